Source: an optimization exercise on an open RTL-to-GDS flow (aim: small area and a short achievable clock period). Production flows keep margins and buffers that such runs may drop.
The RTL was checked by simulation tests, not by an equivalence proof against the original design.
Order is by start time. A run may have started before the one above it ended, and the first run may already hold edits.
Not every run is shown, and edits may drop behaviour that the tests do not exercise.
Power figures rest on the tool's default switching activity, not on a simulated workload.

===== design/flow/run.sh =====
#!/bin/bash
# synth_recipe.tcl (not shown) runs the flow's synth.tcl, then flattens the netlist and writes it again
# the make line also repeats each setting of config.mk as NAME=value (left out here)
make -C /OpenROAD-flow-scripts/flow DESIGN_CONFIG=/design/flow/config.mk WORK_HOME=/design/flow/orfs CLKGATE_MAP_FILE= SYNTH_SCRIPT=/design/flow/synth_recipe.tcl finish

===== design/flow/config.mk =====
export PLATFORM = sky130hd
export DESIGN_NAME = tlb
export DESIGN_NICKNAME = tlb
export VERILOG_FILES = /design/flow/design.v
export SDC_FILE = /design/flow/constraint.sdc
export NUM_CORES = 4
export LEC_CHECK = 0
export CAP_MARGIN = 20
export CORE_MARGIN = 2
export CORE_UTILIZATION = 40
export SLEW_MARGIN = 20

===== design/flow/constraint.sdc =====
create_clock -name core_clock -period 10.0 [get_ports {clk}]
set_input_delay 2.0000 -clock core_clock [delete_from_list [all_inputs] [get_ports {clk}]]
set_output_delay 2.0000 -clock core_clock [all_outputs]
set_load 0.01 [all_outputs]

===== design/flow/design.v =====
`timescale 1ns / 1ps
module tlb(
    input wire clk,
    input wire [18:0] s0_vppn,
    input wire        s0_va_bit12,
    input wire [ 9:0] s0_asid,
    output wire        s0_found,
    output wire [ 3:0] s0_index,
    output wire [19:0] s0_ppn, 
    output wire [ 5:0] s0_ps,
    output wire [ 1:0] s0_plv, 
    output wire [ 1:0] s0_mat,
    output wire        s0_d   ,
    output wire        s0_v   ,
    input wire [18:0] s1_vppn,
    input wire        s1_va_bit12,
    input wire [ 9:0] s1_asid,
    output wire        s1_found,
    output wire [ 3:0] s1_index,
    output wire [19:0] s1_ppn, 
    output wire [ 5:0] s1_ps,
    output wire [ 1:0] s1_plv, 
    output wire [ 1:0] s1_mat,
    output wire        s1_d   ,
    output wire        s1_v   ,
    input wire         invtlb_valid,
    input wire  [ 4:0] invtlb_op,
    input wire        we,
    input wire        w_e,
    input wire [18:0] w_vppn,
    input wire [ 9:0] w_asid,
    input wire        w_g,
    input wire [ 5:0] w_ps,    
    input wire [ 3:0] w_index,
    input wire [19:0] w_ppn0, 
    input wire [ 1:0] w_plv0, 
    input wire [ 1:0] w_mat0,
    input wire        w_d0   ,
    input wire        w_v0   ,
    input wire [19:0] w_ppn1, 
    input wire [ 1:0] w_plv1, 
    input wire [ 1:0] w_mat1,
    input wire        w_d1   ,
    input wire        w_v1   ,    
    input wire [ 3:0] r_index,
    output wire        r_e,
    output wire [18:0] r_vppn,
    output wire [ 9:0] r_asid,
    output wire        r_g,
    output wire [ 5:0] r_ps,    
    output wire [19:0] r_ppn0, 
    output wire [ 1:0] r_plv0, 
    output wire [ 1:0] r_mat0,
    output wire        r_d0   ,
    output wire        r_v0   ,
    output wire [19:0] r_ppn1, 
    output wire [ 1:0] r_plv1, 
    output wire [ 1:0] r_mat1,
    output wire        r_d1   ,
    output wire        r_v1   
    );
reg [15:0] tlb_e;
reg [15:0] tlb_ps4MB;   
reg [18:0] tlb_vppn [15:0];
reg [ 9:0] tlb_asid [15:0];
reg        tlb_g    [15:0];
reg [19:0] tlb_ppn0 [15:0];
reg [ 1:0] tlb_plv0 [15:0]; 
reg [ 1:0] tlb_mat0 [15:0];
reg        tlb_d0   [15:0];
reg        tlb_v0   [15:0];
reg [19:0] tlb_ppn1 [15:0];
reg [ 1:0] tlb_plv1 [15:0]; 
reg [ 1:0] tlb_mat1 [15:0];
reg        tlb_d1   [15:0];
reg        tlb_v1   [15:0];  
wire [15:0] match0;
wire [15:0] match1;
always @(posedge clk) begin
    if (we) begin
        tlb_e[w_index] <= w_e;
        tlb_vppn[w_index] <= w_vppn;
        tlb_asid[w_index] <= w_asid;
        tlb_g[w_index] <= w_g;
        tlb_ps4MB[w_index] <= (w_ps == 6'd21);
        tlb_ppn0[w_index] <= w_ppn0;
        tlb_plv0[w_index] <= w_plv0;
        tlb_mat0[w_index] <= w_mat0;
        tlb_d0[w_index] <= w_d0;
        tlb_v0[w_index] <= w_v0;
        tlb_ppn1[w_index] <= w_ppn1;
        tlb_plv1[w_index] <= w_plv1;
        tlb_mat1[w_index] <= w_mat1;
        tlb_d1[w_index] <= w_d1;
        tlb_v1[w_index] <= w_v1;
    end
    else if(invtlb_valid)begin
        tlb_e <= ~invtlb_mask[invtlb_op] & tlb_e;
    end
end
assign r_e = tlb_e[r_index];
assign r_vppn = tlb_vppn[r_index];
assign r_asid = tlb_asid[r_index];
assign r_g = tlb_g[r_index];
assign r_ps = tlb_ps4MB[r_index] ? 6'd21 : 6'b001100;
assign r_ppn0 = tlb_ppn0[r_index];
assign r_plv0 = tlb_plv0[r_index];
assign r_mat0 = tlb_mat0[r_index];
assign r_d0 = tlb_d0[r_index];
assign r_v0 = tlb_v0[r_index];
assign r_ppn1 = tlb_ppn1[r_index];
assign r_plv1 = tlb_plv1[r_index];
assign r_mat1 = tlb_mat1[r_index];
assign r_d1 = tlb_d1[r_index];
assign r_v1 = tlb_v1[r_index];
assign match0[0] = (s0_vppn[18:9] == tlb_vppn[0][18:9])
                &&  (tlb_ps4MB[0] || s0_vppn[8:0] == tlb_vppn[0][8:0])
                &&  ( (s0_asid == tlb_asid[0]) || tlb_g[0] ) && tlb_e[0];
assign match0[1] = (s0_vppn[18:9] == tlb_vppn[1][18:9])
                &&  (tlb_ps4MB[1] || s0_vppn[8:0] == tlb_vppn[1][8:0])
                &&  ( (s0_asid == tlb_asid[1]) || tlb_g[1] ) && tlb_e[1];
assign match0[2] = (s0_vppn[18:9] == tlb_vppn[2][18:9])
                &&  (tlb_ps4MB[2] || s0_vppn[8:0] == tlb_vppn[2][8:0])
                &&  ( (s0_asid == tlb_asid[2]) || tlb_g[2] ) && tlb_e[2];
assign match0[3] = (s0_vppn[18:9] == tlb_vppn[3][18:9])
                &&  (tlb_ps4MB[3] || s0_vppn[8:0] == tlb_vppn[3][8:0])
                &&  ( (s0_asid == tlb_asid[3]) || tlb_g[3] ) && tlb_e[3];
assign match0[4] = (s0_vppn[18:9] == tlb_vppn[4][18:9])
                &&  (tlb_ps4MB[4] || s0_vppn[8:0] == tlb_vppn[4][8:0])
                &&  ( (s0_asid == tlb_asid[4]) || tlb_g[4] ) && tlb_e[4];
assign match0[5] = (s0_vppn[18:9] == tlb_vppn[5][18:9])
                &&  (tlb_ps4MB[5] || s0_vppn[8:0] == tlb_vppn[5][8:0])
                &&  ( (s0_asid == tlb_asid[5]) || tlb_g[5] ) && tlb_e[5];
assign match0[6] = (s0_vppn[18:9] == tlb_vppn[6][18:9])
                &&  (tlb_ps4MB[6] || s0_vppn[8:0] == tlb_vppn[6][8:0])
                &&  ( (s0_asid == tlb_asid[6]) || tlb_g[6] ) && tlb_e[6];
assign match0[7] = (s0_vppn[18:9] == tlb_vppn[7][18:9])
                &&  (tlb_ps4MB[7] || s0_vppn[8:0] == tlb_vppn[7][8:0])
                &&  ( (s0_asid == tlb_asid[7]) || tlb_g[7] ) && tlb_e[7];
assign match0[8] = (s0_vppn[18:9] == tlb_vppn[8][18:9])
                &&  (tlb_ps4MB[8] || s0_vppn[8:0] == tlb_vppn[8][8:0])
                &&  ( (s0_asid == tlb_asid[8]) || tlb_g[8] ) && tlb_e[8];
assign match0[9] = (s0_vppn[18:9] == tlb_vppn[9][18:9])
                &&  (tlb_ps4MB[9] || s0_vppn[8:0] == tlb_vppn[9][8:0])
                &&  ( (s0_asid == tlb_asid[9]) || tlb_g[9] ) && tlb_e[9];
assign match0[10] = (s0_vppn[18:9] == tlb_vppn[10][18:9])
                &&  (tlb_ps4MB[10] || s0_vppn[8:0] == tlb_vppn[10][8:0])
                &&  ( (s0_asid == tlb_asid[10]) || tlb_g[10] ) && tlb_e[10];
assign match0[11] = (s0_vppn[18:9] == tlb_vppn[11][18:9])
                &&  (tlb_ps4MB[11] || s0_vppn[8:0] == tlb_vppn[11][8:0])
                &&  ( (s0_asid == tlb_asid[11]) || tlb_g[11] ) && tlb_e[11];
assign match0[12] = (s0_vppn[18:9] == tlb_vppn[12][18:9])
                &&  (tlb_ps4MB[12] || s0_vppn[8:0] == tlb_vppn[12][8:0])
                &&  ( (s0_asid == tlb_asid[12]) || tlb_g[12] ) && tlb_e[12];
assign match0[13] = (s0_vppn[18:9] == tlb_vppn[13][18:9])
                &&  (tlb_ps4MB[13] || s0_vppn[8:0] == tlb_vppn[13][8:0])
                &&  ( (s0_asid == tlb_asid[13]) || tlb_g[13] ) && tlb_e[13];
assign match0[14] = (s0_vppn[18:9] == tlb_vppn[14][18:9])
                &&  (tlb_ps4MB[14] || s0_vppn[8:0] == tlb_vppn[14][8:0])
                &&  ( (s0_asid == tlb_asid[14]) || tlb_g[14] ) && tlb_e[14];
assign match0[15] = (s0_vppn[18:9] == tlb_vppn[15][18:9])
                &&  (tlb_ps4MB[15] || s0_vppn[8:0] == tlb_vppn[15][8:0])
                &&  ( (s0_asid == tlb_asid[15]) || tlb_g[15] ) && tlb_e[15];                
assign match1[0] = (s1_vppn[18:9] == tlb_vppn[0][18:9])
                &&  (tlb_ps4MB[0] || s1_vppn[8:0] == tlb_vppn[0][8:0])
                &&  ( (s1_asid == tlb_asid[0]) || tlb_g[0] ) && tlb_e[0];
assign match1[1] = (s1_vppn[18:9] == tlb_vppn[1][18:9])
                &&  (tlb_ps4MB[1] || s1_vppn[8:0] == tlb_vppn[1][8:0])
                &&  ( (s1_asid == tlb_asid[1]) || tlb_g[1] ) && tlb_e[1];
assign match1[2] = (s1_vppn[18:9] == tlb_vppn[2][18:9])
                &&  (tlb_ps4MB[2] || s1_vppn[8:0] == tlb_vppn[2][8:0])
                &&  ( (s1_asid == tlb_asid[2]) || tlb_g[2] ) && tlb_e[2];
assign match1[3] = (s1_vppn[18:9] == tlb_vppn[3][18:9])
                &&  (tlb_ps4MB[3] || s1_vppn[8:0] == tlb_vppn[3][8:0])
                &&  ( (s1_asid == tlb_asid[3]) || tlb_g[3] ) && tlb_e[3];
assign match1[4] = (s1_vppn[18:9] == tlb_vppn[4][18:9])
                &&  (tlb_ps4MB[4] || s1_vppn[8:0] == tlb_vppn[4][8:0])
                &&  ( (s1_asid == tlb_asid[4]) || tlb_g[4] ) && tlb_e[4];
assign match1[5] = (s1_vppn[18:9] == tlb_vppn[5][18:9])
                &&  (tlb_ps4MB[5] || s1_vppn[8:0] == tlb_vppn[5][8:0])
                &&  ( (s1_asid == tlb_asid[5]) || tlb_g[5] ) && tlb_e[5];
assign match1[6] = (s1_vppn[18:9] == tlb_vppn[6][18:9])
                &&  (tlb_ps4MB[6] || s1_vppn[8:0] == tlb_vppn[6][8:0])
                &&  ( (s1_asid == tlb_asid[6]) || tlb_g[6] ) && tlb_e[6];
assign match1[7] = (s1_vppn[18:9] == tlb_vppn[7][18:9])
                &&  (tlb_ps4MB[7] || s1_vppn[8:0] == tlb_vppn[7][8:0])
                &&  ( (s1_asid == tlb_asid[7]) || tlb_g[7] ) && tlb_e[7];
assign match1[8] = (s1_vppn[18:9] == tlb_vppn[8][18:9])
                &&  (tlb_ps4MB[8] || s1_vppn[8:0] == tlb_vppn[8][8:0])
                &&  ( (s1_asid == tlb_asid[8]) || tlb_g[8] ) && tlb_e[8];
assign match1[9] = (s1_vppn[18:9] == tlb_vppn[9][18:9])
                &&  (tlb_ps4MB[9] || s1_vppn[8:0] == tlb_vppn[9][8:0])
                &&  ( (s1_asid == tlb_asid[9]) || tlb_g[9] ) && tlb_e[9];
assign match1[10] = (s1_vppn[18:9] == tlb_vppn[10][18:9])
                &&  (tlb_ps4MB[10] || s1_vppn[8:0] == tlb_vppn[10][8:0])
                &&  ( (s1_asid == tlb_asid[10]) || tlb_g[10] ) && tlb_e[10];
assign match1[11] = (s1_vppn[18:9] == tlb_vppn[11][18:9])
                &&  (tlb_ps4MB[11] || s1_vppn[8:0] == tlb_vppn[11][8:0])
                &&  ( (s1_asid == tlb_asid[11]) || tlb_g[11] ) && tlb_e[11];
assign match1[12] = (s1_vppn[18:9] == tlb_vppn[12][18:9])
                &&  (tlb_ps4MB[12] || s1_vppn[8:0] == tlb_vppn[12][8:0])
                &&  ( (s1_asid == tlb_asid[12]) || tlb_g[12] ) && tlb_e[12];
assign match1[13] = (s1_vppn[18:9] == tlb_vppn[13][18:9])
                &&  (tlb_ps4MB[13] || s1_vppn[8:0] == tlb_vppn[13][8:0])
                &&  ( (s1_asid == tlb_asid[13]) || tlb_g[13] ) && tlb_e[13];
assign match1[14] = (s1_vppn[18:9] == tlb_vppn[14][18:9])
                &&  (tlb_ps4MB[14] || s1_vppn[8:0] == tlb_vppn[14][8:0])
                &&  ( (s1_asid == tlb_asid[14]) || tlb_g[14] ) && tlb_e[14];
assign match1[15] = (s1_vppn[18:9] == tlb_vppn[15][18:9])
                &&  (tlb_ps4MB[15] || s1_vppn[8:0] == tlb_vppn[15][8:0])
                &&  ( (s1_asid == tlb_asid[15]) || tlb_g[15] ) && tlb_e[15];
assign s0_found = (match0[15:0] != 16'b0);
assign s0_index = ({4{match0[15]}} & 4'd15) | ({4{match0[14]}} & 4'd14) | ({4{match0[13]}} & 4'd13) |
                   ({4{match0[12]}} & 4'd12) | ({4{match0[11]}} & 4'd11) | ({4{match0[10]}} & 4'd10) |
                   ({4{match0[9]}} & 4'd9) | ({4{match0[8]}} & 4'd8) | ({4{match0[7]}} & 4'd7) |
                   ({4{match0[6]}} & 4'd6) | ({4{match0[5]}} & 4'd5) | ({4{match0[4]}} & 4'd4) |
                   ({4{match0[3]}} & 4'd3) | ({4{match0[2]}} & 4'd2) | ({4{match0[1]}} & 4'd1) |({4{match0[0]}} & 4'd0);            
wire s0_odd = tlb_ps4MB[s0_index] ? s0_vppn[8] : s0_va_bit12;
assign s0_ps  =   tlb_ps4MB[s0_index]==1'b1 ? 6'd21 :6'd12;
assign s0_ppn =   s0_odd ? tlb_ppn1 [s0_index] : tlb_ppn0 [s0_index];
assign s0_mat =   s0_odd ? tlb_mat1 [s0_index] : tlb_mat0 [s0_index];
assign s0_d   =   s0_odd ? tlb_d1   [s0_index] : tlb_d0   [s0_index];
assign s0_v   =   s0_odd ? tlb_v1   [s0_index] : tlb_v0   [s0_index];
assign s0_plv =   s0_odd ? tlb_plv1 [s0_index] : tlb_plv0 [s0_index];
wire s1_odd  =   tlb_ps4MB[s1_index] ? s1_vppn[8] : s1_va_bit12;
assign s1_ps  =   tlb_ps4MB[s1_index]==1'b1 ? 6'd21 :6'd12;
assign s1_ppn =   s1_odd ? tlb_ppn1 [s1_index] : tlb_ppn0 [s1_index];
assign s1_mat =   s1_odd ? tlb_mat1 [s1_index] : tlb_mat0 [s1_index];
assign s1_d   =   s1_odd ? tlb_d1   [s1_index] : tlb_d0   [s1_index];
assign s1_v   =   s1_odd ? tlb_v1   [s1_index] : tlb_v0   [s1_index];
assign s1_plv =   s1_odd ? tlb_plv1 [s1_index] : tlb_plv0 [s1_index];
assign s1_found = (match1[15:0] != 16'b0);
assign s1_index = ({4{match1[15]}} & 4'd15) | ({4{match1[14]}} & 4'd14) | ({4{match1[13]}} & 4'd13) |
                   ({4{match1[12]}} & 4'd12) | ({4{match1[11]}} & 4'd11) | ({4{match1[10]}} & 4'd10) |
                   ({4{match1[9]}} & 4'd9) | ({4{match1[8]}} & 4'd8) | ({4{match1[7]}} & 4'd7) |
                   ({4{match1[6]}} & 4'd6) | ({4{match1[5]}} & 4'd5) | ({4{match1[4]}} & 4'd4) |
                   ({4{match1[3]}} & 4'd3) | ({4{match1[2]}} & 4'd2) | ({4{match1[1]}} & 4'd1) | ({4{match1[0]}} & 4'd0);           
wire [15:0] cond [3:0];
wire [15:0] invtlb_mask [31:0];
genvar i;
generate for (i = 0;i < 16; i = i + 1)begin
    assign cond[0][i] = ~tlb_g[i];
    assign cond[1][i] = tlb_g[i];
    assign cond[2][i] = s1_asid == tlb_asid[i];
    assign cond[3][i] = (s1_vppn[18:9] == tlb_vppn[i][18:9]) &&  (tlb_ps4MB[i] || s1_vppn[8:0] == tlb_vppn[i][8:0]);
end
endgenerate 
assign invtlb_mask[0] = 16'hffff;
assign invtlb_mask[1] = 16'hffff;
assign invtlb_mask[2] = cond[1];
assign invtlb_mask[3] = cond[0];
assign invtlb_mask[4] = cond[0] & cond[2];
assign invtlb_mask[5] = cond[0] & cond[2] & cond[3];
assign invtlb_mask[6] = (cond[1] | cond[2]) & cond[3];
generate for (i = 7; i < 32; i = i + 1) begin
    assign invtlb_mask[i] = 16'b0; 
end
endgenerate
endmodule

==> results.cfg, run 1 <==
[power]
seqPwrFrac_pct = 46.6
internal_power_mw = 10.4
leakage_nw = 28.1
switching_share_pct = 24.9
total_power_mw = 13.9
ir_worst_vdd_v = 0.000149
power.share.combinational_pct = 10.7
power.density_nw_per_um2 = 151
switchingPower_mw = 3.46
clkPwrFrac_pct = 42.7

[placed_design]
placed_cell_area_um2 = 86800
gp_congestion = 0.983
dpl_worst_slack_ns = 0.350
port_buffers = 318
dp_hpwl_um = 197000

[cts]
clockBufferDepth = 3
cts_max_level = 4
clock_latency_ns = 0.83
post_cts_buffers = 0
cts_inserted_buffers = 157
cts_num_sinks = 1344
clk_pin_slew_ns = 0.07
cts_hold_buf = 0
cts_resized = 0
cts-root-buf = clkbuf_16
cts_tree = yes

[detailed_routing]
highest_layer = met5
wire_per_inst_um = 33.8
wl_met2_um = 144000
viasPerCell = 6.36
antenna_left = 0
drc = 0
drt_wl_total_um = 302000
dr_wl_met3_um = 25800
met1_length_um = 115000
first_iter_violations = 6995
vias = 56800
dr.pass1.iters = 6

[synth]
synth-simple-area-share_pct = 7.65
yosysSeqAreaShare_pct = 50.7
yosys.area.top_type = edfxtp_1
synth_mux_area_share_pct = 24.1
synth_flop_cell = edfxtp_1
syn-cell-area_um2 = 79700
synth-adder-area-share_pct = 0.0785
synthTopCellsByArea = edfxtp_1, mux4_2, mux2i_1, xor2_1, xnor2_1
synth_top_family_by_area = multiplexers
postSynthCellCount = 5830
synth_top_area_share_pct = 50.7
synth_edf_count = 1344
synth_xor_area_share_pct = 10.2
ys_types = 71
synth-async-reset-ratio_pct = 0
synth_area_per_cell_um2 = 13.7
synth_compound_area_share_pct = 3.82
ys_ff_latch = 1344
yosysWarnings = 1

[sta]
rsz0062_at_grt = false
slew_violations = 0
slew_headroom_pct = 20.2
fmax_ghz = 0.101
worstMarginPinSlew_ns = 1.19
fin_ws_ns = 0.116
period_needed_ns = 9.88
clock_skew_ns = 0.0314
final-hold-violation-count = 0
setup_tns_ns = 0
finalSetupViolations = 0
fin_crit_sh_pct = 98.8

[layout]
fin_nets = 6320
mostFrequentLayoutCells = edfxtp_1, mux2i_1, nand2_1
layout_commonest_cell = edfxtp_1
area_growth_syn_to_layout_pct = 15.6
fin_area_um2 = 92100
drive_gt1_share_pct = 16.9

[min_path]
hold_class = reg2reg

[critical_path]
worstPathArrival_ns = 7.88
start_kind = primary input
crit_fanout = 19
cp.required_ns = 8.00
end_kind = output pin
critical_path_class = in2out

[floorplan]
die-width_um = 450
fp.coreArea_um2 = 198000
boundaryPins = 328
die_h_um = 450
die_area_um2 = 203000
initial_core_util_pct = 40.3
rows = 163

[grt]
grt_max_degree = 115
grt_pass1_vias = 56200
grt-ovfl-total = 0
antenna_found_initial = 35
grt_first_pass_wirelength_um = 425000
globalRouteTotalUtil_pct = 29.1

[job]
maxCapViolCount = 0

[status]
status = finished clean
worst paths after layout:
check                 start         end  slack, ns  cells after the start
min reg2reg       tlb_e[13]   tlb_e[13]       0.69                      2
max              s0_asid[5]  s0_ppn[18]       0.12                     17
min               tlb_e[13]   tlb_e[13]       0.69                      2
max reg2reg  tlb_vppn[0][3]    tlb_e[0]       7.06                      9
metal layers:
| layer | GRT usage, % | vias up |
|---|---|---|
| li1 | - | 23300 |
| met1 | 36.8 | 29500 |
| met2 | 47.4 | 3335 |
| met3 | 5.48 | 733 |
| met4 | 15.3 | 26 |
| met5 | 0 | - |
power by group through the flow:
stage	combinational (mW)	sequential, mW	clock, mW
finish	1.49	6.48	5.94
global route	1.55	6.48	6.21
CTS	1.48	6.47	6.00
detailed placement	1.47	6.59	0
global placement	1.48	6.58	0
floorplan	0.808	6.54	0
kinds of logic (layout without fill, tap and decap cells):
group,count (synthesis),count (layout)
compound gates,399,399
xor+xnor,928,928
buf+inv,506,947
fa+ha+maj,5,5
simple gates,1265,1265
mux,1381,1381
other cells,2,21
flops,1344,1344
sequential cells by signal (all words and copies together) (netlist names), 32 cells and up:
signal / cells
tlb_mat1: 32
tlb_vppn: 304
tlb_plv0: 32
tlb_asid: 160
tlb_ppn0: 320
tlb_ppn1: 320
tlb_mat0: 32
tlb_plv1: 32
area by class of cell:
type | count | area, um^2
repair buffers | 620 | 6290
flip-flops and latches | 1344 | 40400
diodes | 12 | 30.0
clock inverters | 104 | 1180
fillers | 17300 | 106000
inverters | 40 | 153
multi-input cells | 3987 | 36700
clock buffers | 183 | 4050
well taps | 2640 | 3300
synth_stat cells (all sizes together) (51+ instances only):
cell type	count
xor2	571
o21ai	80
nor4	135
nand4	191
mux2	60
xnor2	357
buf	286
a21oi	51
edfxtp	1344
nand3	136
clkbuf	163
mux4	420
nand2	630
a32oi	156
mux2i	901
worst max-delay path, stage by stage:
cell and delay [ns]:
clkdlybuf4s50_1 0.79, xor2_1 0.30, nor4_1 0.69, a41oi_1 0.46
a21oi_1 0.34, a21oi_1 0.17, nand4_1 0.24, buf_12 0.21
buf_12 0.23, buf_4 0.24, mux2i_1 0.09, mux2i_1 0.17
mux2i_1 0.10, buf_4 0.13, o21ai_0 0.49, mux2_1 0.53
clkdlybuf4s50_1 0.63
through the flow:
stage	std cells	util [%]	hold slack, ns
final	8930	46.6	0.689
after global routing	8929	46.6	0.739
after CTS	8918	46.6	0.681
after detailed placement	8631	43.9	0.666
after global placement	8630	43.9	0.672
after floorplan	5837	-	0.593
==> inputs of run 2 (changes only) <==
==> design/flow/design.v (replaced) <==
`timescale 1ns / 1ps
module tlb(
    input wire clk,
    input wire [18:0] s0_vppn,
    input wire        s0_va_bit12,
    input wire [ 9:0] s0_asid,
    output wire        s0_found,
    output wire [ 3:0] s0_index,
    output wire [19:0] s0_ppn,
    output wire [ 5:0] s0_ps,
    output wire [ 1:0] s0_plv,
    output wire [ 1:0] s0_mat,
    output wire        s0_d   ,
    output wire        s0_v   ,
    input wire [18:0] s1_vppn,
    input wire        s1_va_bit12,
    input wire [ 9:0] s1_asid,
    output wire        s1_found,
    output wire [ 3:0] s1_index,
    output wire [19:0] s1_ppn,
    output wire [ 5:0] s1_ps,
    output wire [ 1:0] s1_plv,
    output wire [ 1:0] s1_mat,
    output wire        s1_d   ,
    output wire        s1_v   ,
    input wire         invtlb_valid,
    input wire  [ 4:0] invtlb_op,
    input wire        we,
    input wire        w_e,
    input wire [18:0] w_vppn,
    input wire [ 9:0] w_asid,
    input wire        w_g,
    input wire [ 5:0] w_ps,
    input wire [ 3:0] w_index,
    input wire [19:0] w_ppn0,
    input wire [ 1:0] w_plv0,
    input wire [ 1:0] w_mat0,
    input wire        w_d0   ,
    input wire        w_v0   ,
    input wire [19:0] w_ppn1,
    input wire [ 1:0] w_plv1,
    input wire [ 1:0] w_mat1,
    input wire        w_d1   ,
    input wire        w_v1   ,
    input wire [ 3:0] r_index,
    output wire        r_e,
    output wire [18:0] r_vppn,
    output wire [ 9:0] r_asid,
    output wire        r_g,
    output wire [ 5:0] r_ps,
    output wire [19:0] r_ppn0,
    output wire [ 1:0] r_plv0,
    output wire [ 1:0] r_mat0,
    output wire        r_d0   ,
    output wire        r_v0   ,
    output wire [19:0] r_ppn1,
    output wire [ 1:0] r_plv1,
    output wire [ 1:0] r_mat1,
    output wire        r_d1   ,
    output wire        r_v1
    );
wire [25:0] w_p0 = {w_ppn0, w_plv0, w_mat0, w_d0, w_v0};
wire [25:0] w_p1 = {w_ppn1, w_plv1, w_mat1, w_d1, w_v1};
wire        w_big = (w_ps == 6'd21);
wire        inv = invtlb_valid & ~we;
wire [15:0] e_q, big_q, g_q;
wire [18:0] vppn_q [15:0];
wire [ 9:0] asid_q [15:0];
wire [25:0] p0_q   [15:0];
wire [25:0] p1_q   [15:0];
wire [15:0] m0, m1;
wire [15:0] h0e, h0o, h1e, h1o;
genvar i;
generate for (i = 0; i < 16; i = i + 1) begin : ent
    reg        e, big, g;
    reg [18:0] vppn;
    reg [ 9:0] asid;
    reg [25:0] p0, p1;
    wire wsel = we & (w_index == i);
    always @(posedge clk) begin
        if (wsel) begin
            vppn <= w_vppn;
            asid <= w_asid;
            g    <= w_g;
            big  <= w_big;
            p0   <= w_p0;
            p1   <= w_p1;
        end
    end
    wire vm0 = (s0_vppn[18:9] == vppn[18:9]) & (big | (s0_vppn[8:0] == vppn[8:0]));
    wire vm1 = (s1_vppn[18:9] == vppn[18:9]) & (big | (s1_vppn[8:0] == vppn[8:0]));
    wire am0 = (s0_asid == asid);
    wire am1 = (s1_asid == asid);
    assign m0[i] = e & vm0 & (g | am0);
    assign m1[i] = e & vm1 & (g | am1);
    wire kill = (invtlb_op == 5'd0) | (invtlb_op == 5'd1)
              | ((invtlb_op == 5'd2) &  g)
              | ((invtlb_op == 5'd3) & ~g)
              | ((invtlb_op == 5'd4) & ~g & am1)
              | ((invtlb_op == 5'd5) & ~g & am1 & vm1)
              | ((invtlb_op == 5'd6) & (g | am1) & vm1);
    always @(posedge clk) begin
        if (wsel)
            e <= w_e;
        else if (inv & kill)
            e <= 1'b0;
    end
    wire odd0 = big ? s0_vppn[8] : s0_va_bit12;
    wire odd1 = big ? s1_vppn[8] : s1_va_bit12;
    assign h0e[i] = m0[i] & ~odd0;
    assign h0o[i] = m0[i] &  odd0;
    assign h1e[i] = m1[i] & ~odd1;
    assign h1o[i] = m1[i] &  odd1;
    assign e_q[i] = e;
    assign big_q[i] = big;
    assign g_q[i] = g;
    assign vppn_q[i] = vppn;
    assign asid_q[i] = asid;
    assign p0_q[i] = p0;
    assign p1_q[i] = p1;
end endgenerate
wire [25:0] s0_pg, s1_pg;
genvar b;
generate for (b = 0; b < 26; b = b + 1) begin : sel
    wire [15:0] d0, d1;
    for (i = 0; i < 16; i = i + 1) begin : col
        assign d0[i] = p0_q[i][b];
        assign d1[i] = p1_q[i][b];
    end
    tlb_ao32 u0 (.s({h0o, h0e}), .d({d1, d0}), .q(s0_pg[b]));
    tlb_ao32 u1 (.s({h1o, h1e}), .d({d1, d0}), .q(s1_pg[b]));
end endgenerate
wire s0_big = |(m0 & big_q);
wire s1_big = |(m1 & big_q);
assign s0_found = |m0;
assign s0_index = {|(m0 & 16'hff00), |(m0 & 16'hf0f0), |(m0 & 16'hcccc), |(m0 & 16'haaaa)};
assign s0_ps    = s0_big ? 6'd21 : 6'd12;
assign {s0_ppn, s0_plv, s0_mat, s0_d, s0_v} = s0_pg;
assign s1_found = |m1;
assign s1_index = {|(m1 & 16'hff00), |(m1 & 16'hf0f0), |(m1 & 16'hcccc), |(m1 & 16'haaaa)};
assign s1_ps    = s1_big ? 6'd21 : 6'd12;
assign {s1_ppn, s1_plv, s1_mat, s1_d, s1_v} = s1_pg;
wire [15:0] rsel;
wire [83:0] rq;
wire [83:0] rd [15:0];
generate for (i = 0; i < 16; i = i + 1) begin : rdec
    assign rsel[i] = (r_index == i);
    assign rd[i] = {e_q[i], vppn_q[i], asid_q[i], g_q[i], big_q[i], p0_q[i], p1_q[i]};
end endgenerate
generate for (b = 0; b < 84; b = b + 1) begin : rdb
    wire [15:0] c;
    for (i = 0; i < 16; i = i + 1) begin : col
        assign c[i] = rd[i][b];
    end
    tlb_ao16 u (.s(rsel), .d(c), .q(rq[b]));
end endgenerate
wire r_big;
assign {r_e, r_vppn, r_asid, r_g, r_big,
        r_ppn0, r_plv0, r_mat0, r_d0, r_v0,
        r_ppn1, r_plv1, r_mat1, r_d1, r_v1} = rq;
assign r_ps = r_big ? 6'd21 : 6'd12;
endmodule
module tlb_ao32(input wire [31:0] s, input wire [31:0] d, output wire q);
assign q = |(s & d);
endmodule
module tlb_ao16(input wire [15:0] s, input wire [15:0] d, output wire q);
assign q = |(s & d);
endmodule
--- a/design/flow/config.mk
+++ b/design/flow/config.mk
@@ -8,4 +8,6 @@
 export CAP_MARGIN = 20
 export CORE_MARGIN = 2
-export CORE_UTILIZATION = 40
+export CORE_UTILIZATION = 35
+export SETUP_SLACK_MARGIN = 3
 export SLEW_MARGIN = 20
+export SYNTH_HIERARCHICAL = 1
==> results.cfg, run 2 <==
[placed_design]
dp_hpwl_um = 240000
port_buffers = 318
placed_cell_area_um2 = 80000
dpl_worst_slack_ns = 0.810
gp_congestion = 1.01

[synth]
postSynthCellCount = 5023
yosysWarnings = 7
synth_common_cells = edfxtp_1, a22oi_1, xor2_1
ys_ff_latch = 1344
synthTopCellsByArea = edfxtp_1, a22oi_1, a221oi_2, xor2_1, xnor2_1
synth-async-reset-ratio_pct = 0
synth_flop_cell = edfxtp_1
synth_top_area_share_pct = 56.9
synth.most_common_cell = edfxtp_1
yosys.area.top_type = edfxtp_1
synth_edf_count = 1344
ys_types = 73
syn-cell-area_um2 = 70900
yosysSeqAreaShare_pct = 56.9
synth_area_per_cell_um2 = 14.1

[sta]
period_needed_ns = 7.07
fmax_ghz = 0.141
final-hold-violation-count = 0
worstMarginPinSlew_ns = 1.23
rsz0062_at_grt = true
slew_violations = 0
finalSetupViolations = 0
clock_skew_ns = 0.0588
fin_ws_ns = 2.93
fin_crit_sh_pct = 70.7
setup_tns_ns = 0
slew_headroom_pct = 18.0
holdWs_ns = 1.10

[detailed_routing]
dr.pass1.iters = 10
wire_per_inst_um = 43.5
first_iter_violations = 10700
drc = 0
drt_wl_total_um = 379000
viasPerCell = 7.03
antenna_left = 0
vias = 61200

[layout]
drive_gt1_share_pct = 28.1
fin_util_pct = 45.0
area_growth_syn_to_layout_pct = 28.1
largestRegisters = ent.p0 x416, ent.p1 x416, ent.vppn x304
fin_nets = 6065
nFillCells = 17900
fin_area_um2 = 90900
mostFrequentLayoutCells = edfxtp_1, a22oi_1, xor2_1
seq_area_um2 = 40400
multi_input_area_um2 = 32200
layout_commonest_cell = edfxtp_1

[cts]
cts_num_sinks = 1344
cts_inserted_buffers = 153
clk_pin_slew_ns = 0.06
cts_hold_buf = 0
cts_max_level = 4
cts_tree = yes
clock_latency_ns = 0.85
clockBufferDepth = 3
cts-root-buf = clkbuf_16

[min_path]
hold_class = reg2reg

[floorplan]
boundaryPins = 328
rows = 165
die_area_um2 = 206000
fp.coreArea_um2 = 202000
die_h_um = 454
initial_core_util_pct = 35.1
die-width_um = 454

[grt]
antenna_found_initial = 28
globalRouteTotalUtil_pct = 35.4
grt_max_degree = 72
grt_pass1_vias = 58900
grt_first_pass_wirelength_um = 503000
grt-ovfl-total = 0

[critical_path]
crit_end = s1_ppn[11]
reg2regPathDepth = 7
crit_start = s1_asid[2]
reg2reg_slack_ns = 7.32
cp.required_ns = 8.00
end_kind = output pin
rr_startpoint = ent[12].asid[3]
critical_path_class = in2out
start_kind = primary input
worstPathArrival_ns = 5.07
crit_fanout = 11
reg2reg_to = ent[12].e

[status]
status = finished clean

[power]
power.density_nw_per_um2 = 151
ir_worst_vdd_v = 0.000138
leakage_nw = 29.3

[job]
maxCapViolCount = 0
[run 2: worst min-delay path by stage]
| stage | to | depth (start not counted) | slack [ns] | start |
|---|---|---|---|---|
| after floorplan | ent[5].e | 2 | 0.74 | ent[5].g |
| after global placement | ent[5].e | 2 | 0.93 | ent[5].g |
| after detailed placement | ent[5].e | 2 | 0.95 | ent[5].g |
| after CTS | ent[5].e | 2 | 1.01 | ent[5].g |
| after global routing | ent[8].e | 3 | 1.09 | ent[8].g |
| final | ent[5].e | 2 | 1.10 | ent[5].g |
[run 2: timing repair]
action	in CTS	in global routing
pin swaps	157	109
endpoints found under the setup margin	154	69
setup buffers	218	41
gates cloned	14	7
gates resized for setup	827	247
[run 2: cell type report]
type	instances	share of cell area, %
antenna	13	0.0358
clock buffer	176	4.35
clock inverter	106	1.47
inverter	11	0.0454
multi-input combinational	3515	35.4
sequential	1344	44.4
tap	2672	3.68
timing repair buffer	875	10.7
[run 2: power breakdown]
group	internal (mW)	switching, mW	total (mW)
registers	6.33	0.136	6.46
logic	0.479	0.796	1.27
clock network	3.45	2.56	6.01
total	10.3	3.49	13.8
[run 2: per-module statistics from Yosys, one instance, submodules excluded]
module | area (um^2) | times used | flip-flops and latches | cells
tlb | 54200 | 1 | 1344 | 3175
tlb_ao32 | 158 | 52 | 0 | 21
tlb_ao16 | 101 | 84 | 0 | 9
[run 2: cell families (layout without fill, tap and decap cells)]
group                  after synthesis  count (layout)  share of synthesized area [%]
buffers and inverters              177            1168                           1.55
XOR/XNOR                           928             928                           11.5
AO/OA/AOI/OAI                     1657            1657                           22.1
other                                2              22                         0.0106
AND/OR/NAND/NOR                    882             888                           7.53
flip-flops                        1344            1344                           56.9
multiplexers                        33              33                          0.467
[run 2: stage by stage]
| step | instances | total power, mW |
|---|---|---|
| floorplan | 5030 | 7.11 |
| global placement | 8135 | 7.72 |
| detailed placement | 8137 | 7.72 |
| CTS | 8651 | 13.7 |
| global route | 8704 | 14.0 |
| finish | 8712 | 13.8 |
[run 2: metal layers]
layer | vias to the layer above | part of all wire [%] | GRT usage, %
met4 | 30 | 9.7 | 26.5
li1 | 23300 | - | -
met3 | 1672 | 12 | 10.7
met2 | 5688 | 43 | 53.2
met5 | - | 0.073 | 0.280
met1 | 30500 | 35 | 42.6
[run 2: critical path: stages]
cell and delay, ns:
buf_6 0.16, xor2_1 0.36, nor4_1 0.15, a41oi_2 0.38, nor3_2 0.12, and2_4 0.21
buf_12 0.15, buf_4 0.17, a22oi_2 0.19, nand4_1 0.36, or4_4 0.63, buf_2 0.16
==> inputs of run 3 (changes only) <==
--- a/design/flow/design.v
+++ b/design/flow/design.v
@@ -69,5 +69,5 @@
 wire [25:0] p0_q   [15:0];
 wire [25:0] p1_q   [15:0];
-wire [15:0] m0, m1;
+wire [15:0] m0_n, m1_n;
 wire [15:0] h0e, h0o, h1e, h1o;
 genvar i;
@@ -88,16 +88,20 @@
         end
     end
-    wire vm0 = (s0_vppn[18:9] == vppn[18:9]) & (big | (s0_vppn[8:0] == vppn[8:0]));
-    wire vm1 = (s1_vppn[18:9] == vppn[18:9]) & (big | (s1_vppn[8:0] == vppn[8:0]));
-    wire am0 = (s0_asid == asid);
-    wire am1 = (s1_asid == asid);
-    assign m0[i] = e & vm0 & (g | am0);
-    assign m1[i] = e & vm1 & (g | am1);
+    wire odd0 = big ? s0_vppn[8] : s0_va_bit12;
+    wire odd1 = big ? s1_vppn[8] : s1_va_bit12;
+    wire hi0, lo0, as0, hi1, lo1, as1;
+    tlb_cmp c0 (.v(s0_vppn), .a(s0_asid), .sv(vppn), .sa(asid), .e(e), .big(big), .g(g),
+                .odd(odd0), .odd_n(~odd0), .m_n(m0_n[i]), .he(h0e[i]), .ho(h0o[i]),
+                .hi_e(hi0), .lo_eq(lo0), .as_eq(as0));
+    tlb_cmp c1 (.v(s1_vppn), .a(s1_asid), .sv(vppn), .sa(asid), .e(e), .big(big), .g(g),
+                .odd(odd1), .odd_n(~odd1), .m_n(m1_n[i]), .he(h1e[i]), .ho(h1o[i]),
+                .hi_e(hi1), .lo_eq(lo1), .as_eq(as1));
+    wire vm1 = hi1 & (big | lo1);
     wire kill = (invtlb_op == 5'd0) | (invtlb_op == 5'd1)
               | ((invtlb_op == 5'd2) &  g)
               | ((invtlb_op == 5'd3) & ~g)
-              | ((invtlb_op == 5'd4) & ~g & am1)
-              | ((invtlb_op == 5'd5) & ~g & am1 & vm1)
-              | ((invtlb_op == 5'd6) & (g | am1) & vm1);
+              | ((invtlb_op == 5'd4) & ~g & as1)
+              | ((invtlb_op == 5'd5) & ~g & as1 & vm1)
+              | ((invtlb_op == 5'd6) & (g | as1) & vm1);
     always @(posedge clk) begin
         if (wsel)
@@ -106,10 +110,4 @@
             e <= 1'b0;
     end
-    wire odd0 = big ? s0_vppn[8] : s0_va_bit12;
-    wire odd1 = big ? s1_vppn[8] : s1_va_bit12;
-    assign h0e[i] = m0[i] & ~odd0;
-    assign h0o[i] = m0[i] &  odd0;
-    assign h1e[i] = m1[i] & ~odd1;
-    assign h1o[i] = m1[i] &  odd1;
     assign e_q[i] = e;
     assign big_q[i] = big;
@@ -128,7 +126,9 @@
         assign d1[i] = p1_q[i][b];
     end
-    tlb_ao32 u0 (.s({h0o, h0e}), .d({d1, d0}), .q(s0_pg[b]));
-    tlb_ao32 u1 (.s({h1o, h1e}), .d({d1, d0}), .q(s1_pg[b]));
-end endgenerate
+    tlb_sel32 u0 (.he(h0e), .ho(h0o), .d0(d0), .d1(d1), .q(s0_pg[b]));
+    tlb_sel32 u1 (.he(h1e), .ho(h1o), .d0(d0), .d1(d1), .q(s1_pg[b]));
+end endgenerate
+wire [15:0] m0 = ~m0_n;
+wire [15:0] m1 = ~m1_n;
 wire s0_big = |(m0 & big_q);
 wire s1_big = |(m1 & big_q);
@@ -161,8 +161,92 @@
 assign r_ps = r_big ? 6'd21 : 6'd12;
 endmodule
-module tlb_ao32(input wire [31:0] s, input wire [31:0] d, output wire q);
+module tlb_cmp(
+    input  wire [18:0] v,
+    input  wire [ 9:0] a,
+    input  wire [18:0] sv,
+    input  wire [ 9:0] sa,
+    input  wire        e, big, g, odd, odd_n,
+    output wire        m_n, he, ho,
+    output wire        hi_e, lo_eq, as_eq
+);
+wire [18:0] ve;
+wire [ 9:0] ae;
+genvar k;
+generate for (k = 0; k < 19; k = k + 1) begin : vx
+    tlb_xnor2 x (.a(v[k]), .b(sv[k]), .y(ve[k]));
+end
+for (k = 0; k < 10; k = k + 1) begin : ax
+    tlb_xnor2 x (.a(a[k]), .b(sa[k]), .y(ae[k]));
+end endgenerate
+wire h0, h1, h2, l0, l1, l2, a0, a1, a2;
+tlb_nand4 nh0 (.a(ve[18]), .b(ve[17]), .c(ve[16]), .d(ve[15]), .y(h0));
+tlb_nand4 nh1 (.a(ve[14]), .b(ve[13]), .c(ve[12]), .d(e),      .y(h1));
+tlb_nand3 nh2 (.a(ve[11]), .b(ve[10]), .c(ve[9]),               .y(h2));
+tlb_nand3 nl0 (.a(ve[8]),  .b(ve[7]),  .c(ve[6]),               .y(l0));
+tlb_nand3 nl1 (.a(ve[5]),  .b(ve[4]),  .c(ve[3]),               .y(l1));
+tlb_nand3 nl2 (.a(ve[2]),  .b(ve[1]),  .c(ve[0]),               .y(l2));
+tlb_nand4 na0 (.a(ae[9]),  .b(ae[8]),  .c(ae[7]),  .d(ae[6]),   .y(a0));
+tlb_nand3 na1 (.a(ae[5]),  .b(ae[4]),  .c(ae[3]),               .y(a1));
+tlb_nand3 na2 (.a(ae[2]),  .b(ae[1]),  .c(ae[0]),               .y(a2));
+tlb_nor3 rh (.a(h0), .b(h1), .c(h2), .y(hi_e));
+tlb_nor3 rl (.a(l0), .b(l1), .c(l2), .y(lo_eq));
+tlb_nor3 ra (.a(a0), .b(a1), .c(a2), .y(as_eq));
+tlb_o221ai m (.a1(big), .a2(lo_eq), .b1(g), .b2(as_eq), .c1(hi_e), .y(m_n));
+tlb_nor2 se (.a(m_n), .b(odd),   .y(he));
+tlb_nor2 so (.a(m_n), .b(odd_n), .y(ho));
+endmodule
+module tlb_sel32(
+    input  wire [15:0] he, ho, d0, d1,
+    output wire        q
+);
+wire [3:0] n;
+wire [1:0] r;
+genvar k;
+generate for (k = 0; k < 4; k = k + 1) begin : n_
+    tlb_ao8 x (.s({ho[4*k+3:4*k], he[4*k+3:4*k]}), .d({d1[4*k+3:4*k], d0[4*k+3:4*k]}), .q(n[k]));
+end endgenerate
+tlb_nor2 r0 (.a(n[0]), .b(n[1]), .y(r[0]));
+tlb_nor2 r1 (.a(n[2]), .b(n[3]), .y(r[1]));
+tlb_nand2 o (.a(r[0]), .b(r[1]), .y(q));
+endmodule
+module tlb_ao16(
+    input  wire [15:0] s, d,
+    output wire        q
+);
+wire [1:0] n;
+wire r;
+tlb_ao8 n0 (.s(s[7:0]),  .d(d[7:0]),  .q(n[0]));
+tlb_ao8 n1 (.s(s[15:8]), .d(d[15:8]), .q(n[1]));
+tlb_nor2 r0 (.a(n[0]), .b(n[1]), .y(r));
+tlb_inv o (.a(r), .y(q));
+endmodule
+module tlb_ao8(
+    input  wire [7:0] s, d,
+    output wire       q
+);
 assign q = |(s & d);
 endmodule
-module tlb_ao16(input wire [15:0] s, input wire [15:0] d, output wire q);
-assign q = |(s & d);
-endmodule
+module tlb_xnor2(input wire a, b, output wire y);
+assign y = ~(a ^ b);
+endmodule
+module tlb_nand2(input wire a, b, output wire y);
+assign y = ~(a & b);
+endmodule
+module tlb_nand3(input wire a, b, c, output wire y);
+assign y = ~(a & b & c);
+endmodule
+module tlb_nand4(input wire a, b, c, d, output wire y);
+assign y = ~(a & b & c & d);
+endmodule
+module tlb_nor2(input wire a, b, output wire y);
+assign y = ~(a | b);
+endmodule
+module tlb_nor3(input wire a, b, c, output wire y);
+assign y = ~(a | b | c);
+endmodule
+module tlb_inv(input wire a, output wire y);
+assign y = ~a;
+endmodule
+module tlb_o221ai(input wire a1, a2, b1, b2, c1, output wire y);
+assign y = ~((a1 | a2) & (b1 | b2) & c1);
+endmodule
==> design/flow/flow/run.sh (new file) <==
#!/bin/bash
# Standard ORFS layout, except that the port buffers are buf_2 cells instead of
# the default pick (a clock delay cell), which adds about 0.5 ns to every port path.
set -euo pipefail
export BUFFER_PORTS_ARGS="-buffer_cell sky130_fd_sc_hd__buf_2"
bash standard.sh > standard.log 2>&1
==> design/flow/standard.sh (new file) <==
#!/bin/bash
# synth_recipe.tcl (not shown) runs the flow's synth.tcl, then flattens the netlist and writes it again
# the make line also repeats each setting of config.mk as NAME=value (left out here)
make -C /OpenROAD-flow-scripts/flow DESIGN_CONFIG=/design/flow/config.mk WORK_HOME=/design/flow/orfs CLKGATE_MAP_FILE= SYNTH_SCRIPT=/design/flow/synth_recipe.tcl "${@:-finish}"
--- a/design/flow/config.mk
+++ b/design/flow/config.mk
@@ -9,5 +9,8 @@
 export CORE_MARGIN = 2
 export CORE_UTILIZATION = 35
-export SETUP_SLACK_MARGIN = 3
+export CTS_BUF_LIST = sky130_fd_sc_hd__clkbuf_8
+export CTS_CLUSTER_DIAMETER = 50
+export CTS_CLUSTER_SIZE = 12
+export SETUP_SLACK_MARGIN = 3.5
 export SLEW_MARGIN = 20
 export SYNTH_HIERARCHICAL = 1
removed: design/flow/run.sh
==> results.cfg, run 3 <==
[power]
total_power_mw = 11.6
clkPwrFrac_pct = 35.3
leakage_nw = 26.1
internal_power_mw = 8.50
switching_share_pct = 26.5
power.share.combinational_pct = 9.2
switchingPower_mw = 3.06
seqPwrFrac_pct = 55.5
ir_worst_vdd_v = 0.000129
power.density_nw_per_um2 = 139

[critical_path]
critical_path_class = in2out
crit_chain = buf_12, xnor2_1, nand4_1, nor3_4, o221ai_4, nor2_4, buf_12, a22oi_1, nand4_1, nor2_1, nand2_1, buf_2
end_kind = output pin
critPathSlowestCell = nor3_4
worstPathArrival_ns = 4.62
path_buf_inv = 3
crit_family = simple AND/OR/NAND/NOR gates
cp.required_ns = 8.00
slowest_delay_ns = 0.52
start_kind = primary input
crit_fanout = 26

[synth]
synth_edf_count = 1344
synth_flop_cell = edfxtp_1
synth_top_area_share_pct = 58.4
ys_ff_latch = 1344
postSynthCellCount = 5348
synth.most_common_cell = a22oi_1
synth_common_cells = a22oi_1, edfxtp_1, xnor2_1
synth_area_per_cell_um2 = 12.9
yosysSeqAreaShare_pct = 58.4
yosysWarnings = 7
yosys.area.top_type = edfxtp_1
syn-cell-area_um2 = 69100
ys_types = 40
synth-async-reset-ratio_pct = 0
synthTopCellsByArea = edfxtp_1, a22oi_1, xnor2_1, nand4_1, nor2_1

[sta]
fin_crit_sh_pct = 66.2
fin_ws_ns = 3.38
finalSetupViolations = 0
fmax_ghz = 0.151
slew_violations = 0
holdWs_ns = 1.14
period_needed_ns = 6.62
worstMarginPinSlew_ns = 1.17
slew_headroom_pct = 22.0
rsz0062_at_grt = true
setup_tns_ns = 0
final-hold-violation-count = 0
clock_skew_ns = 0.0467

[layout]
mostFrequentLayoutCells = a22oi_1, edfxtp_1, xnor2_1
area_growth_syn_to_layout_pct = 20.2
largestRegisters = ent.p0 x416, ent.p1 x416, ent.vppn x304
layout_commonest_cell = a22oi_1
nFillCells = 18000
fin_nets = 6280
drive_gt1_share_pct = 19.3
final_cell_count_no_fill = 8879

[floorplan]
initial_core_util_pct = 35.1
die_area_um2 = 201000
die-width_um = 448
die_h_um = 448
boundaryPins = 328
rows = 163
fp.coreArea_um2 = 197000

[cts]
clock_latency_ns = 0.98
cts_hold_buf = 0
cts_tree = yes
cts_max_level = 4
cts-root-buf = clkbuf_8
clk_pin_slew_ns = 0.08
clockBufferDepth = 3
cts_num_sinks = 1344
cts_inserted_buffers = 157

[grt]
grt_first_pass_wirelength_um = 438000
grt_max_degree = 85
antenna_found_initial = 30
grt_pass1_vias = 57300
globalRouteTotalUtil_pct = 30.8
grt-ovfl-total = 0

[placed_design]
gp_congestion = 0.994
dpl_worst_slack_ns = 2.24
place_inst = 8404
dp_hpwl_um = 197000
port_buffers = 318

[detailed_routing]
wire_per_inst_um = 36.3
drc = 0
dr.pass1.iters = 11
drt_wl_total_um = 322000
viasPerCell = 6.76
vias = 60000
first_iter_violations = 11000
antenna_left = 0

[job]
maxCapViolCount = 0

[status]
status = finished clean

[min_path]
hold_class = reg2reg
## run 3: cell types whose count changed after synthesis, moves of 61 or more
cell      change
a221oi_2    -336
a22o_1      -336
a22oi_1     +716
buf_2        -61
inv_1       +107
nand3_1     +160
nand4_1     +120
nor2_1      +216
nor3_2       +96
nor4_1      -133
xnor2_1     +555
xor2_1      -538
## run 3: layout make-up
type | count | area (um^2) | area share (%)
repair buffers | 633 | 5890 | 7.09
diodes | 22 | 55.1 | 0.0663
clock inverters | 103 | 981 | 1.18
inverters | 138 | 518 | 0.624
multi-input cells | 3841 | 29800 | 35.8
clock buffers | 158 | 2170 | 2.62
well taps | 2640 | 3300 | 3.98
flip-flops and latches | 1344 | 40400 | 48.6
## run 3: through the flow
stage | utilization (%) | area, um^2
floorplan | - | 69200
global placement | 38.4 | 75600
detailed placement | 38.4 | 75600
CTS | 41.7 | 82000
global route | 42.2 | 83000
finish | 42.2 | 83000
## run 3: worst register-to-register path, cell delays in order (launching register included)
cell and delay, ns:
edfxtp_1 0.44, xnor2_1 0.22, nand4_1 0.28, nor3_4 0.47, o21ai_0 0.28, a211oi_2 0.26, a211o_1 0.15
## run 3: worst paths after layout
check | depth (start not counted) | endpoint | slack, ns | from
worst min-delay path | 3 | ent[6].e | 1.14 | ent[6].g
worst min register to register | 3 | ent[6].e | 1.14 | ent[6].g
worst max register to register | 6 | ent[10].e | 7.63 | ent[10].vppn[16]
worst max-delay path | 12 | s0_ppn[3] | 3.38 | s0_asid[7]
## run 3: layer usage
layer	vias up	part of all wire [%]	GRT usage, %
met5	-	0.11	0.433
met4	32	8.4	20.5
met3	1512	14	11.1
met2	5598	42	45.1
met1	29300	35	38.0
li1	23600	-	-
## run 3: repair_timing
item / in CTS / in global routing
resized for setup: 274 / 121
cloned: 8 / 8
buffers inserted: 158 / 18
endpoints found under the setup margin: 132 / 60
pin swaps: 99 / 54
## run 3: kinds of logic (layout without fill, tap and decap cells)
kind of cell / Yosys count / count (layout) / synth area share (%)
and+or+nand+nor: 1202 / 1208 / 9.81
other: 2 / 31 / 0.0109
xor gates and xnor gates: 944 / 944 / 12.0
buffers and inverters: 176 / 1032 / 1.06
muxes: 32 / 32 / 0.522
DFF: 1344 / 1344 / 58.4
AOI/OAI and AO/OA: 1648 / 1648 / 18.2
## run 3: Yosys stat by module (local to each module, per instance), a selection
module	cell area (um^2)	flops+latches	cells	copies in the design
tlb_nand3	5.00	0	1	192
tlb_nand2	3.75	0	1	52
tlb_nor3	10.0	0	1	96
tlb	42800	1344	1736	1
tlb_inv	3.75	0	1	84
tlb_o221ai	15.0	0	1	32
tlb_xnor2	8.76	0	1	928
tlb_nor2	3.75	0	1	252
tlb_ao8	36.3	0	5	376
tlb_nand4	6.26	0	1	96
## run 3: power by group through the flow
stage / registers, mW / clock network [mW] / logic [mW]
2_1_floorplan: 6.52 / 0 / 0.506
3_3_place_gp: 6.54 / 0 / 0.976
3_5_place_dp: 6.54 / 0 / 0.988
4_1_cts: 6.42 / 4.11 / 1.03
5_1_grt: 6.43 / 4.33 / 1.12
6_report: 6.42 / 4.08 / 1.06
==> inputs of run 4 (changes only) <==
--- a/design/flow/design.v
+++ b/design/flow/design.v
@@ -70,5 +70,8 @@
 wire [25:0] p1_q   [15:0];
 wire [15:0] m0_n, m1_n;
-wire [15:0] h0e, h0o, h1e, h1o;
+wire [15:0] h0e [1:0];
+wire [15:0] h0o [1:0];
+wire [15:0] h1e [1:0];
+wire [15:0] h1o [1:0];
 genvar i;
 generate for (i = 0; i < 16; i = i + 1) begin : ent
@@ -92,8 +95,10 @@
     wire hi0, lo0, as0, hi1, lo1, as1;
     tlb_cmp c0 (.v(s0_vppn), .a(s0_asid), .sv(vppn), .sa(asid), .e(e), .big(big), .g(g),
-                .odd(odd0), .odd_n(~odd0), .m_n(m0_n[i]), .he(h0e[i]), .ho(h0o[i]),
+                .odd(odd0), .odd_n(~odd0), .m_n(m0_n[i]),
+                .he({h0e[1][i], h0e[0][i]}), .ho({h0o[1][i], h0o[0][i]}),
                 .hi_e(hi0), .lo_eq(lo0), .as_eq(as0));
     tlb_cmp c1 (.v(s1_vppn), .a(s1_asid), .sv(vppn), .sa(asid), .e(e), .big(big), .g(g),
-                .odd(odd1), .odd_n(~odd1), .m_n(m1_n[i]), .he(h1e[i]), .ho(h1o[i]),
+                .odd(odd1), .odd_n(~odd1), .m_n(m1_n[i]),
+                .he({h1e[1][i], h1e[0][i]}), .ho({h1o[1][i], h1o[0][i]}),
                 .hi_e(hi1), .lo_eq(lo1), .as_eq(as1));
     wire vm1 = hi1 & (big | lo1);
@@ -126,6 +131,6 @@
         assign d1[i] = p1_q[i][b];
     end
-    tlb_sel32 u0 (.he(h0e), .ho(h0o), .d0(d0), .d1(d1), .q(s0_pg[b]));
-    tlb_sel32 u1 (.he(h1e), .ho(h1o), .d0(d0), .d1(d1), .q(s1_pg[b]));
+    tlb_sel32 u0 (.he(h0e[b / 13]), .ho(h0o[b / 13]), .d0(d0), .d1(d1), .q(s0_pg[b]));
+    tlb_sel32 u1 (.he(h1e[b / 13]), .ho(h1o[b / 13]), .d0(d0), .d1(d1), .q(s1_pg[b]));
 end endgenerate
 wire [15:0] m0 = ~m0_n;
@@ -141,9 +146,11 @@
 assign s1_ps    = s1_big ? 6'd21 : 6'd12;
 assign {s1_ppn, s1_plv, s1_mat, s1_d, s1_v} = s1_pg;
-wire [15:0] rsel;
+wire [15:0] rsel [3:0];
 wire [83:0] rq;
 wire [83:0] rd [15:0];
+generate for (i = 0; i < 4; i = i + 1) begin : rdup
+    tlb_dec4 d (.a(r_index), .y(rsel[i]));
+end endgenerate
 generate for (i = 0; i < 16; i = i + 1) begin : rdec
-    assign rsel[i] = (r_index == i);
     assign rd[i] = {e_q[i], vppn_q[i], asid_q[i], g_q[i], big_q[i], p0_q[i], p1_q[i]};
 end endgenerate
@@ -153,5 +160,5 @@
         assign c[i] = rd[i][b];
     end
-    tlb_ao16 u (.s(rsel), .d(c), .q(rq[b]));
+    tlb_ao16 u (.s(rsel[b / 21]), .d(c), .q(rq[b]));
 end endgenerate
 wire r_big;
@@ -167,5 +174,6 @@
     input  wire [ 9:0] sa,
     input  wire        e, big, g, odd, odd_n,
-    output wire        m_n, he, ho,
+    output wire        m_n,
+    output wire [1:0]  he, ho,
     output wire        hi_e, lo_eq, as_eq
 );
@@ -193,6 +201,8 @@
 tlb_nor3 ra (.a(a0), .b(a1), .c(a2), .y(as_eq));
 tlb_o221ai m (.a1(big), .a2(lo_eq), .b1(g), .b2(as_eq), .c1(hi_e), .y(m_n));
-tlb_nor2 se (.a(m_n), .b(odd),   .y(he));
-tlb_nor2 so (.a(m_n), .b(odd_n), .y(ho));
+tlb_nor2 se0 (.a(m_n), .b(odd),   .y(he[0]));
+tlb_nor2 se1 (.a(m_n), .b(odd),   .y(he[1]));
+tlb_nor2 so0 (.a(m_n), .b(odd_n), .y(ho[0]));
+tlb_nor2 so1 (.a(m_n), .b(odd_n), .y(ho[1]));
 endmodule
 module tlb_sel32(
@@ -227,4 +237,10 @@
 assign q = |(s & d);
 endmodule
+module tlb_dec4(input wire [3:0] a, output wire [15:0] y);
+genvar k;
+generate for (k = 0; k < 16; k = k + 1) begin : d
+    assign y[k] = (a == k);
+end endgenerate
+endmodule
 module tlb_xnor2(input wire a, b, output wire y);
 assign y = ~(a ^ b);
--- a/design/flow/config.mk
+++ b/design/flow/config.mk
@@ -8,5 +8,5 @@
 export CAP_MARGIN = 20
 export CORE_MARGIN = 2
-export CORE_UTILIZATION = 35
+export CORE_UTILIZATION = 65
 export CTS_BUF_LIST = sky130_fd_sc_hd__clkbuf_8
 export CTS_CLUSTER_DIAMETER = 50
==> results.cfg, run 4 <==
[status]
status = finished clean

[synth]
yosysWarnings = 7
synthTopCellsByArea = edfxtp_1, a22oi_1, xnor2_1, nand4_1, nor2_1
synth.most_common_cell = a22oi_1
synth_edf_count = 1344
synth_common_cells = a22oi_1, edfxtp_1, xnor2_1
synth_top_area_share_pct = 57.4
ys_ff_latch = 1344
ys_types = 45
synth-async-reset-ratio_pct = 0
yosys.area.top_type = edfxtp_1
postSynthCellCount = 5471
yosysSeqAreaShare_pct = 57.4
synth_flop_cell = edfxtp_1
synth_area_per_cell_um2 = 12.9
syn-cell-area_um2 = 70300

[detailed_routing]
drc = 0
antenna_left = 0
vias = 63600
wire_per_inst_um = 40.6
first_iter_violations = 14300
drt_wl_total_um = 311000
dr.pass1.iters = 21
viasPerCell = 8.30

[sta]
fmax_ghz = 0.147
slew_headroom_pct = 16.5
setup_tns_ns = 0
rsz0062_at_grt = true
worstMarginPinSlew_ns = 1.25
final-hold-violation-count = 0
clock_skew_ns = 0.0379
slew_violations = 0
period_needed_ns = 6.79
fin_crit_sh_pct = 67.9
finalSetupViolations = 0

[critical_path]
start_kind = primary input
worstPathArrival_ns = 4.79
critical_path_class = in2out
reg2regPathDepth = 6
end_kind = output pin
reg2reg_slack_ns = 7.31
crit_fanout = 16
cp.required_ns = 8.00

[cts]
cts_max_level = 4
cts_num_sinks = 1344
clk_pin_slew_ns = 0.08
clock_latency_ns = 0.91
cts_tree = yes
cts-root-buf = clkbuf_8
clockBufferDepth = 3
cts_inserted_buffers = 148

[grt]
grtUsageMet1_pct = 67.1
use_met2_pct = 72.4
grt_max_degree = 54
antenna_found_initial = 24
grt-ovfl-total = 0
use_met3_pct = 31.7
grt.busiest_layer = met2
grt_pass1_vias = 59200
globalRouteTotalUtil_pct = 54.2
grt_first_pass_wirelength_um = 426000

[layout]
seq_area_um2 = 40400
drive_gt1_share_pct = 17.1
fin_nets = 6332
layout_commonest_cell = a22oi_1
mostFrequentLayoutCells = a22oi_1, edfxtp_1, xnor2_1
multi_input_area_um2 = 30200
fin_area_um2 = 80200
area_growth_syn_to_layout_pct = 14.1
nFillCells = 6812
largestRegisters = ent.p0 x416, ent.p1 x416, ent.vppn x304

[min_path]
hold_class = reg2reg
min_path_cells = 3

[placed_design]
placed_cell_area_um2 = 75100
dp_hpwl_um = 193000
gp_congestion = 1.05
port_buffers = 318

[floorplan]
fp.coreArea_um2 = 107000
boundaryPins = 328
die-width_um = 333
die_area_um2 = 111000
rows = 120
initial_core_util_pct = 65.6
die_h_um = 333

[power]
power.density_nw_per_um2 = 139
ir_worst_vdd_v = 0.000191
leakage_nw = 25.7

[job]
maxCapViolCount = 0
-- run 4: cell count changes after synthesis, sizes merged, moves of 6 or more --
cell and delta:
nor3 -6, and4bb +24, nor2 +51, nor4b +16, buf +17, and4b +16
-- run 4: final timing paths --
check                        from   endpoint
hold / removal          ent[10].g  ent[10].e
setup / recovery       s1_vppn[4]  s1_ppn[2]
setup reg to reg  ent[2].vppn[18]   ent[2].e
hold reg to reg         ent[10].g  ent[10].e
-- run 4: routing by layer --
layer	share of wire, %	vias to the layer above
met5	0.16	-
met1	31	29700
met2	39	7770
met3	22	2175
met4	8.5	25
li1	-	23900
-- run 4: per-stage QoR --
| stage | std cells | setup slack (ns) | power (mW) | utilization [%] | hold slack [ns] |
|---|---|---|---|---|---|
| 6_report | 7660 | 3.21 | 11.2 | 74.8 | 1.11 |
| 5_1_grt | 7653 | 3.42 | 11.4 | 74.8 | 1.12 |
| 4_1_cts | 7608 | 3.47 | 11.0 | 73.8 | 1.04 |
| 3_5_place_dp | 7358 | 2.77 | 7.53 | 70.1 | 1.02 |
| 3_3_place_gp | 7358 | 2.81 | 7.51 | 70.1 | 1.02 |
| 2_1_floorplan | 5478 | 1.35 | 7.05 | - | 0.909 |
-- run 4: cells by family (layout without fill, tap and decap cells) --
family          Yosys count  in the layout  share of synthesized area (%)
buf+inv                 197            961                           1.32
mux                      32             32                          0.512
other cells               2             24                         0.0107
compound gates         1648           1648                           17.9
simple gates           1304           1304                           11.1
flops                  1344           1344                           57.4
xor+xnor                944            944                           11.8
-- run 4: layout make-up --
| cell class | instances | share of cell area, % |
|---|---|---|
| Antenna cell | 15 | 0.0468 |
| Clock buffer | 153 | 2.62 |
| Clock inverter | 72 | 0.731 |
| Inverter | 143 | 0.669 |
| Multi-Input combinational cell | 3937 | 37.6 |
| Sequential cell | 1344 | 50.3 |
| Tap cell | 1403 | 2.19 |
| Timing Repair Buffer | 593 | 5.84 |
-- run 4: report_power, final --
part	internal, mW	switching, mW
clock network	1.59	2.07
registers	6.31	0.111
logic	0.368	0.729
total	8.27	2.91
-- run 4: critical path, cell delays in order --
cell,delay (ns)
buf_4,0.28
xnor2_1,0.18
nand3_1,0.15
nor3_2,0.53
o221ai_2,0.30
nor2_1,0.17
buf_4,0.40
a22oi_1,0.16
nand4_1,0.12
nor2_1,0.08
nand2_1,0.20
buf_2,0.18
-- run 4: Yosys stat by module (local to each module, per instance), excerpt --
module	times used	cells inside	flops+latches
tlb_o221ai	32	1	0
tlb_nand2	52	1	0
tlb_ao8	376	5	0
tlb	1	1715	1344
tlb_nand4	96	1	0
tlb_dec4	4	20	0
tlb_xnor2	928	1	0
tlb_nand3	192	1	0
tlb_inv	84	1	0
tlb_nor3	96	1	0
tlb_nor2	316	1	0
-- run 4: what timing repair did --
item | in CTS | in global routing
buffers inserted | 25 | 34
pin swaps | 37 | 35
resized for setup | 177 | 155
hold buffers | 0 | 0
endpoints found under the setup margin | 150 | 94
gates cloned | 0 | 3
==> inputs of run 5 (changes only) <==
--- a/design/flow/design.v
+++ b/design/flow/design.v
@@ -97,10 +97,10 @@
                 .odd(odd0), .odd_n(~odd0), .m_n(m0_n[i]),
                 .he({h0e[1][i], h0e[0][i]}), .ho({h0o[1][i], h0o[0][i]}),
-                .hi_e(hi0), .lo_eq(lo0), .as_eq(as0));
+                .hi_e(hi0), .lo_ok(lo0), .as_ok(as0));
     tlb_cmp c1 (.v(s1_vppn), .a(s1_asid), .sv(vppn), .sa(asid), .e(e), .big(big), .g(g),
                 .odd(odd1), .odd_n(~odd1), .m_n(m1_n[i]),
                 .he({h1e[1][i], h1e[0][i]}), .ho({h1o[1][i], h1o[0][i]}),
-                .hi_e(hi1), .lo_eq(lo1), .as_eq(as1));
-    wire vm1 = hi1 & (big | lo1);
+                .hi_e(hi1), .lo_ok(lo1), .as_ok(as1));
+    wire vm1 = hi1 & lo1;
     wire kill = (invtlb_op == 5'd0) | (invtlb_op == 5'd1)
               | ((invtlb_op == 5'd2) &  g)
@@ -108,5 +108,5 @@
               | ((invtlb_op == 5'd4) & ~g & as1)
               | ((invtlb_op == 5'd5) & ~g & as1 & vm1)
-              | ((invtlb_op == 5'd6) & (g | as1) & vm1);
+              | ((invtlb_op == 5'd6) & as1 & vm1);
     always @(posedge clk) begin
         if (wsel)
@@ -176,5 +176,5 @@
     output wire        m_n,
     output wire [1:0]  he, ho,
-    output wire        hi_e, lo_eq, as_eq
+    output wire        hi_e, lo_ok, as_ok
 );
 wire [18:0] ve;
@@ -191,14 +191,14 @@
 tlb_nand4 nh1 (.a(ve[14]), .b(ve[13]), .c(ve[12]), .d(e),      .y(h1));
 tlb_nand3 nh2 (.a(ve[11]), .b(ve[10]), .c(ve[9]),               .y(h2));
-tlb_nand3 nl0 (.a(ve[8]),  .b(ve[7]),  .c(ve[6]),               .y(l0));
-tlb_nand3 nl1 (.a(ve[5]),  .b(ve[4]),  .c(ve[3]),               .y(l1));
-tlb_nand3 nl2 (.a(ve[2]),  .b(ve[1]),  .c(ve[0]),               .y(l2));
-tlb_nand4 na0 (.a(ae[9]),  .b(ae[8]),  .c(ae[7]),  .d(ae[6]),   .y(a0));
-tlb_nand3 na1 (.a(ae[5]),  .b(ae[4]),  .c(ae[3]),               .y(a1));
-tlb_nand3 na2 (.a(ae[2]),  .b(ae[1]),  .c(ae[0]),               .y(a2));
+tlb_a31oi nl0 (.a1(ve[8]), .a2(ve[7]), .a3(ve[6]), .b1(big),    .y(l0));
+tlb_a31oi nl1 (.a1(ve[5]), .a2(ve[4]), .a3(ve[3]), .b1(big),    .y(l1));
+tlb_a31oi nl2 (.a1(ve[2]), .a2(ve[1]), .a3(ve[0]), .b1(big),    .y(l2));
+tlb_a41oi na0 (.a1(ae[9]), .a2(ae[8]), .a3(ae[7]), .a4(ae[6]), .b1(g), .y(a0));
+tlb_a31oi na1 (.a1(ae[5]), .a2(ae[4]), .a3(ae[3]), .b1(g),      .y(a1));
+tlb_a31oi na2 (.a1(ae[2]), .a2(ae[1]), .a3(ae[0]), .b1(g),      .y(a2));
 tlb_nor3 rh (.a(h0), .b(h1), .c(h2), .y(hi_e));
-tlb_nor3 rl (.a(l0), .b(l1), .c(l2), .y(lo_eq));
-tlb_nor3 ra (.a(a0), .b(a1), .c(a2), .y(as_eq));
-tlb_o221ai m (.a1(big), .a2(lo_eq), .b1(g), .b2(as_eq), .c1(hi_e), .y(m_n));
+tlb_nor3 rl (.a(l0), .b(l1), .c(l2), .y(lo_ok));
+tlb_nor3 ra (.a(a0), .b(a1), .c(a2), .y(as_ok));
+tlb_nand3 m (.a(hi_e), .b(lo_ok), .c(as_ok), .y(m_n));
 tlb_nor2 se0 (.a(m_n), .b(odd),   .y(he[0]));
 tlb_nor2 se1 (.a(m_n), .b(odd),   .y(he[1]));
@@ -264,5 +264,8 @@
 assign y = ~a;
 endmodule
-module tlb_o221ai(input wire a1, a2, b1, b2, c1, output wire y);
-assign y = ~((a1 | a2) & (b1 | b2) & c1);
-endmodule
+module tlb_a31oi(input wire a1, a2, a3, b1, output wire y);
+assign y = ~((a1 & a2 & a3) | b1);
+endmodule
+module tlb_a41oi(input wire a1, a2, a3, a4, b1, output wire y);
+assign y = ~((a1 & a2 & a3 & a4) | b1);
+endmodule
--- a/design/flow/config.mk
+++ b/design/flow/config.mk
@@ -8,5 +8,5 @@
 export CAP_MARGIN = 20
 export CORE_MARGIN = 2
-export CORE_UTILIZATION = 65
+export CORE_UTILIZATION = 35
 export CTS_BUF_LIST = sky130_fd_sc_hd__clkbuf_8
 export CTS_CLUSTER_DIAMETER = 50
==> results.cfg, run 5 <==
[sta]
fmax_ghz = 0.151
final-hold-violation-count = 0
finalSetupViolations = 0
period_needed_ns = 6.64
holdWs_ns = 1.33
worstMarginPinSlew_ns = 1.15
slew_violations = 0
rsz0062_at_grt = true
slew_headroom_pct = 23.1
fin_crit_sh_pct = 66.4
clock_skew_ns = 0.0544
setup_tns_ns = 0

[floorplan]
initial_core_util_pct = 35.2
die_area_um2 = 205000
die_h_um = 452
die-width_um = 452
boundaryPins = 328
fp.coreArea_um2 = 200000
rows = 164

[synth]
synth-simple-area-share_pct = 10.0
synth_edf_count = 1344
ys_ff_latch = 1344
synth_mux_area_share_pct = 0.512
synth_xor_area_share_pct = 11.7
syn-cell-area_um2 = 70400
synth_compound_area_share_pct = 19.1
yosysSeqAreaShare_pct = 57.3
synth_area_per_cell_um2 = 12.9
synth_common_cells = a22oi_1, edfxtp_1, xnor2_1
postSynthCellCount = 5447
synth_top_family_by_area = compound AO/OA/AOI/OAI gates
synthTopCellsByArea = edfxtp_1, a22oi_1, xnor2_1, nand4_1, nor2_1
synth-async-reset-ratio_pct = 0
synth_top_area_share_pct = 57.3
synth.most_common_cell = a22oi_1
synth_flop_cell = edfxtp_1
yosys.area.top_type = edfxtp_1
ys_types = 44
yosysWarnings = 7
synth-adder-area-share_pct = 0

[grt]
globalRouteTotalUtil_pct = 32.2
grt_max_degree = 86
grt_pass1_vias = 58600
grt_first_pass_wirelength_um = 463000
grt-ovfl-total = 0
antenna_found_initial = 30

[placed_design]
gp_congestion = 1.00
port_buffers = 318
dp_hpwl_um = 221000

[status]
status = finished clean

[layout]
largestRegisters = ent.p0 x416, ent.p1 x416, ent.vppn x304
drive_gt1_share_pct = 20.2
seq_area_um2 = 40400
nFillCells = 18600
fin_util_pct = 41.6
layout_commonest_cell = a22oi_1
multi_input_area_um2 = 30800
mostFrequentLayoutCells = a22oi_1, edfxtp_1, xnor2_1
fin_nets = 6341
area_growth_syn_to_layout_pct = 18.2

[cts]
clk_pin_slew_ns = 0.08
cts_inserted_buffers = 166
clockBufferDepth = 3
cts_tree = yes
cts_num_sinks = 1344
clock_latency_ns = 0.97
cts-root-buf = clkbuf_8
cts_max_level = 4

[critical_path]
end_kind = output pin
worstPathArrival_ns = 4.64
crit_fanout = 21
start_kind = primary input
cp.required_ns = 8.00
critical_path_class = in2out

[detailed_routing]
drc = 0
first_iter_violations = 10700
dr.pass1.iters = 8
drt_wl_total_um = 344000
viasPerCell = 6.86
vias = 61500
antenna_left = 0
wire_per_inst_um = 38.3

[power]
power.density_nw_per_um2 = 143
leakage_nw = 26.1
ir_worst_vdd_v = 0.000122
total_power_mw = 11.9

[job]
maxCapViolCount = 0

[min_path]
hold_class = reg2reg
## run 5: cell types whose count changed in the layout (fill, tap and decap cells not counted), sizes merged, moves of 16 or more
cell / before / now
a211oi: 16 / 0
a21oi: 0 / 16
a31oi: 0 / 160
a41oi: 0 / 32
buf: 587 / 605
clkinv: 22 / 43
nand3: 193 / 65
o21ai: 32 / 0
o221ai: 32 / 0
## run 5: logic make-up after synthesis
logic type                after synthesis
AOI/OAI and AO/OA                    1776
xor gates and xnor gates              944
buffers and inverters                 195
DFF                                  1344
muxes                                  32
other                                   2
and+or+nand+nor                      1154
## run 5: modules after synthesis, one instance, submodules excluded, excerpt
module | cells inside | flip-flops and latches
tlb | 1691 | 1344
tlb_dec4 | 20 | 0
tlb_ao8 | 5 | 0
tlb_a41oi | 1 | 0
tlb_nor3 | 1 | 0
tlb_xnor2 | 1 | 0
tlb_nand4 | 1 | 0
tlb_a31oi | 1 | 0
tlb_nand3 | 1 | 0
tlb_inv | 1 | 0
## run 5: routing by layer
metal | up-vias | wire length (um) | track usage, %
met5 | - | 227 | 0.466
met4 | 18 | 27000 | 20.4
met3 | 1454 | 44400 | 10.1
met2 | 5567 | 150000 | 48.8
met1 | 30500 | 122000 | 39.7
li1 | 24000 | - | -
## run 5: where the power goes
part,switching (mW),internal [mW],total [mW]
Clock,2.32,1.97,4.30
Combinational,0.782,0.385,1.17
Sequential,0.117,6.31,6.43
Total,3.22,8.67,11.9
## run 5: per-stage QoR
stage	setup slack, ns	std cells	cell area, um^2
after global placement	2.32	8585	76700
after floorplan	3.45	5454	70400
after CTS	3.49	8895	81900
after detailed placement	2.47	8585	76700
final	3.36	8970	83200
after global routing	3.44	8956	83100
## run 5: repair_timing
action | CTS | global route
gates resized for setup | 311 | 170
hold buffers | 0 | 0
endpoints found under the setup margin | 154 | 94
buffers inserted | 29 | 48
cloned | 0 | 2
pin swaps | 62 | 47
## run 5: worst max-delay path, stage by stage
cell     delay, ns
buf_4         0.33
buf_4         0.32
and4b_2       0.95
a22oi_1       0.18
nand4_1       0.19
nor2_1        0.07
inv_1         0.31
buf_2         0.21
## run 5: final timing paths
check	cells after the start	from	to	slack [ns]
setup / recovery	8	r_index[1]	r_ppn0[9]	3.36
hold / removal	3	ent[1].g	ent[1].e	1.33
setup reg to reg	6	ent[4].big	ent[4].e	7.43
hold reg to reg	3	ent[1].g	ent[1].e	1.33
## run 5: layout make-up
class | instances | share of cell area [%]
Sequential cell | 1344 | 48.5
Multi-Input combinational cell | 3915 | 37.1
Timing Repair Buffer | 607 | 5.63
Tap cell | 2656 | 4.00
Clock buffer | 169 | 2.80
Clock inverter | 112 | 1.27
Inverter | 142 | 0.641
Antenna cell | 25 | 0.0752
==> inputs of run 6 (changes only) <==
==> design/flow/design.v: back to that of run 3 <==
--- a/design/flow/config.mk
+++ b/design/flow/config.mk
@@ -8,5 +8,5 @@
 export CAP_MARGIN = 20
 export CORE_MARGIN = 2
-export CORE_UTILIZATION = 35
+export CORE_UTILIZATION = 45
 export CTS_BUF_LIST = sky130_fd_sc_hd__clkbuf_8
 export CTS_CLUSTER_DIAMETER = 50
==> results.cfg, run 6 <==
[status]
status = finished clean

[placed_design]
dpl_worst_slack_ns = 2.14
dp_hpwl_um = 192000
gp_congestion = 0.990
place_inst = 7793
port_buffers = 318

[cts]
cts_max_level = 4
clk_pin_slew_ns = 0.08
cts_tree = yes
clock_latency_ns = 0.92
cts_num_sinks = 1344
cts-root-buf = clkbuf_8
cts_inserted_buffers = 164
clockBufferDepth = 3

[synth]
ys_types = 40
syn-cell-area_um2 = 69100
postSynthCellCount = 5348
synth_area_per_cell_um2 = 12.9
synth_mux_area_share_pct = 0.522
yosysWarnings = 7
synth-async-reset-ratio_pct = 0
synth_top_family_by_area = compound AO/OA/AOI/OAI gates
synth_compound_area_share_pct = 18.2
synth-simple-area-share_pct = 9.81
synth_edf_count = 1344
synth_flop_cell = edfxtp_1
synth_top_area_share_pct = 58.4
synth_common_cells = a22oi_1, edfxtp_1, xnor2_1
synthTopCellsByArea = edfxtp_1, a22oi_1, xnor2_1, nand4_1, nor2_1
yosysSeqAreaShare_pct = 58.4
yosys.area.top_type = edfxtp_1
ys_ff_latch = 1344
synth_xor_area_share_pct = 12.0
synth-adder-area-share_pct = 0
synth.most_common_cell = a22oi_1

[critical_path]
crit_fanout = 18
slowest_delay_ns = 0.42
critical_path_class = in2out
end_kind = output pin
worstPathArrival_ns = 4.62
cp.required_ns = 8.00
start_kind = primary input
critPathSlowestCell = nor3_2
path_buf_inv = 3
crit_family = simple AND/OR/NAND/NOR gates
reg2reg_slack_ns = 7.61
crit_chain = buf_4, xnor2_1, nand4_1, nor3_2, o221ai_4, nor2_4, buf_8, a22oi_1, nand4_1, nor2_1, nand2_1, buf_2
path_common_cell = nand4_1

[power]
internal_power_mw = 8.74
leakage_nw = 25.9
switchingPower_mw = 3.05
power.density_nw_per_um2 = 143
seqPwrFrac_pct = 54.5
power.share.combinational_pct = 9.0
switching_share_pct = 25.9
ir_worst_vdd_v = 0.000112
clkPwrFrac_pct = 36.5

[floorplan]
fp.coreArea_um2 = 152000
rows = 143
die-width_um = 396
boundaryPins = 328
initial_core_util_pct = 45.4
die_area_um2 = 157000
die_h_um = 396

[detailed_routing]
drc = 0
dr.pass1.iters = 9
viasPerCell = 7.31
first_iter_violations = 10800
antenna_left = 0
drt_wl_total_um = 315000
vias = 60400
wire_per_inst_um = 38.1

[sta]
setup_tns_ns = 0
fin_ws_ns = 3.38
slew_headroom_pct = 24.9
slew_violations = 0
clock_skew_ns = 0.0451
final-hold-violation-count = 0
holdWs_ns = 1.10
fmax_ghz = 0.151
period_needed_ns = 6.62
worstMarginPinSlew_ns = 1.13
finalSetupViolations = 0
fin_crit_sh_pct = 66.2
rsz0062_at_grt = true

[min_path]
hold_class = reg2reg

[layout]
mostFrequentLayoutCells = a22oi_1, edfxtp_1, xnor2_1
fin_nets = 6259
area_growth_syn_to_layout_pct = 19.2
drive_gt1_share_pct = 19.1
layout_commonest_cell = a22oi_1
final_cell_count_no_fill = 8260
largestRegisters = ent.p0 x416, ent.p1 x416, ent.vppn x304
nFillCells = 12500

[grt]
grt-ovfl-total = 0
globalRouteTotalUtil_pct = 38.9
antenna_found_initial = 26
grt_max_degree = 82
grt_first_pass_wirelength_um = 433000
grt_pass1_vias = 57300

[job]
maxCapViolCount = 0
[run 6: cell types whose count changed after synthesis, sizes merged, moves of 16 or more]
cell / delta
a211oi: +16
a21oi: -16
nand3: +128
buf: -17
o221ai: +32
a31oi: -160
a41oi: -32
nor4b: -16
nand4: +18
nor2: -49
and4b: -16
o21ai: +32
and4bb: -24
[run 6: repair_timing]
action	in CTS	in global routing
setup endpoints to repair	149	85
pin swaps	120	41
hold buffers	0	0
setup buffers	129	16
cloned	19	0
resized for setup	251	95
[run 6: power groups by stage]
stage | sequential, mW | combinational (mW) | clock [mW]
final | 6.42 | 1.06 | 4.31
after global routing | 6.43 | 1.11 | 4.55
after CTS | 6.42 | 1.02 | 4.34
after detailed placement | 6.54 | 0.979 | 0
after global placement | 6.54 | 0.965 | 0
after floorplan | 6.52 | 0.506 | 0
[run 6: cells by family after synthesis]
| kind of cell | count (synthesis) |
|---|---|
| compound gates | 1648 |
| xor+xnor | 944 |
| buf+inv | 176 |
| flops | 1344 |
| mux | 32 |
| other cells | 2 |
| simple gates | 1202 |
[run 6: metal layers]
| metal | GRT usage, % | part of all wire (%) | vias up |
|---|---|---|---|
| li1 | - | - | 23600 |
| met5 | 1.72 | 0.14 | - |
| met4 | 26.1 | 8.4 | 22 |
| met2 | 56.7 | 42 | 5805 |
| met1 | 47.6 | 34 | 29400 |
| met3 | 15.2 | 15 | 1591 |
[run 6: final cells by class]
| class | instances | area, um^2 | share of cell area [%] |
|---|---|---|---|
| diodes | 26 | 65.1 | 0.0790 |
| clock buffers | 167 | 2300 | 2.79 |
| clock inverters | 109 | 1140 | 1.38 |
| inverters | 138 | 518 | 0.629 |
| multi-input cells | 3854 | 29800 | 36.2 |
| flip-flops and latches | 1344 | 40400 | 49.0 |
| well taps | 2030 | 2540 | 3.08 |
| repair buffers | 592 | 5580 | 6.78 |
[run 6: stage by stage]
stage | instance area, um^2 | utilization, % | total power [mW]
finish | 82300 | 54.1 | 11.8
global route | 82300 | 54.0 | 12.1
CTS | 81600 | 53.6 | 11.8
detailed placement | 75300 | 49.4 | 7.52
global placement | 74600 | 49.0 | 7.51
floorplan | 69200 | - | 7.02
[run 6: path summary, 6_finish.rpt]
| path | from | endpoint | depth (start not counted) |
|---|---|---|---|
| max | s1_vppn[12] | s1_ppn[12] | 12 |
| min | ent[3].g | ent[3].e | 3 |
| max reg2reg | ent[13].vppn[3] | ent[13].e | 6 |
| min reg2reg | ent[3].g | ent[3].e | 3 |
[run 6: Yosys stat by module (local to each module, per instance), a selection]
module      times used  cell area, um^2  flops+latches  cells inside
tlb_o221ai          32             15.0              0             1
tlb_nor2           252             3.75              0             1
tlb_inv             84             3.75              0             1
tlb_nand2           52             3.75              0             1
tlb_nand4           96             6.26              0             1
tlb_nor3            96             10.0              0             1
tlb_ao8            376             36.3              0             5
tlb                  1            42800           1344          1736
tlb_xnor2          928             8.76              0             1
tlb_nand3          192             5.00              0             1
[run 6: worst reg2reg max path, stage by stage, from the launching register on]
cell and delay [ns]:
edfxtp_1 0.44, xnor2_1 0.19, nand3_1 0.25, nor3_2 0.46, o21ai_0 0.20, a211oi_2 0.28
a211o_1 0.27
==> inputs of run 7 (changes only) <==
==> design/flow/design.v: back to that of run 5 <==
==> results.cfg, run 7 <==
[critical_path]
start_kind = primary input
worstPathArrival_ns = 4.73
reg2regPathDepth = 6
reg2reg_to = ent[2].e
critical_path_class = in2out
reg2reg_slack_ns = 7.52
cp.required_ns = 8.00
end_kind = output pin
crit_fanout = 16
rr_startpoint = ent[2].big

[synth]
synth_area_per_cell_um2 = 12.9
synth_edf_count = 1344
yosysWarnings = 7
syn-cell-area_um2 = 70400
synth_common_cells = a22oi_1, edfxtp_1, xnor2_1
ys_ff_latch = 1344
synthTopCellsByArea = edfxtp_1, a22oi_1, xnor2_1, nand4_1, nor2_1
postSynthCellCount = 5447
synth_flop_cell = edfxtp_1
synth-async-reset-ratio_pct = 0
yosys.area.top_type = edfxtp_1
ys_types = 44
synth.most_common_cell = a22oi_1
yosysSeqAreaShare_pct = 57.3
synth_top_area_share_pct = 57.3

[detailed_routing]
antenna_left = 0
wire_per_inst_um = 39.6
dr.pass1.iters = 10
vias = 61100
drc = 0
drt_wl_total_um = 330000
first_iter_violations = 11900
viasPerCell = 7.33

[sta]
setup_tns_ns = 0
slew_violations = 0
final-hold-violation-count = 0
rsz0062_at_grt = true
fin_crit_sh_pct = 67.3
finalSetupViolations = 0
slew_headroom_pct = 22.0
clock_skew_ns = 0.0565
worstMarginPinSlew_ns = 1.17
period_needed_ns = 6.73
fmax_ghz = 0.149

[cts]
clk_pin_slew_ns = 0.08
clock_latency_ns = 0.93
clockBufferDepth = 3
cts_tree = yes
cts_inserted_buffers = 163
cts-root-buf = clkbuf_8
cts_max_level = 4
cts_num_sinks = 1344

[grt]
antenna_found_initial = 15
grt_max_degree = 71
globalRouteTotalUtil_pct = 40.1
grt_pass1_vias = 57600
grt-ovfl-total = 0
grt_first_pass_wirelength_um = 446000

[layout]
largestRegisters = ent.p0 x416, ent.p1 x416, ent.vppn x304
layout_commonest_cell = a22oi_1
final_cell_count_no_fill = 8334
drive_gt1_share_pct = 19.6
area_growth_syn_to_layout_pct = 16.6
mostFrequentLayoutCells = a22oi_1, edfxtp_1, xnor2_1
nFillCells = 13300
fin_nets = 6327

[placed_design]
gp_congestion = 1.00
port_buffers = 318
dp_hpwl_um = 212000
place_inst = 7985

[floorplan]
boundaryPins = 328
initial_core_util_pct = 45.2
fp.coreArea_um2 = 156000
die_area_um2 = 160000
rows = 145
die-width_um = 399
die_h_um = 399

[power]
leakage_nw = 25.9
ir_worst_vdd_v = 0.000117
power.density_nw_per_um2 = 143

[job]
maxCapViolCount = 0

[min_path]
hold_class = reg2reg
min_from = ent[13].g
hold_end = ent[13].e
min_path_cells = 3

[status]
status = finished clean
==> run 7: cell types whose count changed after synthesis, sizes merged, moves of 18 or more <==
cell    previous run  this run
a31oi              0       160
a41oi              0        32
and4bb             0        24
nand3            193        65
nand4            487       469
nor2             295       344
o21ai             32         0
o221ai            32         0
==> run 7: kinds of logic (layout without fill, tap and decap cells) <==
group	after synthesis	in the layout	share of synthesized area, %
muxes	32	32	0.512
buffers and inverters	195	1001	1.32
xor gates and xnor gates	944	944	11.7
other	2	25	0.0107
AOI/OAI and AO/OA	1776	1776	19.1
and+or+nand+nor	1154	1154	10.0
DFF	1344	1344	57.3
==> run 7: Yosys stat by module (local to each module, per instance), a selection <==
module     cells inside  copies in the design  flops+latches
tlb_xnor2             1                   928              0
tlb_a41oi             1                    32              0
tlb_dec4             20                     4              0
tlb_nand2             1                    52              0
tlb_ao8               5                   376              0
tlb_a31oi             1                   160              0
tlb_inv               1                    84              0
tlb_nand3             1                    64              0
tlb_nor2              1                   316              0
tlb_nor3              1                    96              0
tlb                1691                     1           1344
tlb_nand4             1                    64              0
==> run 7: final cells by class <==
class                           instances  area [um^2]  share of cell area (%)
Antenna cell                           16         40.0                  0.0488
Clock buffer                          169         2330                    2.83
Clock inverter                         94          903                    1.10
Inverter                              142          533                   0.650
Multi-Input combinational cell       3915        30600                    37.3
Sequential cell                      1344        40400                    49.2
Tap cell                             2058         2570                    3.14
Timing Repair Buffer                  596         4700                    5.72
==> run 7: worst max-delay path by stage <==
stage,startpoint,end,slack [ns],depth (start not counted)
after detailed placement,s1_asid[7],s1_ppn[13],2.74,12
after CTS,s1_vppn[12],s1_ppn[13],3.44,12
after global placement,s1_asid[6],s1_ppn[13],2.71,12
final,s0_vppn[18],s0_ppn[13],3.27,12
after floorplan,w_index[3],ent[2].e,3.45,3
after global routing,s0_vppn[18],s0_ppn[0],3.35,12
==> run 7: metal layers <==
layer	vias up	track usage, %	share of wire [%]
li1	24000	-	-
met1	29900	50.3	35
met2	5630	59.3	43
met3	1529	13.7	14
met4	6	24.8	8.0
met5	-	0.787	0.052
==> run 7: report_power, final <==
part / switching (mW) / internal (mW)
Sequential: 0.115 / 6.31
Clock: 2.20 / 1.92
Combinational: 0.771 / 0.388
==> run 7: worst max-delay path: stages <==
cell and delay (ns):
buf_6 0.22, xnor2_1 0.16, nand4_1 0.47, nor3_4 0.48
nand3_4 0.21, nor2_1 0.18, buf_6 0.28, a22oi_1 0.11
nand4_1 0.11, nor2_1 0.10, nand2_1 0.22, buf_2 0.18
==> run 7: repair_timing <==
action                     CTS  global route
hold buffers                 0             0
cloned                       0             6
pin swaps                   39            62
gates resized for setup    256           183
setup endpoints to repair  152            78
setup buffers               13            51
==> run 7: per-stage QoR <==
| stage | power (mW) | util (%) | hold WS (ns) | cell area, um^2 | setup slack [ns] |
|---|---|---|---|---|---|
| floorplan | 7.05 | - | 0.972 | 70400 | 3.45 |
| global placement | 7.59 | 48.7 | 1.18 | 75900 | 2.71 |
| detailed placement | 7.60 | 48.7 | 1.18 | 76000 | 2.74 |
| CTS | 11.7 | 51.7 | 1.20 | 80500 | 3.44 |
| global route | 12.0 | 52.6 | 1.27 | 82000 | 3.35 |
| finish | 11.7 | 52.6 | 1.20 | 82000 | 3.27 |
==> inputs of run 8 (changes only) <==
==> design/flow/design.v: back to that of run 3 <==
==> design/flow/flow/run.sh (replaced) <==
#!/bin/bash
# Standard ORFS layout, except that the port buffers are buf_4 cells instead of
# the default pick (a clock delay cell), which adds about 0.5 ns to every port path.
set -euo pipefail
export BUFFER_PORTS_ARGS="-buffer_cell sky130_fd_sc_hd__buf_4"
bash standard.sh > standard.log 2>&1
--- a/design/flow/config.mk
+++ b/design/flow/config.mk
@@ -8,5 +8,5 @@
 export CAP_MARGIN = 20
 export CORE_MARGIN = 2
-export CORE_UTILIZATION = 45
+export CORE_UTILIZATION = 35
 export CTS_BUF_LIST = sky130_fd_sc_hd__clkbuf_8
 export CTS_CLUSTER_DIAMETER = 50
==> results.cfg, run 8 <==
[grt]
grt_first_pass_wirelength_um = 435000
grt_max_degree = 62
use_met3_pct = 10.1
grt-ovfl-total = 0
globalRouteTotalUtil_pct = 30.7
grt.busiest_layer = met2
grt_pass1_vias = 56600
antenna_found_initial = 22
grtUsageMet1_pct = 38.2
use_met2_pct = 45.9

[cts]
cts_inserted_buffers = 156
clock_latency_ns = 0.96
cts_num_sinks = 1344
clockBufferDepth = 3
cts_tree = yes
cts_hold_buf = 0
cts-root-buf = clkbuf_8
clk_pin_slew_ns = 0.07
cts_max_level = 4

[layout]
nFillCells = 18000
mostFrequentLayoutCells = a22oi_1, edfxtp_1, xnor2_1
area_growth_syn_to_layout_pct = 19.8
fin_util_pct = 42.1
drive_gt1_share_pct = 18.3
layout_commonest_cell = a22oi_1
multi_input_area_um2 = 29700
largestRegisters = ent.p0 x416, ent.p1 x416, ent.vppn x304
seq_area_um2 = 40400
fin_area_um2 = 82800
fin_nets = 6208

[critical_path]
critPathSlowestCell = nor2_4
reg2reg_to = ent[12].e
path_common_cell = buf_4
reg2regPathDepth = 6
crit_fanout = 16
reg2reg_slack_ns = 7.71
critical_path_class = in2out
crit_chain = buf_6, xnor2_1, nand3_1, nor3_4, buf_4, o221ai_4, nor2_4, buf_4, a22oi_1, nand4_1, nor2_1, nand2_1, buf_4
start_kind = primary input
rr_startpoint = ent[12].vppn[3]
slowest_delay_ns = 0.37
end_kind = output pin
cp.required_ns = 8.00
worstPathArrival_ns = 4.59

[synth]
synthTopCellsByArea = edfxtp_1, a22oi_1, xnor2_1, nand4_1, nor2_1
synth.most_common_cell = a22oi_1
synth-async-reset-ratio_pct = 0
yosysSeqAreaShare_pct = 58.4
synth_area_per_cell_um2 = 12.9
synth_flop_cell = edfxtp_1
synth_top_area_share_pct = 58.4
yosys.area.top_type = edfxtp_1
syn-cell-area_um2 = 69100
postSynthCellCount = 5348
ys_types = 40
ys_ff_latch = 1344
yosysWarnings = 7
synth_edf_count = 1344
synth_common_cells = a22oi_1, edfxtp_1, xnor2_1

[power]
internal_power_mw = 8.48
power.density_nw_per_um2 = 139
switching_share_pct = 26.3
seqPwrFrac_pct = 55.8
leakage_nw = 25.7
power.share.combinational_pct = 9.5
clkPwrFrac_pct = 34.7
switchingPower_mw = 3.03
ir_worst_vdd_v = 0.000110

[placed_design]
placed_cell_area_um2 = 76400
gp_congestion = 0.998
dp_hpwl_um = 197000
dpl_worst_slack_ns = 2.57
port_buffers = 318

[sta]
final-hold-violation-count = 0
holdWs_ns = 1.07
worstMarginPinSlew_ns = 1.17
fin_ws_ns = 3.41
rsz0062_at_grt = true
fmax_ghz = 0.152
period_needed_ns = 6.59
finalSetupViolations = 0
slew_headroom_pct = 22.0
setup_tns_ns = 0
fin_crit_sh_pct = 65.9
slew_violations = 0
clock_skew_ns = 0.0758

[status]
status = finished clean

[detailed_routing]
vias = 59500
drt_wl_total_um = 321000
viasPerCell = 6.77
wire_per_inst_um = 36.5
first_iter_violations = 10900
drc = 0
antenna_left = 0
dr.pass1.iters = 12

[min_path]
hold_end = ent[3].e
hold_class = reg2reg
min_path_cells = 3
min_from = ent[3].g

[floorplan]
fp.coreArea_um2 = 197000
die-width_um = 448
initial_core_util_pct = 35.1
rows = 163
boundaryPins = 328
die_area_um2 = 201000
die_h_um = 448

[job]
maxCapViolCount = 0
[run 8: cell types whose count changed after synthesis, sizes merged, moves of 17 or more]
cell,change
o221ai,+32
a31oi,-160
and4bb,-24
nand4,+18
nor2,-49
nand3,+128
o21ai,+32
buf,-17
a41oi,-32
[run 8: cells by family (layout without fill, tap and decap cells)]
kind of cell,Yosys count,after routing,share of synthesized area [%]
flops,1344,1344,58.4
mux,32,32,0.522
other cells,2,26,0.0109
xor+xnor,944,944,12.0
simple gates,1202,1204,9.81
compound gates,1648,1648,18.2
buf+inv,176,949,1.06
[run 8: cell type report]
type                    count  share of cell area, %
well taps                2640                   3.99
inverters                 138                  0.626
repair buffers            566                   7.02
diodes                     17                 0.0514
clock inverters            89                   1.05
flip-flops and latches   1344                   48.8
multi-input cells        3837                   35.9
clock buffers             156                   2.59
[run 8: per-stage QoR]
step	instances	power [mW]
finish	8787	11.5
floorplan	5355	7.02
global route	8780	11.8
CTS	8744	11.5
global placement	8414	7.57
detailed placement	8414	7.58
[run 8: power by group through the flow]
| stage | logic, mW | registers, mW | clock network [mW] |
|---|---|---|---|
| 6_report | 1.10 | 6.42 | 3.99 |
| 5_1_grt | 1.15 | 6.43 | 4.22 |
| 4_1_cts | 1.07 | 6.42 | 4.03 |
| 3_5_place_dp | 1.04 | 6.54 | 0 |
| 3_3_place_gp | 1.03 | 6.54 | 0 |
| 2_1_floorplan | 0.506 | 6.52 | 0 |
[run 8: worst max-delay path: cells and delay by family]
family	cells	cell delay [ns]
and+or+nand+nor	6	1.18
buffers and inverters	4	0.89
AOI/OAI and AO/OA	2	0.31
xor gates and xnor gates	1	0.16
[run 8: how the worst max path moves through the flow]
stage	startpoint	end	slack, ns	depth (start not counted)
final	s1_vppn[2]	s1_ppn[3]	3.41	13
after CTS	s1_vppn[17]	s1_ppn[17]	3.50	12
after global placement	s0_vppn[3]	s0_ppn[3]	2.64	12
after global routing	s1_asid[6]	s1_ppn[3]	3.48	13
after detailed placement	s0_vppn[5]	s0_ppn[3]	2.57	12
after floorplan	w_index[0]	ent[4].e	1.35	3
[run 8: repair_timing]
item | in CTS | in global routing
gates resized for setup | 288 | 104
endpoints found under the setup margin | 123 | 74
pin swaps | 79 | 42
cloned | 3 | 5
buffers inserted | 82 | 21
[run 8: per-module statistics from Yosys (local to each module, per instance), excerpt]
module | cells | times used | cell area [um^2] | flip-flops and latches
tlb_ao8 | 5 | 376 | 36.3 | 0
tlb_nand4 | 1 | 96 | 6.26 | 0
tlb_nor2 | 1 | 252 | 3.75 | 0
tlb | 1736 | 1 | 42800 | 1344
tlb_nor3 | 1 | 96 | 10.0 | 0
tlb_nand3 | 1 | 192 | 5.00 | 0
tlb_xnor2 | 1 | 928 | 8.76 | 0
tlb_inv | 1 | 84 | 3.75 | 0
tlb_o221ai | 1 | 32 | 15.0 | 0
tlb_nand2 | 1 | 52 | 3.75 | 0
[run 8: layer usage]
layer	share of wire, %	vias up
met5	0.031	-
met2	43	5516
met4	7.6	14
met1	35	29300
li1	-	23400
met3	14	1295
==> inputs of run 9 (changes only) <==
==> design/flow/flow/run.sh (replaced) <==
#!/bin/bash
# Standard ORFS layout, except that the port buffers are buf_2 cells instead of
# the default pick (a clock delay cell), which adds about 0.5 ns to every port path.
set -euo pipefail
export BUFFER_PORTS_ARGS="-buffer_cell sky130_fd_sc_hd__buf_2"
bash standard.sh > standard.log 2>&1
--- a/design/flow/config.mk
+++ b/design/flow/config.mk
@@ -6,5 +6,5 @@
 export NUM_CORES = 4
 export LEC_CHECK = 0
-export CAP_MARGIN = 20
+export CAP_MARGIN = 10
 export CORE_MARGIN = 2
 export CORE_UTILIZATION = 35
@@ -13,4 +13,4 @@
 export CTS_CLUSTER_SIZE = 12
 export SETUP_SLACK_MARGIN = 3.5
-export SLEW_MARGIN = 20
+export SLEW_MARGIN = 10
 export SYNTH_HIERARCHICAL = 1
==> results.cfg, run 9 <==
[sta]
rsz0062_at_grt = true
fin_crit_sh_pct = 66.5
slew_headroom_pct = 19.9
worstMarginPinSlew_ns = 1.20
fmax_ghz = 0.150
slew_violations = 0
finalSetupViolations = 0
clock_skew_ns = 0.0667
setup_tns_ns = 0
period_needed_ns = 6.65
final-hold-violation-count = 0

[critical_path]
start_kind = primary input
cp.required_ns = 8.00
end_kind = output pin
reg2reg_slack_ns = 7.69
critical_path_class = in2out
worstPathArrival_ns = 4.65
crit_fanout = 36

[detailed_routing]
drt_wl_total_um = 323000
dr.pass1.iters = 10
first_iter_violations = 11900
viasPerCell = 6.77
antenna_left = 0
drc = 0
vias = 60400
wire_per_inst_um = 36.2

[grt]
grt_first_pass_wirelength_um = 439000
antenna_found_initial = 31
grt_pass1_vias = 57400
globalRouteTotalUtil_pct = 30.8
grt-ovfl-total = 0
grt_max_degree = 85

[layout]
drive_gt1_share_pct = 20.6
fin_nets = 6313
layout_commonest_cell = a22oi_1
mostFrequentLayoutCells = a22oi_1, edfxtp_1, xnor2_1
largestRegisters = ent.p0 x416, ent.p1 x416, ent.vppn x304
area_growth_syn_to_layout_pct = 21.0
fin_util_pct = 42.5
nFillCells = 18000

[floorplan]
fp.coreArea_um2 = 197000
initial_core_util_pct = 35.1
boundaryPins = 328
rows = 163
die-width_um = 448
die_h_um = 448
die_area_um2 = 201000

[synth]
ys_ff_latch = 1344
synth_edf_count = 1344
synth_flop_cell = edfxtp_1
syn-cell-area_um2 = 69100
ys_types = 40
synth_common_cells = a22oi_1, edfxtp_1, xnor2_1
synthTopCellsByArea = edfxtp_1, a22oi_1, xnor2_1, nand4_1, nor2_1
yosys.area.top_type = edfxtp_1
synth.most_common_cell = a22oi_1
synth_area_per_cell_um2 = 12.9
yosysWarnings = 7
synth_top_area_share_pct = 58.4
postSynthCellCount = 5348
synth-async-reset-ratio_pct = 0
yosysSeqAreaShare_pct = 58.4

[placed_design]
port_buffers = 318
dp_hpwl_um = 197000
gp_congestion = 0.994

[cts]
cts-root-buf = clkbuf_8
cts_max_level = 4
cts_num_sinks = 1344
clockBufferDepth = 3
clk_pin_slew_ns = 0.08
clock_latency_ns = 0.97
cts_inserted_buffers = 163
cts_tree = yes

[power]
seqPwrFrac_pct = 55.5
leakage_nw = 26.2
internal_power_mw = 8.48
switching_share_pct = 26.8
clkPwrFrac_pct = 35.3
power.density_nw_per_um2 = 138
ir_worst_vdd_v = 0.000106
power.share.combinational_pct = 9.2
switchingPower_mw = 3.10

[job]
maxCapViolCount = 0

[status]
status = finished clean

[min_path]
hold_class = reg2reg
==> run 9: cell counts after synthesis <==
Identical to the previous run, type by type.
==> run 9: metrics by stage <==
stage                     area [um^2]  total power [mW]  setup slack (ns)  hold WS (ns)  instances
final                           83600              11.6              3.35          1.14       8918
after global placement          75600              7.52              2.22          1.03       8403
after floorplan                 69200              7.02              1.35         0.909       5355
after CTS                       82100              11.6              3.45          1.11       8847
after detailed placement        75600              7.53              2.21          1.05       8403
after global routing            83600              11.9              3.40          1.20       8900
==> run 9: worst paths after layout <==
| path | start | endpoint | depth (start not counted) |
|---|---|---|---|
| max | r_index[2] | r_mat1[1] | 9 |
| min | ent[6].g | ent[6].e | 3 |
| max reg2reg | ent[12].asid[9] | ent[12].e | 7 |
| min reg2reg | ent[6].g | ent[6].e | 3 |
==> run 9: logic make-up (layout without fill, tap and decap cells) <==
kind of cell,Yosys count,count (layout),share of synthesized area (%)
compound gates,1648,1648,18.2
xor+xnor,944,944,12.0
buf+inv,176,1066,1.06
flops,1344,1344,58.4
mux,32,32,0.522
other cells,2,35,0.0109
simple gates,1202,1209,9.81
==> run 9: critical path: stages <==
cell and delay [ns]:
buf_2 0.29, nand2b_2 0.55, nor2_4 0.11, buf_4 0.34, a22oi_1 0.33, nand4_1 0.16, nor2_1 0.53, inv_1 0.09
buf_2 0.16
==> run 9: repair_timing <==
item	in CTS	in global routing
buffers inserted	166	37
gates cloned	9	8
endpoints found under the hold margin	0	0
resized for setup	279	172
pin swaps	93	132
setup endpoints to repair	133	66
hold buffers	0	0
==> run 9: Yosys stat by module, one instance, submodules excluded, a selection <==
module | times used | flip-flops and latches
tlb_nand2 | 52 | 0
tlb_nor2 | 252 | 0
tlb_o221ai | 32 | 0
tlb_ao8 | 376 | 0
tlb_nand4 | 96 | 0
tlb_nand3 | 192 | 0
tlb_inv | 84 | 0
tlb | 1 | 1344
==> run 9: final cells by class <==
type / instances / area (um^2) / area share [%]
Sequential cell: 1344 / 40400 / 48.3
Multi-Input combinational cell: 3842 / 30000 / 35.9
Timing Repair Buffer: 659 / 6180 / 7.39
Tap cell: 2640 / 3300 / 3.95
Clock buffer: 167 / 2300 / 2.75
Clock inverter: 102 / 902 / 1.08
Inverter: 138 / 518 / 0.620
Antenna cell: 26 / 65.1 / 0.0778
==> run 9: power by group through the flow <==
stage          Sequential [mW]  Combinational [mW]  Clock, mW
2_1_floorplan             6.52               0.506          0
3_3_place_gp              6.54               0.976          0
3_5_place_dp              6.54               0.988          0
4_1_cts                   6.42                1.03       4.12
5_1_grt                   6.43                1.12       4.34
6_report                  6.42                1.07       4.09
==> run 9: metal layers <==
layer  part of all wire, %  track usage, %  vias up
li1                      -               -    23600
met1                    35            38.5    29500
met2                    42            45.2     5762
met3                    14            10.7     1450
met4                   8.1            19.9       24
met5                  0.10           0.938        -

-- static timing again, ports no longer ideal --
How much do the figures lean on ideal ports? The routed layouts below were timed once more, with nothing changed but the port constraints. Step 1: set_driving_cell puts a clkbuf_16 on clk and a buf_2 on each other input, an assumption about the parent block. Step 2 also shifts input and output timing later by t, the mid clock arrival at the registers, as if the neighbouring blocks saw the same clock. Slacks: ideal / step 1 / step 2; pairs: ideal / step 1.
run	shift t [ns]	setup WS [ns]	slew at the worst register clock pin (ns)
run 1	0.905	0.116 / 0.092 / 0.092	0.07 / 0.07
run 2	0.921	2.932 / 2.885 / 2.885	0.08 / 0.08
run 3	1.079	3.384 / 3.305 / 3.305	0.10 / 0.10
run 4	0.986	3.211 / 3.181 / 3.181	0.09 / 0.09
run 5	1.038	3.359 / 3.309 / 3.309	0.09 / 0.09
run 6	1.004	3.384 / 3.328 / 3.328	0.09 / 0.09
run 7	0.974	3.267 / 3.230 / 3.230	0.09 / 0.09
run 8	1.016	3.414 / 3.331 / 3.331	0.10 / 0.10
run 9	1.034	3.352 / 3.291 / 3.291	0.09 / 0.09
After both steps setup and hold are still met in every run listed. The setup slack of run 8, which loses most, moves by -0.083 ns with the drivers and by -0.083 ns with both steps.
